Context: an optimization exercise on an open-source flow, tuned for small area, a short achievable clock period and few clock cycles per item. The choices shown serve that exercise and are no tape-out recipe.
In this exercise RTL edits were held to simulation tests only and were not proved equivalent to the original.
Order is by start time. A run may have started before the one above it ended, and the first run may already hold edits.
The series may have gaps, and a smaller design here may also do less where the tests do not look.
Power is estimated from default activity; no workload was simulated.

<file path="design/flow/config.mk">
export PLATFORM = sky130hd
export DESIGN_NAME = GEMM
export DESIGN_NICKNAME = GEMM
export VERILOG_FILES = /design/flow/design.v
export SDC_FILE = /design/flow/constraint.sdc
export NUM_CORES = 4
export LEC_CHECK = 0
export CAP_MARGIN = 20
export CORE_MARGIN = 2
export CORE_UTILIZATION = 55
export PLACE_DENSITY = 0.65
export SLEW_MARGIN = 20
export SYNTH_HIERARCHICAL = 1
</file>
<file path="design/flow/constraint.sdc">
create_clock -name core_clock -period 11.0 [get_ports {clk}]
set_input_delay 2.2000 -clock core_clock [delete_from_list [all_inputs] [get_ports {clk}]]
set_output_delay 2.2000 -clock core_clock [all_outputs]
set_load 0.01 [all_outputs]
</file>
<file path="design/flow/design.v">
module PE (
    input wire [7:0] a0,
    input wire [7:0] a1,
    input wire [7:0] a2,
    input wire [7:0] a3,
    input wire [7:0] b0,
    input wire [7:0] b1,
    input wire [7:0] b2,
    input wire [7:0] b3,
    output wire [17:0] s,
    output wire [17:0] t
);
    wire pp1, pp2, pp3, pp4, pp5, pp6, pp7, pp8, pp9, pp10, pp11, pp12, pp13, pp14, pp15, pp16, pp17, pp18, pp19, pp20, pp21, pp22, pp23, pp24, pp25, pp26, pp27, pp28, pp29, pp30, pp31, pp32, pp33, pp34, pp35, pp36, pp37, pp38, pp39, pp40, pp41, pp42, pp43, pp44, pp45, pp46, pp47, pp48, pp49, pp50, pp51, pp52, pp53, pp54, pp55, pp56, pp57, pp58, pp59, pp60, pp61, pp62, pp63, pp64, pp65, pp66, pp67, pp68, pp69, pp70, pp71, pp72, pp73, pp74, pp75, pp76, pp77, pp78, pp79, pp80, pp81, pp82, pp83, pp84, pp85, pp86, pp87, pp88, pp89, pp90, pp91, pp92, pp93, pp94, pp95, pp96, pp97, pp98, pp99, pp100, pp101, pp102, pp103, pp104, pp105, pp106, pp107, pp108, pp109, pp110, pp111, pp112, pp113, pp114, pp115, pp116, pp117, pp118, pp119, pp120, pp121, pp122, pp123, pp124, pp125, pp126, pp127, pp128, pp129, pp130, pp131, pp132, pp133, pp134, pp135, pp136, pp137, pp138, pp139, pp140, pp141, pp142, pp143, pp144, pp145, pp146, pp147, pp148, pp149, pp150, pp151, pp152, pp153, pp154, pp155, pp156, pp157, pp158, pp159, pp160, pp161, pp162, pp163, pp164, pp165, pp166, pp167, pp168, pp169, pp170, pp171, pp172, pp173, pp174, pp175, pp176, pp177, pp178, pp179, pp180, pp181, pp182, pp183, pp184, pp185, pp186, pp187, pp188, pp189, pp190, pp191, pp192, pp193, pp194, pp195, pp196, pp197, pp198, pp199, pp200, pp201, pp202, pp203, pp204, pp205, pp206, pp207, pp208, pp209, pp210, pp211, pp212, pp213, pp214, pp215, pp216, pp217, pp218, pp219, pp220, pp221, pp222, pp223, pp224, pp225, pp226, pp227, pp228, pp229, pp230, pp231, pp232, pp233, pp234, pp235, pp236, pp237, pp238, pp239, pp240, pp241, pp242, pp243, pp244, pp245, pp246, pp247, pp248, pp249, pp250, pp251, pp252, pp253, pp254, pp255, pp256, s257, c258, s259, c260, s261, c262, s263, c264, s265, c266, s267, c268, s269, c270, s271, c272, s273, c274, s275, c276, s277, c278, s279, c280, s281, c282, s283, c284, s285, c286, s287, c288, s289, c290, s291, c292, s293, c294, s295, c296, s297, c298, s299, c300, s301, c302, s303, c304, s305, c306, s307, c308, s309, c310, s311, c312, s313, c314, s315, c316, s317, c318, s319, c320, s321, c322, s323, c324, s325, c326, s327, c328, s329, c330, s331, c332, s333, c334, s335, c336, s337, c338, s339, c340, s341, c342, s343, c344, s345, c346, s347, c348, s349, c350, s351, c352, s353, c354, s355, c356, s357, c358, s359, c360, s361, c362, s363, c364, s365, c366, s367, c368, s369, c370, s371, c372, s373, c374, s375, c376, s377, c378, s379, c380, s381, c382, s383, c384, s385, c386, s387, c388, s389, c390, s391, c392, s393, c394, s395, c396, s397, c398, s399, c400, s401, c402, s403, c404, s405, c406, s407, c408, s409, c410, s411, c412, s413, c414, s415, c416, s417, c418, s419, c420, s421, c422, s423, c424, s425, c426, s427, c428, s429, c430, s431, c432, s433, c434, s435, c436, s437, c438, s439, c440, s441, c442, s443, c444, s445, c446, s447, c448, s449, c450, s451, c452, s453, c454, s455, c456, s457, c458, s459, c460, s461, c462, s463, c464, s465, c466, s467, c468, s469, c470, s471, c472, s473, c474, s475, c476, s477, c478, s479, c480, s481, c482, s483, c484, s485, c486, s487, c488, s489, c490, s491, c492, s493, c494, s495, c496, s497, c498, s499, c500, s501, c502, s503, c504, s505, c506, s507, c508, s509, c510, s511, c512, s513, c514, s515, c516, s517, c518, s519, c520, s521, c522, s523, c524, s525, c526, s527, c528, s529, c530, s531, c532, s533, c534, s535, c536, s537, c538, s539, c540, s541, c542, s543, c544, s545, c546, s547, c548, s549, c550, s551, c552, s553, c554, s555, c556, s557, c558, s559, c560, s561, c562, s563, c564, s565, c566, s567, c568, s569, c570, s571, c572, s573, c574, s575, c576, s577, c578, s579, c580, s581, c582, s583, c584, s585, c586, s587, c588, s589, c590, s591, c592, s593, c594, s595, c596, s597, c598, s599, c600, s601, c602, s603, c604, s605, c606, s607, c608, s609, c610, s611, c612, s613, c614, s615, c616, s617, c618, s619, c620, s621, c622, s623, c624, s625, c626, s627, c628, s629, c630, s631, c632, s633, c634, s635, c636, s637, c638, s639, c640, s641, c642, s643, c644, s645, c646, s647, c648, s649, c650, s651, c652, s653, c654, s655, c656, s657, c658, s659, c660, s661, c662, s663, c664, s665, c666, s667, c668, s669, c670, s671, c672, s673, c674, s675, c676, s677, c678, s679, c680, s681, c682, s683, c684, s685, c686, s687, c688, s689, c690, s691, c692, s693, c694, s695, c696, s697, c698, s699, c700, s701, c702, s703, c704, s705, c706, s707, c708, s709, c710, s711, c712, s713, c714, s715, c716, s717, c718, s719, c720, s721, c722, s723, c724, s725, c726;
    assign pp1 = a0[0] & b0[0];
    assign pp2 = a0[0] & b0[1];
    assign pp3 = a0[0] & b0[2];
    assign pp4 = a0[0] & b0[3];
    assign pp5 = a0[0] & b0[4];
    assign pp6 = a0[0] & b0[5];
    assign pp7 = a0[0] & b0[6];
    assign pp8 = ~(a0[0] & b0[7]);
    assign pp9 = a0[1] & b0[0];
    assign pp10 = a0[1] & b0[1];
    assign pp11 = a0[1] & b0[2];
    assign pp12 = a0[1] & b0[3];
    assign pp13 = a0[1] & b0[4];
    assign pp14 = a0[1] & b0[5];
    assign pp15 = a0[1] & b0[6];
    assign pp16 = ~(a0[1] & b0[7]);
    assign pp17 = a0[2] & b0[0];
    assign pp18 = a0[2] & b0[1];
    assign pp19 = a0[2] & b0[2];
    assign pp20 = a0[2] & b0[3];
    assign pp21 = a0[2] & b0[4];
    assign pp22 = a0[2] & b0[5];
    assign pp23 = a0[2] & b0[6];
    assign pp24 = ~(a0[2] & b0[7]);
    assign pp25 = a0[3] & b0[0];
    assign pp26 = a0[3] & b0[1];
    assign pp27 = a0[3] & b0[2];
    assign pp28 = a0[3] & b0[3];
    assign pp29 = a0[3] & b0[4];
    assign pp30 = a0[3] & b0[5];
    assign pp31 = a0[3] & b0[6];
    assign pp32 = ~(a0[3] & b0[7]);
    assign pp33 = a0[4] & b0[0];
    assign pp34 = a0[4] & b0[1];
    assign pp35 = a0[4] & b0[2];
    assign pp36 = a0[4] & b0[3];
    assign pp37 = a0[4] & b0[4];
    assign pp38 = a0[4] & b0[5];
    assign pp39 = a0[4] & b0[6];
    assign pp40 = ~(a0[4] & b0[7]);
    assign pp41 = a0[5] & b0[0];
    assign pp42 = a0[5] & b0[1];
    assign pp43 = a0[5] & b0[2];
    assign pp44 = a0[5] & b0[3];
    assign pp45 = a0[5] & b0[4];
    assign pp46 = a0[5] & b0[5];
    assign pp47 = a0[5] & b0[6];
    assign pp48 = ~(a0[5] & b0[7]);
    assign pp49 = a0[6] & b0[0];
    assign pp50 = a0[6] & b0[1];
    assign pp51 = a0[6] & b0[2];
    assign pp52 = a0[6] & b0[3];
    assign pp53 = a0[6] & b0[4];
    assign pp54 = a0[6] & b0[5];
    assign pp55 = a0[6] & b0[6];
    assign pp56 = ~(a0[6] & b0[7]);
    assign pp57 = ~(a0[7] & b0[0]);
    assign pp58 = ~(a0[7] & b0[1]);
    assign pp59 = ~(a0[7] & b0[2]);
    assign pp60 = ~(a0[7] & b0[3]);
    assign pp61 = ~(a0[7] & b0[4]);
    assign pp62 = ~(a0[7] & b0[5]);
    assign pp63 = ~(a0[7] & b0[6]);
    assign pp64 = a0[7] & b0[7];
    assign pp65 = a1[0] & b1[0];
    assign pp66 = a1[0] & b1[1];
    assign pp67 = a1[0] & b1[2];
    assign pp68 = a1[0] & b1[3];
    assign pp69 = a1[0] & b1[4];
    assign pp70 = a1[0] & b1[5];
    assign pp71 = a1[0] & b1[6];
    assign pp72 = ~(a1[0] & b1[7]);
    assign pp73 = a1[1] & b1[0];
    assign pp74 = a1[1] & b1[1];
    assign pp75 = a1[1] & b1[2];
    assign pp76 = a1[1] & b1[3];
    assign pp77 = a1[1] & b1[4];
    assign pp78 = a1[1] & b1[5];
    assign pp79 = a1[1] & b1[6];
    assign pp80 = ~(a1[1] & b1[7]);
    assign pp81 = a1[2] & b1[0];
    assign pp82 = a1[2] & b1[1];
    assign pp83 = a1[2] & b1[2];
    assign pp84 = a1[2] & b1[3];
    assign pp85 = a1[2] & b1[4];
    assign pp86 = a1[2] & b1[5];
    assign pp87 = a1[2] & b1[6];
    assign pp88 = ~(a1[2] & b1[7]);
    assign pp89 = a1[3] & b1[0];
    assign pp90 = a1[3] & b1[1];
    assign pp91 = a1[3] & b1[2];
    assign pp92 = a1[3] & b1[3];
    assign pp93 = a1[3] & b1[4];
    assign pp94 = a1[3] & b1[5];
    assign pp95 = a1[3] & b1[6];
    assign pp96 = ~(a1[3] & b1[7]);
    assign pp97 = a1[4] & b1[0];
    assign pp98 = a1[4] & b1[1];
    assign pp99 = a1[4] & b1[2];
    assign pp100 = a1[4] & b1[3];
    assign pp101 = a1[4] & b1[4];
    assign pp102 = a1[4] & b1[5];
    assign pp103 = a1[4] & b1[6];
    assign pp104 = ~(a1[4] & b1[7]);
    assign pp105 = a1[5] & b1[0];
    assign pp106 = a1[5] & b1[1];
    assign pp107 = a1[5] & b1[2];
    assign pp108 = a1[5] & b1[3];
    assign pp109 = a1[5] & b1[4];
    assign pp110 = a1[5] & b1[5];
    assign pp111 = a1[5] & b1[6];
    assign pp112 = ~(a1[5] & b1[7]);
    assign pp113 = a1[6] & b1[0];
    assign pp114 = a1[6] & b1[1];
    assign pp115 = a1[6] & b1[2];
    assign pp116 = a1[6] & b1[3];
    assign pp117 = a1[6] & b1[4];
    assign pp118 = a1[6] & b1[5];
    assign pp119 = a1[6] & b1[6];
    assign pp120 = ~(a1[6] & b1[7]);
    assign pp121 = ~(a1[7] & b1[0]);
    assign pp122 = ~(a1[7] & b1[1]);
    assign pp123 = ~(a1[7] & b1[2]);
    assign pp124 = ~(a1[7] & b1[3]);
    assign pp125 = ~(a1[7] & b1[4]);
    assign pp126 = ~(a1[7] & b1[5]);
    assign pp127 = ~(a1[7] & b1[6]);
    assign pp128 = a1[7] & b1[7];
    assign pp129 = a2[0] & b2[0];
    assign pp130 = a2[0] & b2[1];
    assign pp131 = a2[0] & b2[2];
    assign pp132 = a2[0] & b2[3];
    assign pp133 = a2[0] & b2[4];
    assign pp134 = a2[0] & b2[5];
    assign pp135 = a2[0] & b2[6];
    assign pp136 = ~(a2[0] & b2[7]);
    assign pp137 = a2[1] & b2[0];
    assign pp138 = a2[1] & b2[1];
    assign pp139 = a2[1] & b2[2];
    assign pp140 = a2[1] & b2[3];
    assign pp141 = a2[1] & b2[4];
    assign pp142 = a2[1] & b2[5];
    assign pp143 = a2[1] & b2[6];
    assign pp144 = ~(a2[1] & b2[7]);
    assign pp145 = a2[2] & b2[0];
    assign pp146 = a2[2] & b2[1];
    assign pp147 = a2[2] & b2[2];
    assign pp148 = a2[2] & b2[3];
    assign pp149 = a2[2] & b2[4];
    assign pp150 = a2[2] & b2[5];
    assign pp151 = a2[2] & b2[6];
    assign pp152 = ~(a2[2] & b2[7]);
    assign pp153 = a2[3] & b2[0];
    assign pp154 = a2[3] & b2[1];
    assign pp155 = a2[3] & b2[2];
    assign pp156 = a2[3] & b2[3];
    assign pp157 = a2[3] & b2[4];
    assign pp158 = a2[3] & b2[5];
    assign pp159 = a2[3] & b2[6];
    assign pp160 = ~(a2[3] & b2[7]);
    assign pp161 = a2[4] & b2[0];
    assign pp162 = a2[4] & b2[1];
    assign pp163 = a2[4] & b2[2];
    assign pp164 = a2[4] & b2[3];
    assign pp165 = a2[4] & b2[4];
    assign pp166 = a2[4] & b2[5];
    assign pp167 = a2[4] & b2[6];
    assign pp168 = ~(a2[4] & b2[7]);
    assign pp169 = a2[5] & b2[0];
    assign pp170 = a2[5] & b2[1];
    assign pp171 = a2[5] & b2[2];
    assign pp172 = a2[5] & b2[3];
    assign pp173 = a2[5] & b2[4];
    assign pp174 = a2[5] & b2[5];
    assign pp175 = a2[5] & b2[6];
    assign pp176 = ~(a2[5] & b2[7]);
    assign pp177 = a2[6] & b2[0];
    assign pp178 = a2[6] & b2[1];
    assign pp179 = a2[6] & b2[2];
    assign pp180 = a2[6] & b2[3];
    assign pp181 = a2[6] & b2[4];
    assign pp182 = a2[6] & b2[5];
    assign pp183 = a2[6] & b2[6];
    assign pp184 = ~(a2[6] & b2[7]);
    assign pp185 = ~(a2[7] & b2[0]);
    assign pp186 = ~(a2[7] & b2[1]);
    assign pp187 = ~(a2[7] & b2[2]);
    assign pp188 = ~(a2[7] & b2[3]);
    assign pp189 = ~(a2[7] & b2[4]);
    assign pp190 = ~(a2[7] & b2[5]);
    assign pp191 = ~(a2[7] & b2[6]);
    assign pp192 = a2[7] & b2[7];
    assign pp193 = a3[0] & b3[0];
    assign pp194 = a3[0] & b3[1];
    assign pp195 = a3[0] & b3[2];
    assign pp196 = a3[0] & b3[3];
    assign pp197 = a3[0] & b3[4];
    assign pp198 = a3[0] & b3[5];
    assign pp199 = a3[0] & b3[6];
    assign pp200 = ~(a3[0] & b3[7]);
    assign pp201 = a3[1] & b3[0];
    assign pp202 = a3[1] & b3[1];
    assign pp203 = a3[1] & b3[2];
    assign pp204 = a3[1] & b3[3];
    assign pp205 = a3[1] & b3[4];
    assign pp206 = a3[1] & b3[5];
    assign pp207 = a3[1] & b3[6];
    assign pp208 = ~(a3[1] & b3[7]);
    assign pp209 = a3[2] & b3[0];
    assign pp210 = a3[2] & b3[1];
    assign pp211 = a3[2] & b3[2];
    assign pp212 = a3[2] & b3[3];
    assign pp213 = a3[2] & b3[4];
    assign pp214 = a3[2] & b3[5];
    assign pp215 = a3[2] & b3[6];
    assign pp216 = ~(a3[2] & b3[7]);
    assign pp217 = a3[3] & b3[0];
    assign pp218 = a3[3] & b3[1];
    assign pp219 = a3[3] & b3[2];
    assign pp220 = a3[3] & b3[3];
    assign pp221 = a3[3] & b3[4];
    assign pp222 = a3[3] & b3[5];
    assign pp223 = a3[3] & b3[6];
    assign pp224 = ~(a3[3] & b3[7]);
    assign pp225 = a3[4] & b3[0];
    assign pp226 = a3[4] & b3[1];
    assign pp227 = a3[4] & b3[2];
    assign pp228 = a3[4] & b3[3];
    assign pp229 = a3[4] & b3[4];
    assign pp230 = a3[4] & b3[5];
    assign pp231 = a3[4] & b3[6];
    assign pp232 = ~(a3[4] & b3[7]);
    assign pp233 = a3[5] & b3[0];
    assign pp234 = a3[5] & b3[1];
    assign pp235 = a3[5] & b3[2];
    assign pp236 = a3[5] & b3[3];
    assign pp237 = a3[5] & b3[4];
    assign pp238 = a3[5] & b3[5];
    assign pp239 = a3[5] & b3[6];
    assign pp240 = ~(a3[5] & b3[7]);
    assign pp241 = a3[6] & b3[0];
    assign pp242 = a3[6] & b3[1];
    assign pp243 = a3[6] & b3[2];
    assign pp244 = a3[6] & b3[3];
    assign pp245 = a3[6] & b3[4];
    assign pp246 = a3[6] & b3[5];
    assign pp247 = a3[6] & b3[6];
    assign pp248 = ~(a3[6] & b3[7]);
    assign pp249 = ~(a3[7] & b3[0]);
    assign pp250 = ~(a3[7] & b3[1]);
    assign pp251 = ~(a3[7] & b3[2]);
    assign pp252 = ~(a3[7] & b3[3]);
    assign pp253 = ~(a3[7] & b3[4]);
    assign pp254 = ~(a3[7] & b3[5]);
    assign pp255 = ~(a3[7] & b3[6]);
    assign pp256 = a3[7] & b3[7];
    FA fa0 (.a(pp100), .b(pp107), .c(pp114), .s(s257), .co(c258));
    FA fa1 (.a(pp121), .b(pp136), .c(pp143), .s(s259), .co(c260));
    FA fa2 (.a(pp101), .b(pp108), .c(pp115), .s(s261), .co(c262));
    HA ha0 (.a(pp12), .b(pp133), .s(s263), .co(c264));
    FA fa3 (.a(pp105), .b(pp13), .c(pp134), .s(s265), .co(c266));
    FA fa4 (.a(pp141), .b(pp148), .c(pp155), .s(s267), .co(c268));
    FA fa5 (.a(pp162), .b(pp169), .c(pp198), .s(s269), .co(c270));
    FA fa6 (.a(pp106), .b(pp113), .c(pp135), .s(s271), .co(c272));
    FA fa7 (.a(pp14), .b(pp142), .c(pp149), .s(s273), .co(c274));
    FA fa8 (.a(pp156), .b(pp163), .c(pp170), .s(s275), .co(c276));
    FA fa9 (.a(pp177), .b(pp199), .c(pp206), .s(s277), .co(c278));
    FA fa10 (.a(pp21), .b(pp213), .c(pp220), .s(s279), .co(c280));
    FA fa11 (.a(pp227), .b(pp234), .c(pp241), .s(s281), .co(c282));
    FA fa12 (.a(pp15), .b(pp150), .c(pp157), .s(s283), .co(c284));
    FA fa13 (.a(pp164), .b(pp171), .c(pp178), .s(s285), .co(c286));
    FA fa14 (.a(pp185), .b(pp200), .c(pp207), .s(s287), .co(c288));
    FA fa15 (.a(pp214), .b(pp22), .c(pp221), .s(s289), .co(c290));
    FA fa16 (.a(pp228), .b(pp235), .c(pp242), .s(s291), .co(c292));
    FA fa17 (.a(pp249), .b(pp29), .c(pp36), .s(s293), .co(c294));
    FA fa18 (.a(pp43), .b(pp50), .c(pp57), .s(s295), .co(c296));
    HA ha1 (.a(pp72), .b(pp79), .s(s297), .co(c298));
    FA fa19 (.a(pp122), .b(pp144), .c(pp151), .s(s299), .co(c300));
    FA fa20 (.a(pp158), .b(pp16), .c(pp165), .s(s301), .co(c302));
    FA fa21 (.a(pp172), .b(pp179), .c(pp186), .s(s303), .co(c304));
    FA fa22 (.a(pp208), .b(pp215), .c(pp222), .s(s305), .co(c306));
    FA fa23 (.a(pp229), .b(pp23), .c(pp236), .s(s307), .co(c308));
    FA fa24 (.a(pp243), .b(pp250), .c(pp30), .s(s309), .co(c310));
    FA fa25 (.a(pp37), .b(pp44), .c(pp51), .s(s311), .co(c312));
    FA fa26 (.a(pp58), .b(pp80), .c(pp87), .s(s313), .co(c314));
    HA ha2 (.a(pp94), .b(c258), .s(s315), .co(c316));
    FA fa27 (.a(pp102), .b(pp109), .c(pp116), .s(s317), .co(c318));
    FA fa28 (.a(pp123), .b(pp152), .c(pp159), .s(s319), .co(c320));
    FA fa29 (.a(pp166), .b(pp173), .c(pp180), .s(s321), .co(c322));
    FA fa30 (.a(pp187), .b(pp216), .c(pp223), .s(s323), .co(c324));
    FA fa31 (.a(pp230), .b(pp237), .c(pp24), .s(s325), .co(c326));
    FA fa32 (.a(pp244), .b(pp251), .c(pp31), .s(s327), .co(c328));
    FA fa33 (.a(pp38), .b(pp45), .c(pp52), .s(s329), .co(c330));
    HA ha3 (.a(pp59), .b(pp88), .s(s331), .co(c332));
    FA fa34 (.a(1'b1), .b(pp103), .c(pp110), .s(s333), .co(c334));
    FA fa35 (.a(pp117), .b(pp124), .c(pp160), .s(s335), .co(c336));
    FA fa36 (.a(pp167), .b(pp174), .c(pp181), .s(s337), .co(c338));
    FA fa37 (.a(pp188), .b(pp224), .c(pp231), .s(s339), .co(c340));
    FA fa38 (.a(pp238), .b(pp245), .c(pp252), .s(s341), .co(c342));
    FA fa39 (.a(pp104), .b(pp111), .c(pp118), .s(s343), .co(c344));
    FA fa40 (.a(pp11), .b(pp132), .c(pp139), .s(s345), .co(c346));
    HA ha4 (.a(pp146), .b(pp153), .s(s347), .co(c348));
    FA fa41 (.a(pp140), .b(pp147), .c(pp154), .s(s349), .co(c350));
    FA fa42 (.a(pp161), .b(pp19), .c(pp197), .s(s351), .co(c352));
    FA fa43 (.a(pp204), .b(pp211), .c(pp218), .s(s353), .co(c354));
    FA fa44 (.a(pp225), .b(pp26), .c(pp33), .s(s355), .co(c356));
    FA fa45 (.a(pp20), .b(pp205), .c(pp212), .s(s357), .co(c358));
    FA fa46 (.a(pp219), .b(pp226), .c(pp233), .s(s359), .co(c360));
    FA fa47 (.a(pp27), .b(pp34), .c(pp41), .s(s361), .co(c362));
    FA fa48 (.a(pp6), .b(pp70), .c(pp77), .s(s363), .co(c364));
    FA fa49 (.a(pp84), .b(pp91), .c(pp98), .s(s365), .co(c366));
    FA fa50 (.a(pp28), .b(pp35), .c(pp42), .s(s367), .co(c368));
    FA fa51 (.a(pp49), .b(pp7), .c(pp71), .s(s369), .co(c370));
    FA fa52 (.a(pp78), .b(pp85), .c(pp92), .s(s371), .co(c372));
    FA fa53 (.a(pp99), .b(c266), .c(c268), .s(s373), .co(c374));
    FA fa54 (.a(c270), .b(s271), .c(s273), .s(s375), .co(c376));
    HA ha5 (.a(s275), .b(s277), .s(s377), .co(c378));
    FA fa55 (.a(pp8), .b(pp86), .c(pp93), .s(s379), .co(c380));
    FA fa56 (.a(s297), .b(c272), .c(c274), .s(s381), .co(c382));
    FA fa57 (.a(c276), .b(c278), .c(c280), .s(s383), .co(c384));
    FA fa58 (.a(c282), .b(s257), .c(s259), .s(s385), .co(c386));
    FA fa59 (.a(s283), .b(s285), .c(s287), .s(s387), .co(c388));
    FA fa60 (.a(s289), .b(s291), .c(s293), .s(s389), .co(c390));
    FA fa61 (.a(c298), .b(c260), .c(c284), .s(s391), .co(c392));
    FA fa62 (.a(c286), .b(c288), .c(c290), .s(s393), .co(c394));
    FA fa63 (.a(c292), .b(c294), .c(c296), .s(s395), .co(c396));
    FA fa64 (.a(s261), .b(s299), .c(s301), .s(s397), .co(c398));
    FA fa65 (.a(s303), .b(s305), .c(s307), .s(s399), .co(c400));
    FA fa66 (.a(s309), .b(s311), .c(s313), .s(s401), .co(c402));
    FA fa67 (.a(pp95), .b(s331), .c(c262), .s(s403), .co(c404));
    FA fa68 (.a(c300), .b(c302), .c(c304), .s(s405), .co(c406));
    FA fa69 (.a(c306), .b(c308), .c(c310), .s(s407), .co(c408));
    FA fa70 (.a(c312), .b(c314), .c(s317), .s(s409), .co(c410));
    FA fa71 (.a(s319), .b(s321), .c(s323), .s(s411), .co(c412));
    FA fa72 (.a(s325), .b(s327), .c(s329), .s(s413), .co(c414));
    FA fa73 (.a(pp32), .b(pp39), .c(pp46), .s(s415), .co(c416));
    FA fa74 (.a(pp53), .b(pp60), .c(pp96), .s(s417), .co(c418));
    FA fa75 (.a(c332), .b(c318), .c(c320), .s(s419), .co(c420));
    FA fa76 (.a(c322), .b(c324), .c(c326), .s(s421), .co(c422));
    FA fa77 (.a(c328), .b(c330), .c(s333), .s(s423), .co(c424));
    FA fa78 (.a(s335), .b(s337), .c(s339), .s(s425), .co(c426));
    FA fa79 (.a(pp125), .b(pp168), .c(pp175), .s(s427), .co(c428));
    FA fa80 (.a(pp182), .b(pp189), .c(pp232), .s(s429), .co(c430));
    FA fa81 (.a(pp239), .b(pp246), .c(pp253), .s(s431), .co(c432));
    FA fa82 (.a(pp40), .b(pp47), .c(pp54), .s(s433), .co(c434));
    FA fa83 (.a(pp61), .b(c334), .c(c336), .s(s435), .co(c436));
    FA fa84 (.a(c338), .b(c340), .c(c342), .s(s437), .co(c438));
    FA fa85 (.a(pp112), .b(pp119), .c(pp126), .s(s439), .co(c440));
    FA fa86 (.a(pp176), .b(pp183), .c(pp190), .s(s441), .co(c442));
    FA fa87 (.a(pp240), .b(pp247), .c(pp254), .s(s443), .co(c444));
    FA fa88 (.a(pp10), .b(pp131), .c(pp138), .s(s445), .co(c446));
    HA ha6 (.a(pp145), .b(pp17), .s(s447), .co(c448));
    FA fa89 (.a(pp18), .b(pp196), .c(pp203), .s(s449), .co(c450));
    FA fa90 (.a(pp210), .b(pp217), .c(pp25), .s(s451), .co(c452));
    FA fa91 (.a(pp4), .b(pp68), .c(pp75), .s(s453), .co(c454));
    FA fa92 (.a(pp5), .b(pp69), .c(pp76), .s(s455), .co(c456));
    FA fa93 (.a(pp83), .b(pp90), .c(pp97), .s(s457), .co(c458));
    FA fa94 (.a(c348), .b(s263), .c(c346), .s(s459), .co(c460));
    HA ha7 (.a(s349), .b(s351), .s(s461), .co(c462));
    FA fa95 (.a(c264), .b(c350), .c(c352), .s(s463), .co(c464));
    FA fa96 (.a(c354), .b(c356), .c(s265), .s(s465), .co(c466));
    FA fa97 (.a(s267), .b(s269), .c(s357), .s(s467), .co(c468));
    FA fa98 (.a(s359), .b(s361), .c(s363), .s(s469), .co(c470));
    FA fa99 (.a(c358), .b(c360), .c(c362), .s(s471), .co(c472));
    FA fa100 (.a(c364), .b(c366), .c(s279), .s(s473), .co(c474));
    FA fa101 (.a(s281), .b(s367), .c(s369), .s(s475), .co(c476));
    FA fa102 (.a(s371), .b(s377), .c(s373), .s(s477), .co(c478));
    FA fa103 (.a(c368), .b(c370), .c(c372), .s(s479), .co(c480));
    FA fa104 (.a(s295), .b(s379), .c(c378), .s(s481), .co(c482));
    FA fa105 (.a(c374), .b(c376), .c(s381), .s(s483), .co(c484));
    FA fa106 (.a(s383), .b(s385), .c(s387), .s(s485), .co(c486));
    FA fa107 (.a(c380), .b(s315), .c(c382), .s(s487), .co(c488));
    FA fa108 (.a(c384), .b(c386), .c(c388), .s(s489), .co(c490));
    FA fa109 (.a(c390), .b(s391), .c(s393), .s(s491), .co(c492));
    FA fa110 (.a(s395), .b(s397), .c(s399), .s(s493), .co(c494));
    FA fa111 (.a(c316), .b(c392), .c(c394), .s(s495), .co(c496));
    FA fa112 (.a(c396), .b(c398), .c(c400), .s(s497), .co(c498));
    FA fa113 (.a(c402), .b(s403), .c(s405), .s(s499), .co(c500));
    FA fa114 (.a(s407), .b(s409), .c(s411), .s(s501), .co(c502));
    FA fa115 (.a(s341), .b(s415), .c(s417), .s(s503), .co(c504));
    FA fa116 (.a(c404), .b(c406), .c(c408), .s(s505), .co(c506));
    FA fa117 (.a(c410), .b(c412), .c(c414), .s(s507), .co(c508));
    FA fa118 (.a(s419), .b(s421), .c(s423), .s(s509), .co(c510));
    FA fa119 (.a(c416), .b(c418), .c(s343), .s(s511), .co(c512));
    FA fa120 (.a(s427), .b(s429), .c(s431), .s(s513), .co(c514));
    FA fa121 (.a(s433), .b(c420), .c(c422), .s(s515), .co(c516));
    FA fa122 (.a(c424), .b(c426), .c(s435), .s(s517), .co(c518));
    FA fa123 (.a(pp48), .b(pp55), .c(pp62), .s(s519), .co(c520));
    FA fa124 (.a(c344), .b(c428), .c(c430), .s(s521), .co(c522));
    FA fa125 (.a(c432), .b(c434), .c(s439), .s(s523), .co(c524));
    FA fa126 (.a(s441), .b(s443), .c(c436), .s(s525), .co(c526));
    FA fa127 (.a(pp120), .b(pp127), .c(pp184), .s(s527), .co(c528));
    FA fa128 (.a(pp191), .b(pp248), .c(pp255), .s(s529), .co(c530));
    FA fa129 (.a(pp56), .b(pp63), .c(c440), .s(s531), .co(c532));
    FA fa130 (.a(pp130), .b(pp137), .c(pp194), .s(s533), .co(c534));
    FA fa131 (.a(pp195), .b(pp202), .c(pp209), .s(s535), .co(c536));
    FA fa132 (.a(pp3), .b(pp67), .c(pp74), .s(s537), .co(c538));
    FA fa133 (.a(pp82), .b(pp89), .c(c448), .s(s539), .co(c540));
    FA fa134 (.a(s347), .b(c446), .c(s345), .s(s541), .co(c542));
    HA ha8 (.a(s449), .b(s451), .s(s543), .co(c544));
    FA fa135 (.a(c450), .b(c452), .c(c454), .s(s545), .co(c546));
    FA fa136 (.a(s353), .b(s355), .c(s455), .s(s547), .co(c548));
    FA fa137 (.a(s457), .b(s461), .c(s459), .s(s549), .co(c550));
    FA fa138 (.a(c456), .b(c458), .c(s365), .s(s551), .co(c552));
    FA fa139 (.a(c462), .b(c460), .c(s463), .s(s553), .co(c554));
    FA fa140 (.a(s465), .b(s467), .c(s469), .s(s555), .co(c556));
    FA fa141 (.a(c464), .b(c466), .c(c468), .s(s557), .co(c558));
    FA fa142 (.a(c470), .b(s375), .c(s471), .s(s559), .co(c560));
    FA fa143 (.a(s473), .b(s475), .c(s477), .s(s561), .co(c562));
    FA fa144 (.a(c472), .b(c474), .c(c476), .s(s563), .co(c564));
    FA fa145 (.a(s389), .b(s479), .c(s481), .s(s565), .co(c566));
    FA fa146 (.a(c478), .b(s483), .c(s485), .s(s567), .co(c568));
    FA fa147 (.a(c480), .b(s401), .c(c482), .s(s569), .co(c570));
    FA fa148 (.a(c484), .b(c486), .c(s487), .s(s571), .co(c572));
    FA fa149 (.a(s489), .b(s491), .c(s493), .s(s573), .co(c574));
    FA fa150 (.a(s413), .b(c488), .c(c490), .s(s575), .co(c576));
    FA fa151 (.a(c492), .b(c494), .c(s495), .s(s577), .co(c578));
    FA fa152 (.a(s497), .b(s499), .c(s501), .s(s579), .co(c580));
    FA fa153 (.a(s425), .b(s503), .c(c496), .s(s581), .co(c582));
    FA fa154 (.a(c498), .b(c500), .c(c502), .s(s583), .co(c584));
    FA fa155 (.a(s505), .b(s507), .c(s509), .s(s585), .co(c586));
    FA fa156 (.a(c504), .b(s437), .c(s511), .s(s587), .co(c588));
    FA fa157 (.a(s513), .b(c506), .c(c508), .s(s589), .co(c590));
    FA fa158 (.a(c510), .b(s515), .c(s517), .s(s591), .co(c592));
    FA fa159 (.a(s519), .b(c438), .c(c512), .s(s593), .co(c594));
    FA fa160 (.a(c514), .b(s521), .c(s523), .s(s595), .co(c596));
    FA fa161 (.a(c516), .b(c518), .c(s525), .s(s597), .co(c598));
    FA fa162 (.a(c442), .b(c444), .c(c520), .s(s599), .co(c600));
    FA fa163 (.a(s527), .b(s529), .c(c522), .s(s601), .co(c602));
    FA fa164 (.a(c524), .b(s531), .c(c526), .s(s603), .co(c604));
    FA fa165 (.a(pp128), .b(pp192), .c(pp256), .s(s605), .co(c606));
    FA fa166 (.a(pp64), .b(c528), .c(c530), .s(s607), .co(c608));
    FA fa167 (.a(pp2), .b(pp201), .c(pp66), .s(s609), .co(c610));
    FA fa168 (.a(pp81), .b(s447), .c(c534), .s(s611), .co(c612));
    HA ha9 (.a(s445), .b(s535), .s(s613), .co(c614));
    FA fa169 (.a(c536), .b(c538), .c(s453), .s(s615), .co(c616));
    FA fa170 (.a(s539), .b(s543), .c(s541), .s(s617), .co(c618));
    FA fa171 (.a(c540), .b(c544), .c(c542), .s(s619), .co(c620));
    FA fa172 (.a(s545), .b(s547), .c(s549), .s(s621), .co(c622));
    FA fa173 (.a(c546), .b(c548), .c(s551), .s(s623), .co(c624));
    FA fa174 (.a(c550), .b(s553), .c(s555), .s(s625), .co(c626));
    FA fa175 (.a(c552), .b(c554), .c(c556), .s(s627), .co(c628));
    FA fa176 (.a(s557), .b(s559), .c(s561), .s(s629), .co(c630));
    FA fa177 (.a(c558), .b(c560), .c(s563), .s(s631), .co(c632));
    FA fa178 (.a(s565), .b(c562), .c(s567), .s(s633), .co(c634));
    FA fa179 (.a(c564), .b(c566), .c(s569), .s(s635), .co(c636));
    FA fa180 (.a(c568), .b(s571), .c(s573), .s(s637), .co(c638));
    FA fa181 (.a(c570), .b(c572), .c(c574), .s(s639), .co(c640));
    FA fa182 (.a(s575), .b(s577), .c(s579), .s(s641), .co(c642));
    FA fa183 (.a(c576), .b(c578), .c(c580), .s(s643), .co(c644));
    FA fa184 (.a(s581), .b(s583), .c(s585), .s(s645), .co(c646));
    FA fa185 (.a(s587), .b(c582), .c(c584), .s(s647), .co(c648));
    FA fa186 (.a(c586), .b(s589), .c(s591), .s(s649), .co(c650));
    FA fa187 (.a(c588), .b(s593), .c(s595), .s(s651), .co(c652));
    FA fa188 (.a(c590), .b(c592), .c(s597), .s(s653), .co(c654));
    FA fa189 (.a(s599), .b(c594), .c(c596), .s(s655), .co(c656));
    FA fa190 (.a(s601), .b(c598), .c(s603), .s(s657), .co(c658));
    FA fa191 (.a(s605), .b(c532), .c(c600), .s(s659), .co(c660));
    FA fa192 (.a(s607), .b(c602), .c(c604), .s(s661), .co(c662));
    HA ha10 (.a(pp1), .b(pp129), .s(s663), .co(c664));
    FA fa193 (.a(pp73), .b(pp9), .c(s533), .s(s665), .co(c666));
    FA fa194 (.a(c610), .b(s537), .c(s613), .s(s667), .co(c668));
    FA fa195 (.a(c614), .b(c612), .c(s615), .s(s669), .co(c670));
    FA fa196 (.a(c616), .b(c618), .c(s619), .s(s671), .co(c672));
    FA fa197 (.a(c620), .b(s623), .c(c622), .s(s673), .co(c674));
    FA fa198 (.a(c624), .b(c626), .c(s627), .s(s675), .co(c676));
    FA fa199 (.a(c628), .b(s631), .c(c630), .s(s677), .co(c678));
    FA fa200 (.a(c632), .b(s635), .c(c634), .s(s679), .co(c680));
    FA fa201 (.a(c636), .b(c638), .c(s639), .s(s681), .co(c682));
    FA fa202 (.a(c640), .b(c642), .c(s643), .s(s683), .co(c684));
    FA fa203 (.a(c644), .b(c646), .c(s647), .s(s685), .co(c686));
    FA fa204 (.a(s651), .b(c648), .c(c650), .s(s687), .co(c688));
    FA fa205 (.a(c652), .b(s655), .c(c654), .s(s689), .co(c690));
    FA fa206 (.a(s659), .b(c656), .c(c658), .s(s691), .co(c692));
    FA fa207 (.a(c606), .b(c608), .c(c660), .s(s693), .co(c694));
    HA ha11 (.a(pp193), .b(pp65), .s(s695), .co(c696));
    FA fa208 (.a(c664), .b(s609), .c(s665), .s(s697), .co(c698));
    FA fa209 (.a(c666), .b(s611), .c(s667), .s(s699), .co(c700));
    FA fa210 (.a(c668), .b(s617), .c(s669), .s(s701), .co(c702));
    FA fa211 (.a(c670), .b(s621), .c(s671), .s(s703), .co(c704));
    FA fa212 (.a(c672), .b(s625), .c(s673), .s(s705), .co(c706));
    FA fa213 (.a(c674), .b(s629), .c(s675), .s(s707), .co(c708));
    FA fa214 (.a(c676), .b(s633), .c(s677), .s(s709), .co(c710));
    FA fa215 (.a(s637), .b(c678), .c(s679), .s(s711), .co(c712));
    FA fa216 (.a(s641), .b(c680), .c(s681), .s(s713), .co(c714));
    FA fa217 (.a(s645), .b(c682), .c(s683), .s(s715), .co(c716));
    FA fa218 (.a(s649), .b(c684), .c(s685), .s(s717), .co(c718));
    FA fa219 (.a(s653), .b(c686), .c(s687), .s(s719), .co(c720));
    FA fa220 (.a(s657), .b(c688), .c(s689), .s(s721), .co(c722));
    FA fa221 (.a(s661), .b(c690), .c(s691), .s(s723), .co(c724));
    FA fa222 (.a(s693), .b(c662), .c(c692), .s(s725), .co(c726));
    assign s = {1'b1, c694, c724, c722, c720, c718, c716, c714, c712, c710, c708, c706, c704, c702, c700, c698, c696, s663};
    assign t = {1'b0, c726, s725, s723, s721, s719, s717, s715, s713, s711, s709, s707, s705, s703, s701, s699, s697, s695};
endmodule
module FA (
    input wire a, b, c,
    output wire s, co
);
    assign s = a ^ b ^ c;
    assign co = (a & b) | (a & c) | (b & c);
endmodule
module HA (
    input wire a, b,
    output wire s, co
);
    assign s = a ^ b;
    assign co = a & b;
endmodule
module SystolicArray (
    input wire clk,
    input wire [127:0] A_matrix,
    input wire [127:0] B_matrix,
    output reg [127:0] a_q,
    output reg [127:0] b_q
);
    always @(posedge clk) begin
        a_q <= A_matrix;
        b_q <= B_matrix;
    end
endmodule
module GEMMController (
    input wire clk,
    input wire reset_n,
    input wire in_valid,
    output wire in_ready,
    output wire out_valid
);
    reg [1:0] v;
    assign in_ready = 1'b1;
    assign out_valid = v[1];
    always @(posedge clk or negedge reset_n) begin
        if (!reset_n)
            v <= 0;
        else
            v <= {v[0:0], in_valid};
    end
endmodule
module GEMM #(parameter M = 4, K = 4, N = 4)(
    input wire clk,
    input wire reset_n,
    input wire in_valid,
    output wire in_ready,
    input wire [M*K*8-1:0] A_matrix,  
    input wire [K*N*8-1:0] B_matrix,  
    output wire out_valid,
    output wire [M*N*32-1:0] C_matrix  
);
    wire [127:0] a_q;
    wire [127:0] b_q;
    GEMMController ctrl (
        .clk(clk), .reset_n(reset_n), .in_valid(in_valid),
        .in_ready(in_ready), .out_valid(out_valid)
    );
    SystolicArray sa (
        .clk(clk), .A_matrix(A_matrix), .B_matrix(B_matrix), .a_q(a_q),
        .b_q(b_q)
    );
    genvar i, j;
    generate
        for (i = 0; i < M; i = i + 1) begin : row
            for (j = 0; j < N; j = j + 1) begin : col
                wire [17:0] s, t;
                PE pe (
                    .a0(a_q[(i*K+0)*8 +: 8]), .a1(a_q[(i*K+1)*8 +: 8]),
                    .a2(a_q[(i*K+2)*8 +: 8]), .a3(a_q[(i*K+3)*8 +: 8]),
                    .b0(b_q[(0*N+j)*8 +: 8]), .b1(b_q[(1*N+j)*8 +: 8]),
                    .b2(b_q[(2*N+j)*8 +: 8]), .b3(b_q[(3*N+j)*8 +: 8]),
                    .s(s), .t(t)
                );
                reg [17:0] s_q, t_q;
                always @(posedge clk) begin
                    s_q <= s;
                    t_q <= t;
                end
                wire [17:0] c = s_q + t_q;
                assign C_matrix[(i*N+j)*32 +: 32] = {{14{c[17]}}, c};
            end
        end
    endgenerate
endmodule
</file>
<file path="design/flow/run.sh">
#!/bin/bash
# synth_recipe.tcl (not shown) runs the flow's synth.tcl, then flattens the netlist and writes it again
# the make line also repeats each setting of config.mk as NAME=value (left out here)
make -C /OpenROAD-flow-scripts/flow DESIGN_CONFIG=/design/flow/config.mk WORK_HOME=/design/flow/orfs CLKGATE_MAP_FILE= SYNTH_SCRIPT=/design/flow/synth_recipe.tcl finish
</file>
==> results of run 1 <==
## power by group through the flow
stage / clock network, mW / logic, mW / registers (mW)
floorplan: 0 / 31.6 / 5.21
global placement: 0 / 37.7 / 5.15
detailed placement: 0 / 38.0 / 5.18
CTS: 3.80 / 38.2 / 5.13
global route: 3.91 / 41.4 / 5.21
finish: 3.73 / 38.5 / 5.13
## modules after synthesis (local to each module, per instance)
module,times used,cells,area (sq um),flops+latches
GEMMController,1,4,61.3,2
GEMM,1,2454,25400,576
PE,16,297,1750,0
HA,192,1,12.5,0
SystolicArray,1,256,5120,256
FA,3568,1,20.0,0
## metal layers
layer / up-vias / global-route usage, %
li1: 35100 / -
met1: 49900 / 49.8
met2: 8825 / 62.1
met3: 2375 / 15.2
met4: 12 / 27.5
met5: - / 0.920
## state kept, by name (all words and copies together) (netlist names)
| signal | flops |
|---|---|
| ctrl.v | 2 |
| row.col.s_q | 288 |
| row.col.t_q | 288 |
| sa.a_q | 128 |
| sa.b_q | 128 |
## cell families (layout without fill, tap and decap cells)
logic type | Yosys count | count (layout) | synth area share (%)
AO/OA/AOI/OAI | 629 | 629 | 3.09
XOR/XNOR | 250 | 250 | 1.65
adder cells (fa/ha/maj) | 4048 | 4048 | 58.5
buffers and inverters | 972 | 1310 | 5.07
flip-flops | 834 | 834 | 12.6
multiplexers | 5 | 5 | 0.0378
other | 33 | 201 | 0.0935
AND/OR/NAND/NOR | 4455 | 4455 | 18.9
## layout make-up
cell class,count,area share (%)
tap,3185,2.77
sequential,834,11.7
antenna,152,0.264
multi-input combinational,9436,75.8
clock inverter,59,0.568
inverter,114,0.297
clock buffer,136,2.02
timing repair buffer,1001,6.57
## final timing paths
| check | slack [ps] | depth (start not counted) | endpoint |
|---|---|---|---|
| worst max-delay path | 4330 | 11 | C_matrix[144] |
| worst min-delay path | 350 | 0 | ctrl.v[1] |
| worst max register to register | 5720 | 9 | row[0].col[1].t_q[9] |
| worst min register to register | 350 | 0 | ctrl.v[1] |
| max in group asynchronous | 9340 | 1 | ctrl.v[0] |
| min in group asynchronous | 1550 | 1 | ctrl.v[1] |
## placed cells by master, fill, tap and decap left out, types with 49 or more instances in the layout
cell and n:
a21oi_1 192, dfxtp_2 117, nor3_1 51, clkdlybuf4s50_1 771, nand2_1 974, xnor2_1 177, o21ai_0 75, diode_2 152
nor2_1 99, conb_1 49, buf_4 229, and2_1 3204, inv_1 114, ha_1 464, a21o_1 93, fa_1 3584
clkbuf_16 103, dfxtp_1 712, xor2_1 72
## stage by stage
stage,util (%),hold slack [ps]
4_1_cts,59.8,357
3_5_place_dp,58.3,342
2_1_floorplan,-,331
5_1_grt,59.8,369
6_report,60.0,352
3_3_place_gp,58.3,338
==> impl_results.md, run 1 <==
- Outcome: complete, but fails checks
- SO Faults: antenna violations
- Crit path max-delay family: compound AO/OA/AOI/OAI gates
- Share of Yosys cell area claimed by the top area cell type: 54.1%
- Clock Skew: 63.7 ps
- Die outline height: 495 microns
- Mapped Area: 133,000 sq um
- Final Hold Fails: 0
- Vias: 96,200
- Met2 wire len: 223 mm
- CP max stage delay: 670 ps
- Post-synth EDFFs: 0
- Max Cap Viol: 0
- Area of the multi-input gates: 109,000 sq um
- Mapped Cells: 11,200
- Finish-stage setup viols: 0
- Initial antenna violation count: 87
- Post-synth top area cell: fa_1
- Max FO, Critical Path: 4
- Routed WL: 499 mm
- Sw power: 22.6 mW
- CTS buffer count: 103
- Buffers and inverters on the worst path: 2
- Metal-1 WL: 168 mm
- Avg WL per Cell: 33.4 microns
- Slew at the pin closest to its max-slew limit: 1270 ps
- Slowest-stage cell, CP: clkdlybuf4s50_1
- Worst Slack Setup Final: 4330 ps
- Synthesized flop and latch total: 834
- Min-delay src: ctrl.v[0]
- Core box area: 240,000 sq um
- Fin crit period: 6670 ps
- Top Layer Used: met5
- Most common library cells after synthesis: fa_1 (3,584), and2_1 (3,204), nand2_1 (974), dfxtp_1 (832), buf_4 (801)
- Skew-Pair Late Insertion Delay: 810 ps
- Top-count cell post-synth: fa_1
- Top cells by area, synth: fa_1 (54%), and2_1 (15%), dfxtp_1 (13%)
- FF-to-FF Start: sa.a_q[31]
- Leak: 60.4 nW
- Placed cell areas: 140,000 sq um
- Nets: 15,800
- Clk sinks: 834
- Ys async rst share: 0.240%
- Hold crit path type: reg -> reg
- Clock transition at path regs: 60 ps
- Syn Area/Cell: 11.8 sq um
- Comb pwr share: 81.3%
- Total track usage: 41.3%
- Reg power frac: 10.8%
- Cts hold-fix bufs: 0
- Final HPWL DP: 311 mm
- Max-slew headroom: 15.1%
- Detailed Routing Iterations Pass 1: 8
- RSZ-0062 raised after global routing: false
- Pint: 24.7 mW
- First-pass GRT wire length: 722 mm
- Root buffer cell: clkbuf_16
- Initial Util: 55.2%
- Clock share of power: 7.9%
- Placed cell count: 14,600
- Number of setup buffers added after CTS: 0
- Post-CTS resize count: 0
- Sw frac: 47.7%
- FF+latch area: 16,900 sq um
- PD cells: 329 nW/um^2
- Crit path DAT: 4470 ps
- WP data required: 8800 ps
- Die Width: 495 microns
- Share of layout cells above drive strength 1: 4.91%
- Die area: 245,000 sq um
- Cell-by-cell trace of the critical path: ha_1, inv_1, fa_1, nor2b_1, o21ai_1, a21boi_1, o22ai_1, o31ai_1, a21oi_1, xnor2_1, clkdlybuf4s50_1
- Iter 0 DRT Violations: 11,000
- Maximum VDD drop: 480 uV
- ANT nets after route: 1
- Grt ovf: 0
- Crit. Startpoint: row[1].col[0].t_q[0]
- Register area share after synthesis: 12.6%
- Non-Filler Instances: 14,900
- Final Total Pwr: 47.4 mW
- YS warnings: 9
- Crit path kind: reg -> out
- CP Launch Type: flip-flop
- Largest net degree at the start of global routing: 33
- Via density: 6.45
- I/O pin total: 773
- Post-route DRC violation count: 0
- Post-Layout Inst Area: 144,000 sq um
- CP endpoint kind: primary output
- Final Wtd Congestion: 0.943
- Port bufs: 771
- H-Tree Depth: 3
- Tcrit/Tclk final: 60.6%
- Fin Setup TNS: 0 ps
- WL met3: 68.8 mm
- Vias in the first global route: 107,000
- Pre-CTS setup slack: 5300 ps
- Synth cell types: 68
- CTS tree: yes
- Area grow syn2layout: 8.68%
- Synth Flop Type: dfxtp_1
- FILL cells: 19,400
- Num rows: 180
- Final Slew Violations: 0
- FMAX: 150 MHz
- Longest Clk Path Bufs: 3
Testbench counts, summed over its fixed seeds: cycles 784, items 768.
==> inputs of run 2 (changes only) <==
--- a/design/flow/config.mk
+++ b/design/flow/config.mk
@@ -9,5 +9,6 @@
 export CORE_MARGIN = 2
 export CORE_UTILIZATION = 55
 export PLACE_DENSITY = 0.65
+export SETUP_SLACK_MARGIN = 5
 export SLEW_MARGIN = 20
 export SYNTH_HIERARCHICAL = 1
==> impl_results.md, run 2 <==
- Core box area: 240,000 sq um
- Leak: 61.0 nW
- Top-count cell post-synth: fa_1
- CTS tree: yes
- RSZ-0062 raised after global routing: true
- Post-route DRC violation count: 0
- Die Width: 495 microns
- Total track usage: 41.3%
- Non-Filler Instances: 14,900
- CTS buffer count: 103
- Reg2Reg Depth: 9
- Longest Clk Path Bufs: 3
- Fin util: 60.4%
- Fin crit period: 5970 ps
- Post-Synth Adder-Cell Area: 58.5%
- Reg power frac: 10.7%
- Post-synthesis mux area share: 0.0378%
- Finish-stage setup viols: 0
- Ys async rst share: 0.240%
- Clock share of power: 7.8%
- H-Tree Depth: 3
- Cts hold-fix bufs: 0
- Post-Layout Inst Area: 145,000 sq um
- YS warnings: 9
- Most common library cells after synthesis: fa_1 (3,584), and2_1 (3,204), nand2_1 (974), dfxtp_1 (832), buf_4 (801)
- First-pass GRT wire length: 722 mm
- Most frequent cells in the layout: fa_1 (3,584), and2_1 (3,204), nand2_1 (973)
- Area grow syn2layout: 9.40%
- Crit path kind: reg -> out
- Share of Yosys cell area claimed by the top area cell type: 54.1%
- Final HPWL DP: 311 mm
- Post-Synth XOR/XNOR Area: 1.65%
- Initial Util: 55.2%
- Max FO, Critical Path: 4
- Hold crit path type: reg -> reg
- Simple-gate share of the synthesized area: 18.9%
- WP data required: 8800 ps
- Hold slack: 352 ps
- Maximum VDD drop: 473 uV
- Top cells by area, synth: fa_1 (54%), and2_1 (15%), dfxtp_1 (13%)
- Synthesized flop and latch total: 834
- Routed WL: 501 mm
- Post-synth EDFFs: 0
- ANT nets after route: 0
- Die outline height: 495 microns
- Commonest non-fill, non-tap cell in the layout: fa_1
- Outcome: no timing/DRC/antenna violations
- Sw power: 22.9 mW
- Worst hold path cell count: 0
- Clock Skew: 71.7 ps
- Nets: 15,800
- Vias in the first global route: 107,000
- Num rows: 180
- Compound-gate portion of the synthesized area: 3.09%
- CP endpoint kind: primary output
- Crit path DAT: 3770 ps
- Detailed Routing Iterations Pass 1: 8
- Clock transition at path regs: 60 ps
- Vias: 96,100
- Port bufs: 771
- Largest family of logic cells by synthesized area: adder cells
- Final Hold Fails: 0
- Mapped Cells: 11,200
- PD cells: 332 nW/um^2
- Avg WL per Cell: 33.6 microns
- Largest net degree at the start of global routing: 33
- Die area: 245,000 sq um
- Placed cell areas: 140,000 sq um
- Syn Area/Cell: 11.8 sq um
- Placed cell count: 14,600
- Max Cap Viol: 0
- Max-slew headroom: 16.7%
- Skew-Pair Late Insertion Delay: 820 ps
- FMAX: 167 MHz
- Tcrit/Tclk final: 54.3%
- CP Launch Type: flip-flop
- I/O pin total: 773
- Top flop regs: row.col.s_q: 288 flops, row.col.t_q: 288 flops
- Post-synth top area cell: fa_1
- Final Slew Violations: 0
- Fin Setup TNS: 0 ps
- Slew at the pin closest to its max-slew limit: 1250 ps
- Register area share after synthesis: 12.6%
- Via density: 6.45
- Grt ovf: 0
- Iter 0 DRT Violations: 10,600
- Initial antenna violation count: 89
- Synth Flop Type: dfxtp_1
- Clk sinks: 834
- FILL cells: 19,300
- Pint: 25.2 mW
- Sw frac: 47.7%
- Final Wtd Congestion: 0.943
- Synth cell types: 68
- Mapped Area: 133,000 sq um
- Comb pwr share: 81.6%
- Root buffer cell: clkbuf_16
- Share of layout cells above drive strength 1: 5.82%
run 2: cell counts after synthesis:
No cell type changed its count.
run 2: modules after synthesis (local to each module, per instance):
module	area [sq um]	flip-flops and latches	copies in the design	cells
SystolicArray	5120	256	1	256
PE	1750	0	16	297
GEMMController	61.3	2	1	4
GEMM	25400	576	1	2454
FA	20.0	0	3568	1
HA	12.5	0	192	1
run 2: cells by family (layout without fill, tap and decap cells):
logic type	Yosys count	count (layout)
AND/OR/NAND/NOR	4455	4455
other	33	168
adder cells (fa/ha/maj)	4048	4048
buffers and inverters	972	1330
flip-flops	834	834
multiplexers	5	5
XOR/XNOR	250	250
AO/OA/AOI/OAI	629	629
run 2: repair_timing:
action / in CTS / in global routing
setup endpoints to repair: 242 / 272
setup buffers: 4 / 15
endpoints found under the hold margin: 0 / 0
pin swaps: 9 / 29
resized for setup: 51 / 97
gates cloned: 0 / 1
run 2: final cells by class:
cell class                      instances  area [sq um]  area share, %
Antenna cell                          119           298          0.205
Multi-Input combinational cell       9436        110000           75.8
Sequential cell                       834         16900           11.6
Inverter                              114           428          0.295
Timing Repair Buffer                 1021          9790           6.75
Clock buffer                          136          2910           2.01
Clock inverter                         59           818          0.564
Tap cell                             3185          3990           2.75
run 2: per-layer routing:
layer,wire (microns),part of all wire [%],track usage (%),up-vias
li1,-,-,-,35100
met1,169000,34,49.9,50100
met2,223000,45,62.1,8580
met3,68400,14,15.2,2398
met4,39800,7.9,27.5,20
met5,258,0.052,0.352,-
run 2: critical path: stages (launching register included):
cell             delay (ps)
dfxtp_1                 320
ha_1                    270
a21o_1                  100
a21oi_1                  90
nor2b_1                 270
o22ai_2                 170
buf_4                   160
o21ai_1                 260
a41oi_1                 190
xnor2_1                 500
clkdlybuf4s50_1         650
run 2: stage by stage:
step | setup WS (ps) | power, mW
after global routing | 4930 | 51.2
after CTS | 5000 | 47.4
after floorplan | 5770 | 36.9
after detailed placement | 5300 | 43.1
after global placement | 5410 | 42.9
final | 5030 | 48.1
run 2: power groups by stage:
stage | registers [mW] | logic, mW | clock network [mW]
floorplan | 5.21 | 31.6 | 0
global placement | 5.15 | 37.7 | 0
detailed placement | 5.18 | 38.0 | 0
CTS | 5.13 | 38.5 | 3.80
global route | 5.21 | 42.1 | 3.91
finish | 5.13 | 39.3 | 3.73
run 2: final timing paths:
path                                       from                    end  slack, ps
max                        row[3].col[1].s_q[1]          C_matrix[429]       5030
min                                   ctrl.v[0]              ctrl.v[1]        350
max reg2reg                          sa.a_q[31]  row[0].col[3].t_q[10]       5720
min reg2reg                           ctrl.v[0]              ctrl.v[1]        350
max in group asynchronous               reset_n              ctrl.v[0]       9330
min in group asynchronous               reset_n              ctrl.v[1]       1550
==> inputs of run 3 (changes only) <==
==> design/flow/design.v (replaced) <==
module PE (
    input wire [7:0] a0,
    input wire [7:0] a1,
    input wire [7:0] a2,
    input wire [7:0] a3,
    input wire [3:0] neg0, one0, two0,
    input wire [3:0] neg1, one1, two1,
    input wire [3:0] neg2, one2, two2,
    input wire [3:0] neg3, one3, two3,
    input wire [8:0] nsum,
    output wire [17:0] s,
    output wire [17:0] t
);
    wire pp1, pp2, pp3, pp4, pp5, pp6, pp7, pp8, pp9, pp10, pp11, pp12, pp13, pp14, pp15, pp16;
    wire pp17, pp18, pp19, pp20, pp21, pp22, pp23, pp24, pp25, pp26, pp27, pp28, pp29, pp30, pp31, pp32;
    wire pp33, pp34, pp35, pp36, pp37, pp38, pp39, pp40, pp41, pp42, pp43, pp44, pp45, pp46, pp47, pp48;
    wire pp49, pp50, pp51, pp52, pp53, pp54, pp55, pp56, pp57, pp58, pp59, pp60, pp61, pp62, pp63, pp64;
    wire pp65, pp66, pp67, pp68, pp69, pp70, pp71, pp72, pp73, pp74, pp75, pp76, pp77, pp78, pp79, pp80;
    wire pp81, pp82, pp83, pp84, pp85, pp86, pp87, pp88, pp89, pp90, pp91, pp92, pp93, pp94, pp95, pp96;
    wire pp97, pp98, pp99, pp100, pp101, pp102, pp103, pp104, pp105, pp106, pp107, pp108, pp109, pp110, pp111, pp112;
    wire pp113, pp114, pp115, pp116, pp117, pp118, pp119, pp120, pp121, pp122, pp123, pp124, pp125, pp126, pp127, pp128;
    wire pp129, pp130, pp131, pp132, pp133, pp134, pp135, pp136, pp137, pp138, pp139, pp140, pp141, pp142, pp143, pp144;
    wire s145, c146, s147, c148, s149, c150, s151, c152, s153, c154, s155, c156, s157, c158, s159, c160;
    wire s161, c162, s163, c164, s165, c166, s167, c168, s169, c170, s171, c172, s173, c174, s175, c176;
    wire s177, c178, s179, c180, s181, c182, s183, c184, s185, c186, s187, c188, s189, c190, s191, c192;
    wire s193, c194, s195, c196, s197, c198, s199, c200, s201, c202, s203, c204, s205, c206, s207, c208;
    wire s209, c210, s211, c212, s213, c214, s215, c216, s217, c218, s219, c220, s221, c222, s223, c224;
    wire s225, c226, s227, c228, s229, c230, s231, c232, s233, c234, s235, c236, s237, c238, s239, c240;
    wire s241, c242, s243, c244, s245, c246, s247, c248, s249, c250, s251, c252, s253, c254, s255, c256;
    wire s257, c258, s259, c260, s261, c262, s263, c264, s265, c266, s267, c268, s269, c270, s271, c272;
    wire s273, c274, s275, c276, s277, c278, s279, c280, s281, c282, s283, c284, s285, c286, s287, c288;
    wire s289, c290, s291, c292, s293, c294, s295, c296, s297, c298, s299, c300, s301, c302, s303, c304;
    wire s305, c306, s307, c308, s309, c310, s311, c312, s313, c314, s315, c316, s317, c318, s319, c320;
    wire s321, c322, s323, c324, s325, c326, s327, c328, s329, c330, s331, c332, s333, c334, s335, c336;
    wire s337, c338, s339, c340, s341, c342, s343, c344, s345, c346, s347, c348, s349, c350, s351, c352;
    wire s353, c354, s355, c356, s357, c358, s359, c360, s361, c362, s363, c364, s365, c366, s367, c368;
    wire s369, c370, s371, c372, s373, c374, s375, c376, s377, c378, s379, c380, s381, c382, s383, c384;
    wire s385, c386, s387, c388, s389, c390, s391, c392, s393, c394, s395, c396, s397, c398, s399, c400;
    wire s401, c402, s403, c404, s405, c406, s407, c408, s409, c410, s411, c412, s413, c414;
    SEL0 sel1 (.one(one0[0]), .neg(neg0[0]), .x(a0[0]), .p(pp1));
    SEL sel2 (.one(one0[0]), .two(two0[0]), .neg(neg0[0]), .x(a0[1]), .y(a0[0]), .p(pp2));
    SEL sel3 (.one(one0[0]), .two(two0[0]), .neg(neg0[0]), .x(a0[2]), .y(a0[1]), .p(pp3));
    SEL sel4 (.one(one0[0]), .two(two0[0]), .neg(neg0[0]), .x(a0[3]), .y(a0[2]), .p(pp4));
    SEL sel5 (.one(one0[0]), .two(two0[0]), .neg(neg0[0]), .x(a0[4]), .y(a0[3]), .p(pp5));
    SEL sel6 (.one(one0[0]), .two(two0[0]), .neg(neg0[0]), .x(a0[5]), .y(a0[4]), .p(pp6));
    SEL sel7 (.one(one0[0]), .two(two0[0]), .neg(neg0[0]), .x(a0[6]), .y(a0[5]), .p(pp7));
    SEL sel8 (.one(one0[0]), .two(two0[0]), .neg(neg0[0]), .x(a0[7]), .y(a0[6]), .p(pp8));
    SELN sel9 (.one(one0[0]), .two(two0[0]), .neg(neg0[0]), .x(a0[7]), .p(pp9));
    SEL0 sel10 (.one(one0[1]), .neg(neg0[1]), .x(a0[0]), .p(pp10));
    SEL sel11 (.one(one0[1]), .two(two0[1]), .neg(neg0[1]), .x(a0[1]), .y(a0[0]), .p(pp11));
    SEL sel12 (.one(one0[1]), .two(two0[1]), .neg(neg0[1]), .x(a0[2]), .y(a0[1]), .p(pp12));
    SEL sel13 (.one(one0[1]), .two(two0[1]), .neg(neg0[1]), .x(a0[3]), .y(a0[2]), .p(pp13));
    SEL sel14 (.one(one0[1]), .two(two0[1]), .neg(neg0[1]), .x(a0[4]), .y(a0[3]), .p(pp14));
    SEL sel15 (.one(one0[1]), .two(two0[1]), .neg(neg0[1]), .x(a0[5]), .y(a0[4]), .p(pp15));
    SEL sel16 (.one(one0[1]), .two(two0[1]), .neg(neg0[1]), .x(a0[6]), .y(a0[5]), .p(pp16));
    SEL sel17 (.one(one0[1]), .two(two0[1]), .neg(neg0[1]), .x(a0[7]), .y(a0[6]), .p(pp17));
    SELN sel18 (.one(one0[1]), .two(two0[1]), .neg(neg0[1]), .x(a0[7]), .p(pp18));
    SEL0 sel19 (.one(one0[2]), .neg(neg0[2]), .x(a0[0]), .p(pp19));
    SEL sel20 (.one(one0[2]), .two(two0[2]), .neg(neg0[2]), .x(a0[1]), .y(a0[0]), .p(pp20));
    SEL sel21 (.one(one0[2]), .two(two0[2]), .neg(neg0[2]), .x(a0[2]), .y(a0[1]), .p(pp21));
    SEL sel22 (.one(one0[2]), .two(two0[2]), .neg(neg0[2]), .x(a0[3]), .y(a0[2]), .p(pp22));
    SEL sel23 (.one(one0[2]), .two(two0[2]), .neg(neg0[2]), .x(a0[4]), .y(a0[3]), .p(pp23));
    SEL sel24 (.one(one0[2]), .two(two0[2]), .neg(neg0[2]), .x(a0[5]), .y(a0[4]), .p(pp24));
    SEL sel25 (.one(one0[2]), .two(two0[2]), .neg(neg0[2]), .x(a0[6]), .y(a0[5]), .p(pp25));
    SEL sel26 (.one(one0[2]), .two(two0[2]), .neg(neg0[2]), .x(a0[7]), .y(a0[6]), .p(pp26));
    SELN sel27 (.one(one0[2]), .two(two0[2]), .neg(neg0[2]), .x(a0[7]), .p(pp27));
    SEL0 sel28 (.one(one0[3]), .neg(neg0[3]), .x(a0[0]), .p(pp28));
    SEL sel29 (.one(one0[3]), .two(two0[3]), .neg(neg0[3]), .x(a0[1]), .y(a0[0]), .p(pp29));
    SEL sel30 (.one(one0[3]), .two(two0[3]), .neg(neg0[3]), .x(a0[2]), .y(a0[1]), .p(pp30));
    SEL sel31 (.one(one0[3]), .two(two0[3]), .neg(neg0[3]), .x(a0[3]), .y(a0[2]), .p(pp31));
    SEL sel32 (.one(one0[3]), .two(two0[3]), .neg(neg0[3]), .x(a0[4]), .y(a0[3]), .p(pp32));
    SEL sel33 (.one(one0[3]), .two(two0[3]), .neg(neg0[3]), .x(a0[5]), .y(a0[4]), .p(pp33));
    SEL sel34 (.one(one0[3]), .two(two0[3]), .neg(neg0[3]), .x(a0[6]), .y(a0[5]), .p(pp34));
    SEL sel35 (.one(one0[3]), .two(two0[3]), .neg(neg0[3]), .x(a0[7]), .y(a0[6]), .p(pp35));
    SELN sel36 (.one(one0[3]), .two(two0[3]), .neg(neg0[3]), .x(a0[7]), .p(pp36));
    SEL0 sel37 (.one(one1[0]), .neg(neg1[0]), .x(a1[0]), .p(pp37));
    SEL sel38 (.one(one1[0]), .two(two1[0]), .neg(neg1[0]), .x(a1[1]), .y(a1[0]), .p(pp38));
    SEL sel39 (.one(one1[0]), .two(two1[0]), .neg(neg1[0]), .x(a1[2]), .y(a1[1]), .p(pp39));
    SEL sel40 (.one(one1[0]), .two(two1[0]), .neg(neg1[0]), .x(a1[3]), .y(a1[2]), .p(pp40));
    SEL sel41 (.one(one1[0]), .two(two1[0]), .neg(neg1[0]), .x(a1[4]), .y(a1[3]), .p(pp41));
    SEL sel42 (.one(one1[0]), .two(two1[0]), .neg(neg1[0]), .x(a1[5]), .y(a1[4]), .p(pp42));
    SEL sel43 (.one(one1[0]), .two(two1[0]), .neg(neg1[0]), .x(a1[6]), .y(a1[5]), .p(pp43));
    SEL sel44 (.one(one1[0]), .two(two1[0]), .neg(neg1[0]), .x(a1[7]), .y(a1[6]), .p(pp44));
    SELN sel45 (.one(one1[0]), .two(two1[0]), .neg(neg1[0]), .x(a1[7]), .p(pp45));
    SEL0 sel46 (.one(one1[1]), .neg(neg1[1]), .x(a1[0]), .p(pp46));
    SEL sel47 (.one(one1[1]), .two(two1[1]), .neg(neg1[1]), .x(a1[1]), .y(a1[0]), .p(pp47));
    SEL sel48 (.one(one1[1]), .two(two1[1]), .neg(neg1[1]), .x(a1[2]), .y(a1[1]), .p(pp48));
    SEL sel49 (.one(one1[1]), .two(two1[1]), .neg(neg1[1]), .x(a1[3]), .y(a1[2]), .p(pp49));
    SEL sel50 (.one(one1[1]), .two(two1[1]), .neg(neg1[1]), .x(a1[4]), .y(a1[3]), .p(pp50));
    SEL sel51 (.one(one1[1]), .two(two1[1]), .neg(neg1[1]), .x(a1[5]), .y(a1[4]), .p(pp51));
    SEL sel52 (.one(one1[1]), .two(two1[1]), .neg(neg1[1]), .x(a1[6]), .y(a1[5]), .p(pp52));
    SEL sel53 (.one(one1[1]), .two(two1[1]), .neg(neg1[1]), .x(a1[7]), .y(a1[6]), .p(pp53));
    SELN sel54 (.one(one1[1]), .two(two1[1]), .neg(neg1[1]), .x(a1[7]), .p(pp54));
    SEL0 sel55 (.one(one1[2]), .neg(neg1[2]), .x(a1[0]), .p(pp55));
    SEL sel56 (.one(one1[2]), .two(two1[2]), .neg(neg1[2]), .x(a1[1]), .y(a1[0]), .p(pp56));
    SEL sel57 (.one(one1[2]), .two(two1[2]), .neg(neg1[2]), .x(a1[2]), .y(a1[1]), .p(pp57));
    SEL sel58 (.one(one1[2]), .two(two1[2]), .neg(neg1[2]), .x(a1[3]), .y(a1[2]), .p(pp58));
    SEL sel59 (.one(one1[2]), .two(two1[2]), .neg(neg1[2]), .x(a1[4]), .y(a1[3]), .p(pp59));
    SEL sel60 (.one(one1[2]), .two(two1[2]), .neg(neg1[2]), .x(a1[5]), .y(a1[4]), .p(pp60));
    SEL sel61 (.one(one1[2]), .two(two1[2]), .neg(neg1[2]), .x(a1[6]), .y(a1[5]), .p(pp61));
    SEL sel62 (.one(one1[2]), .two(two1[2]), .neg(neg1[2]), .x(a1[7]), .y(a1[6]), .p(pp62));
    SELN sel63 (.one(one1[2]), .two(two1[2]), .neg(neg1[2]), .x(a1[7]), .p(pp63));
    SEL0 sel64 (.one(one1[3]), .neg(neg1[3]), .x(a1[0]), .p(pp64));
    SEL sel65 (.one(one1[3]), .two(two1[3]), .neg(neg1[3]), .x(a1[1]), .y(a1[0]), .p(pp65));
    SEL sel66 (.one(one1[3]), .two(two1[3]), .neg(neg1[3]), .x(a1[2]), .y(a1[1]), .p(pp66));
    SEL sel67 (.one(one1[3]), .two(two1[3]), .neg(neg1[3]), .x(a1[3]), .y(a1[2]), .p(pp67));
    SEL sel68 (.one(one1[3]), .two(two1[3]), .neg(neg1[3]), .x(a1[4]), .y(a1[3]), .p(pp68));
    SEL sel69 (.one(one1[3]), .two(two1[3]), .neg(neg1[3]), .x(a1[5]), .y(a1[4]), .p(pp69));
    SEL sel70 (.one(one1[3]), .two(two1[3]), .neg(neg1[3]), .x(a1[6]), .y(a1[5]), .p(pp70));
    SEL sel71 (.one(one1[3]), .two(two1[3]), .neg(neg1[3]), .x(a1[7]), .y(a1[6]), .p(pp71));
    SELN sel72 (.one(one1[3]), .two(two1[3]), .neg(neg1[3]), .x(a1[7]), .p(pp72));
    SEL0 sel73 (.one(one2[0]), .neg(neg2[0]), .x(a2[0]), .p(pp73));
    SEL sel74 (.one(one2[0]), .two(two2[0]), .neg(neg2[0]), .x(a2[1]), .y(a2[0]), .p(pp74));
    SEL sel75 (.one(one2[0]), .two(two2[0]), .neg(neg2[0]), .x(a2[2]), .y(a2[1]), .p(pp75));
    SEL sel76 (.one(one2[0]), .two(two2[0]), .neg(neg2[0]), .x(a2[3]), .y(a2[2]), .p(pp76));
    SEL sel77 (.one(one2[0]), .two(two2[0]), .neg(neg2[0]), .x(a2[4]), .y(a2[3]), .p(pp77));
    SEL sel78 (.one(one2[0]), .two(two2[0]), .neg(neg2[0]), .x(a2[5]), .y(a2[4]), .p(pp78));
    SEL sel79 (.one(one2[0]), .two(two2[0]), .neg(neg2[0]), .x(a2[6]), .y(a2[5]), .p(pp79));
    SEL sel80 (.one(one2[0]), .two(two2[0]), .neg(neg2[0]), .x(a2[7]), .y(a2[6]), .p(pp80));
    SELN sel81 (.one(one2[0]), .two(two2[0]), .neg(neg2[0]), .x(a2[7]), .p(pp81));
    SEL0 sel82 (.one(one2[1]), .neg(neg2[1]), .x(a2[0]), .p(pp82));
    SEL sel83 (.one(one2[1]), .two(two2[1]), .neg(neg2[1]), .x(a2[1]), .y(a2[0]), .p(pp83));
    SEL sel84 (.one(one2[1]), .two(two2[1]), .neg(neg2[1]), .x(a2[2]), .y(a2[1]), .p(pp84));
    SEL sel85 (.one(one2[1]), .two(two2[1]), .neg(neg2[1]), .x(a2[3]), .y(a2[2]), .p(pp85));
    SEL sel86 (.one(one2[1]), .two(two2[1]), .neg(neg2[1]), .x(a2[4]), .y(a2[3]), .p(pp86));
    SEL sel87 (.one(one2[1]), .two(two2[1]), .neg(neg2[1]), .x(a2[5]), .y(a2[4]), .p(pp87));
    SEL sel88 (.one(one2[1]), .two(two2[1]), .neg(neg2[1]), .x(a2[6]), .y(a2[5]), .p(pp88));
    SEL sel89 (.one(one2[1]), .two(two2[1]), .neg(neg2[1]), .x(a2[7]), .y(a2[6]), .p(pp89));
    SELN sel90 (.one(one2[1]), .two(two2[1]), .neg(neg2[1]), .x(a2[7]), .p(pp90));
    SEL0 sel91 (.one(one2[2]), .neg(neg2[2]), .x(a2[0]), .p(pp91));
    SEL sel92 (.one(one2[2]), .two(two2[2]), .neg(neg2[2]), .x(a2[1]), .y(a2[0]), .p(pp92));
    SEL sel93 (.one(one2[2]), .two(two2[2]), .neg(neg2[2]), .x(a2[2]), .y(a2[1]), .p(pp93));
    SEL sel94 (.one(one2[2]), .two(two2[2]), .neg(neg2[2]), .x(a2[3]), .y(a2[2]), .p(pp94));
    SEL sel95 (.one(one2[2]), .two(two2[2]), .neg(neg2[2]), .x(a2[4]), .y(a2[3]), .p(pp95));
    SEL sel96 (.one(one2[2]), .two(two2[2]), .neg(neg2[2]), .x(a2[5]), .y(a2[4]), .p(pp96));
    SEL sel97 (.one(one2[2]), .two(two2[2]), .neg(neg2[2]), .x(a2[6]), .y(a2[5]), .p(pp97));
    SEL sel98 (.one(one2[2]), .two(two2[2]), .neg(neg2[2]), .x(a2[7]), .y(a2[6]), .p(pp98));
    SELN sel99 (.one(one2[2]), .two(two2[2]), .neg(neg2[2]), .x(a2[7]), .p(pp99));
    SEL0 sel100 (.one(one2[3]), .neg(neg2[3]), .x(a2[0]), .p(pp100));
    SEL sel101 (.one(one2[3]), .two(two2[3]), .neg(neg2[3]), .x(a2[1]), .y(a2[0]), .p(pp101));
    SEL sel102 (.one(one2[3]), .two(two2[3]), .neg(neg2[3]), .x(a2[2]), .y(a2[1]), .p(pp102));
    SEL sel103 (.one(one2[3]), .two(two2[3]), .neg(neg2[3]), .x(a2[3]), .y(a2[2]), .p(pp103));
    SEL sel104 (.one(one2[3]), .two(two2[3]), .neg(neg2[3]), .x(a2[4]), .y(a2[3]), .p(pp104));
    SEL sel105 (.one(one2[3]), .two(two2[3]), .neg(neg2[3]), .x(a2[5]), .y(a2[4]), .p(pp105));
    SEL sel106 (.one(one2[3]), .two(two2[3]), .neg(neg2[3]), .x(a2[6]), .y(a2[5]), .p(pp106));
    SEL sel107 (.one(one2[3]), .two(two2[3]), .neg(neg2[3]), .x(a2[7]), .y(a2[6]), .p(pp107));
    SELN sel108 (.one(one2[3]), .two(two2[3]), .neg(neg2[3]), .x(a2[7]), .p(pp108));
    SEL0 sel109 (.one(one3[0]), .neg(neg3[0]), .x(a3[0]), .p(pp109));
    SEL sel110 (.one(one3[0]), .two(two3[0]), .neg(neg3[0]), .x(a3[1]), .y(a3[0]), .p(pp110));
    SEL sel111 (.one(one3[0]), .two(two3[0]), .neg(neg3[0]), .x(a3[2]), .y(a3[1]), .p(pp111));
    SEL sel112 (.one(one3[0]), .two(two3[0]), .neg(neg3[0]), .x(a3[3]), .y(a3[2]), .p(pp112));
    SEL sel113 (.one(one3[0]), .two(two3[0]), .neg(neg3[0]), .x(a3[4]), .y(a3[3]), .p(pp113));
    SEL sel114 (.one(one3[0]), .two(two3[0]), .neg(neg3[0]), .x(a3[5]), .y(a3[4]), .p(pp114));
    SEL sel115 (.one(one3[0]), .two(two3[0]), .neg(neg3[0]), .x(a3[6]), .y(a3[5]), .p(pp115));
    SEL sel116 (.one(one3[0]), .two(two3[0]), .neg(neg3[0]), .x(a3[7]), .y(a3[6]), .p(pp116));
    SELN sel117 (.one(one3[0]), .two(two3[0]), .neg(neg3[0]), .x(a3[7]), .p(pp117));
    SEL0 sel118 (.one(one3[1]), .neg(neg3[1]), .x(a3[0]), .p(pp118));
    SEL sel119 (.one(one3[1]), .two(two3[1]), .neg(neg3[1]), .x(a3[1]), .y(a3[0]), .p(pp119));
    SEL sel120 (.one(one3[1]), .two(two3[1]), .neg(neg3[1]), .x(a3[2]), .y(a3[1]), .p(pp120));
    SEL sel121 (.one(one3[1]), .two(two3[1]), .neg(neg3[1]), .x(a3[3]), .y(a3[2]), .p(pp121));
    SEL sel122 (.one(one3[1]), .two(two3[1]), .neg(neg3[1]), .x(a3[4]), .y(a3[3]), .p(pp122));
    SEL sel123 (.one(one3[1]), .two(two3[1]), .neg(neg3[1]), .x(a3[5]), .y(a3[4]), .p(pp123));
    SEL sel124 (.one(one3[1]), .two(two3[1]), .neg(neg3[1]), .x(a3[6]), .y(a3[5]), .p(pp124));
    SEL sel125 (.one(one3[1]), .two(two3[1]), .neg(neg3[1]), .x(a3[7]), .y(a3[6]), .p(pp125));
    SELN sel126 (.one(one3[1]), .two(two3[1]), .neg(neg3[1]), .x(a3[7]), .p(pp126));
    SEL0 sel127 (.one(one3[2]), .neg(neg3[2]), .x(a3[0]), .p(pp127));
    SEL sel128 (.one(one3[2]), .two(two3[2]), .neg(neg3[2]), .x(a3[1]), .y(a3[0]), .p(pp128));
    SEL sel129 (.one(one3[2]), .two(two3[2]), .neg(neg3[2]), .x(a3[2]), .y(a3[1]), .p(pp129));
    SEL sel130 (.one(one3[2]), .two(two3[2]), .neg(neg3[2]), .x(a3[3]), .y(a3[2]), .p(pp130));
    SEL sel131 (.one(one3[2]), .two(two3[2]), .neg(neg3[2]), .x(a3[4]), .y(a3[3]), .p(pp131));
    SEL sel132 (.one(one3[2]), .two(two3[2]), .neg(neg3[2]), .x(a3[5]), .y(a3[4]), .p(pp132));
    SEL sel133 (.one(one3[2]), .two(two3[2]), .neg(neg3[2]), .x(a3[6]), .y(a3[5]), .p(pp133));
    SEL sel134 (.one(one3[2]), .two(two3[2]), .neg(neg3[2]), .x(a3[7]), .y(a3[6]), .p(pp134));
    SELN sel135 (.one(one3[2]), .two(two3[2]), .neg(neg3[2]), .x(a3[7]), .p(pp135));
    SEL0 sel136 (.one(one3[3]), .neg(neg3[3]), .x(a3[0]), .p(pp136));
    SEL sel137 (.one(one3[3]), .two(two3[3]), .neg(neg3[3]), .x(a3[1]), .y(a3[0]), .p(pp137));
    SEL sel138 (.one(one3[3]), .two(two3[3]), .neg(neg3[3]), .x(a3[2]), .y(a3[1]), .p(pp138));
    SEL sel139 (.one(one3[3]), .two(two3[3]), .neg(neg3[3]), .x(a3[3]), .y(a3[2]), .p(pp139));
    SEL sel140 (.one(one3[3]), .two(two3[3]), .neg(neg3[3]), .x(a3[4]), .y(a3[3]), .p(pp140));
    SEL sel141 (.one(one3[3]), .two(two3[3]), .neg(neg3[3]), .x(a3[5]), .y(a3[4]), .p(pp141));
    SEL sel142 (.one(one3[3]), .two(two3[3]), .neg(neg3[3]), .x(a3[6]), .y(a3[5]), .p(pp142));
    SEL sel143 (.one(one3[3]), .two(two3[3]), .neg(neg3[3]), .x(a3[7]), .y(a3[6]), .p(pp143));
    SELN sel144 (.one(one3[3]), .two(two3[3]), .neg(neg3[3]), .x(a3[7]), .p(pp144));
    FA fa0 (.a(nsum[6]), .b(pp100), .c(pp115), .s(s145), .co(c146));
    FA fa1 (.a(pp122), .b(pp129), .c(pp136), .s(s147), .co(c148));
    FA fa2 (.a(nsum[7]), .b(pp101), .c(pp116), .s(s149), .co(c150));
    FA fa3 (.a(pp123), .b(pp130), .c(pp137), .s(s151), .co(c152));
    FA fa4 (.a(pp15), .b(pp22), .c(pp29), .s(s153), .co(c154));
    FA fa5 (.a(nsum[8]), .b(pp102), .c(pp117), .s(s155), .co(c156));
    FA fa6 (.a(pp124), .b(pp131), .c(pp138), .s(s157), .co(c158));
    FA fa7 (.a(pp16), .b(pp23), .c(pp30), .s(s159), .co(c160));
    HA ha0 (.a(pp45), .b(pp52), .s(s161), .co(c162));
    FA fa8 (.a(pp103), .b(pp125), .c(pp132), .s(s163), .co(c164));
    HA ha1 (.a(pp139), .b(pp17), .s(s165), .co(c166));
    FA fa9 (.a(1'b1), .b(pp104), .c(pp126), .s(s167), .co(c168));
    FA fa10 (.a(nsum[4]), .b(pp113), .c(pp12), .s(s169), .co(c170));
    FA fa11 (.a(pp120), .b(pp127), .c(pp19), .s(s171), .co(c172));
    FA fa12 (.a(nsum[5]), .b(pp114), .c(pp121), .s(s173), .co(c174));
    FA fa13 (.a(pp128), .b(pp13), .c(pp20), .s(s175), .co(c176));
    FA fa14 (.a(pp42), .b(pp49), .c(pp56), .s(s177), .co(c178));
    FA fa15 (.a(pp14), .b(pp21), .c(pp28), .s(s179), .co(c180));
    FA fa16 (.a(pp43), .b(pp50), .c(pp57), .s(s181), .co(c182));
    FA fa17 (.a(pp64), .b(pp7), .c(pp79), .s(s183), .co(c184));
    HA ha2 (.a(pp86), .b(pp93), .s(s185), .co(c186));
    FA fa18 (.a(pp44), .b(pp51), .c(pp58), .s(s187), .co(c188));
    FA fa19 (.a(pp65), .b(pp8), .c(pp80), .s(s189), .co(c190));
    FA fa20 (.a(pp87), .b(pp94), .c(c146), .s(s191), .co(c192));
    FA fa21 (.a(c148), .b(s149), .c(s151), .s(s193), .co(c194));
    FA fa22 (.a(pp59), .b(pp66), .c(pp81), .s(s195), .co(c196));
    FA fa23 (.a(pp88), .b(pp9), .c(pp95), .s(s197), .co(c198));
    FA fa24 (.a(s161), .b(c150), .c(c152), .s(s199), .co(c200));
    FA fa25 (.a(c154), .b(s155), .c(s157), .s(s201), .co(c202));
    FA fa26 (.a(pp24), .b(pp31), .c(pp53), .s(s203), .co(c204));
    FA fa27 (.a(pp60), .b(pp67), .c(pp89), .s(s205), .co(c206));
    FA fa28 (.a(pp96), .b(c162), .c(s165), .s(s207), .co(c208));
    FA fa29 (.a(c156), .b(c158), .c(c160), .s(s209), .co(c210));
    FA fa30 (.a(pp133), .b(pp140), .c(pp18), .s(s211), .co(c212));
    FA fa31 (.a(pp25), .b(pp32), .c(pp54), .s(s213), .co(c214));
    FA fa32 (.a(pp61), .b(pp68), .c(pp90), .s(s215), .co(c216));
    FA fa33 (.a(pp97), .b(c166), .c(c164), .s(s217), .co(c218));
    FA fa34 (.a(1'b1), .b(pp105), .c(pp134), .s(s219), .co(c220));
    FA fa35 (.a(pp141), .b(pp26), .c(pp33), .s(s221), .co(c222));
    HA ha3 (.a(pp62), .b(pp69), .s(s223), .co(c224));
    FA fa36 (.a(pp106), .b(pp135), .c(pp142), .s(s225), .co(c226));
    FA fa37 (.a(nsum[2]), .b(pp10), .c(pp111), .s(s227), .co(c228));
    HA ha4 (.a(pp118), .b(pp3), .s(s229), .co(c230));
    FA fa38 (.a(nsum[3]), .b(pp11), .c(pp112), .s(s231), .co(c232));
    FA fa39 (.a(pp119), .b(pp4), .c(pp40), .s(s233), .co(c234));
    HA ha5 (.a(pp47), .b(pp76), .s(s235), .co(c236));
    FA fa40 (.a(pp41), .b(pp48), .c(pp5), .s(s237), .co(c238));
    FA fa41 (.a(pp55), .b(pp77), .c(pp84), .s(s239), .co(c240));
    FA fa42 (.a(pp91), .b(s169), .c(s171), .s(s241), .co(c242));
    FA fa43 (.a(pp6), .b(pp78), .c(pp85), .s(s243), .co(c244));
    FA fa44 (.a(pp92), .b(c170), .c(c172), .s(s245), .co(c246));
    FA fa45 (.a(s173), .b(s175), .c(s177), .s(s247), .co(c248));
    FA fa46 (.a(s185), .b(c174), .c(c176), .s(s249), .co(c250));
    FA fa47 (.a(c178), .b(s145), .c(s147), .s(s251), .co(c252));
    FA fa48 (.a(s179), .b(s181), .c(s183), .s(s253), .co(c254));
    FA fa49 (.a(c186), .b(c180), .c(c182), .s(s255), .co(c256));
    FA fa50 (.a(c184), .b(s153), .c(s187), .s(s257), .co(c258));
    FA fa51 (.a(s189), .b(s191), .c(s193), .s(s259), .co(c260));
    FA fa52 (.a(c188), .b(c190), .c(s159), .s(s261), .co(c262));
    FA fa53 (.a(s195), .b(s197), .c(c192), .s(s263), .co(c264));
    FA fa54 (.a(c194), .b(s199), .c(s201), .s(s265), .co(c266));
    FA fa55 (.a(c196), .b(c198), .c(s163), .s(s267), .co(c268));
    FA fa56 (.a(s203), .b(s205), .c(s207), .s(s269), .co(c270));
    FA fa57 (.a(c200), .b(c202), .c(s209), .s(s271), .co(c272));
    FA fa58 (.a(c204), .b(c206), .c(s167), .s(s273), .co(c274));
    FA fa59 (.a(s211), .b(s213), .c(s215), .s(s275), .co(c276));
    FA fa60 (.a(c208), .b(c210), .c(s217), .s(s277), .co(c278));
    FA fa61 (.a(pp98), .b(s223), .c(c168), .s(s279), .co(c280));
    FA fa62 (.a(c212), .b(c214), .c(c216), .s(s281), .co(c282));
    FA fa63 (.a(s219), .b(s221), .c(c218), .s(s283), .co(c284));
    FA fa64 (.a(pp27), .b(pp34), .c(pp63), .s(s285), .co(c286));
    FA fa65 (.a(pp70), .b(pp99), .c(c224), .s(s287), .co(c288));
    FA fa66 (.a(c220), .b(c222), .c(s225), .s(s289), .co(c290));
    FA fa67 (.a(1'b1), .b(pp107), .c(pp143), .s(s291), .co(c292));
    HA ha6 (.a(pp35), .b(pp71), .s(s293), .co(c294));
    HA ha7 (.a(nsum[0]), .b(pp1), .s(s295), .co(c296));
    FA fa68 (.a(nsum[1]), .b(pp110), .c(pp2), .s(s297), .co(c298));
    FA fa69 (.a(pp39), .b(pp46), .c(pp75), .s(s299), .co(c300));
    HA ha8 (.a(pp82), .b(s229), .s(s301), .co(c302));
    FA fa70 (.a(pp83), .b(c230), .c(s235), .s(s303), .co(c304));
    FA fa71 (.a(c228), .b(s231), .c(s233), .s(s305), .co(c306));
    FA fa72 (.a(c236), .b(c232), .c(c234), .s(s307), .co(c308));
    FA fa73 (.a(s237), .b(s239), .c(s241), .s(s309), .co(c310));
    FA fa74 (.a(c238), .b(c240), .c(s243), .s(s311), .co(c312));
    FA fa75 (.a(c242), .b(s245), .c(s247), .s(s313), .co(c314));
    FA fa76 (.a(c244), .b(c246), .c(c248), .s(s315), .co(c316));
    FA fa77 (.a(s249), .b(s251), .c(s253), .s(s317), .co(c318));
    FA fa78 (.a(c250), .b(c252), .c(c254), .s(s319), .co(c320));
    FA fa79 (.a(s255), .b(s257), .c(s259), .s(s321), .co(c322));
    FA fa80 (.a(c256), .b(c258), .c(s261), .s(s323), .co(c324));
    FA fa81 (.a(c260), .b(s263), .c(s265), .s(s325), .co(c326));
    FA fa82 (.a(c262), .b(s267), .c(s269), .s(s327), .co(c328));
    FA fa83 (.a(c264), .b(c266), .c(s271), .s(s329), .co(c330));
    FA fa84 (.a(c268), .b(s273), .c(s275), .s(s331), .co(c332));
    FA fa85 (.a(c270), .b(c272), .c(s277), .s(s333), .co(c334));
    FA fa86 (.a(c274), .b(c276), .c(s279), .s(s335), .co(c336));
    FA fa87 (.a(s281), .b(c278), .c(s283), .s(s337), .co(c338));
    FA fa88 (.a(s285), .b(s287), .c(c280), .s(s339), .co(c340));
    FA fa89 (.a(c282), .b(s289), .c(c284), .s(s341), .co(c342));
    FA fa90 (.a(s293), .b(c226), .c(c286), .s(s343), .co(c344));
    FA fa91 (.a(s291), .b(c288), .c(c290), .s(s345), .co(c346));
    FA fa92 (.a(pp108), .b(pp144), .c(pp36), .s(s347), .co(c348));
    FA fa93 (.a(pp72), .b(c294), .c(c292), .s(s349), .co(c350));
    HA ha9 (.a(pp109), .b(pp37), .s(s351), .co(c352));
    FA fa94 (.a(pp38), .b(pp74), .c(c296), .s(s353), .co(c354));
    FA fa95 (.a(c298), .b(s227), .c(s299), .s(s355), .co(c356));
    FA fa96 (.a(c300), .b(c302), .c(s303), .s(s357), .co(c358));
    FA fa97 (.a(c304), .b(c306), .c(s307), .s(s359), .co(c360));
    FA fa98 (.a(c308), .b(s311), .c(c310), .s(s361), .co(c362));
    FA fa99 (.a(c312), .b(c314), .c(s315), .s(s363), .co(c364));
    FA fa100 (.a(c316), .b(c318), .c(s319), .s(s365), .co(c366));
    FA fa101 (.a(c320), .b(s323), .c(c322), .s(s367), .co(c368));
    FA fa102 (.a(c324), .b(s327), .c(c326), .s(s369), .co(c370));
    FA fa103 (.a(s331), .b(c328), .c(c330), .s(s371), .co(c372));
    FA fa104 (.a(c332), .b(s335), .c(c334), .s(s373), .co(c374));
    FA fa105 (.a(c336), .b(s339), .c(c338), .s(s375), .co(c376));
    FA fa106 (.a(s343), .b(c340), .c(s345), .s(s377), .co(c378));
    FA fa107 (.a(s347), .b(c344), .c(s349), .s(s379), .co(c380));
    HA ha10 (.a(1'b1), .b(c348), .s(s381), .co(c382));
    HA ha11 (.a(pp73), .b(s295), .s(s383), .co(c384));
    FA fa108 (.a(c352), .b(s297), .c(s353), .s(s385), .co(c386));
    FA fa109 (.a(s301), .b(c354), .c(s355), .s(s387), .co(c388));
    FA fa110 (.a(c356), .b(s305), .c(s357), .s(s389), .co(c390));
    FA fa111 (.a(c358), .b(s309), .c(s359), .s(s391), .co(c392));
    FA fa112 (.a(c360), .b(s313), .c(s361), .s(s393), .co(c394));
    FA fa113 (.a(s317), .b(c362), .c(s363), .s(s395), .co(c396));
    FA fa114 (.a(c364), .b(s321), .c(s365), .s(s397), .co(c398));
    FA fa115 (.a(c366), .b(s325), .c(s367), .s(s399), .co(c400));
    FA fa116 (.a(s329), .b(c368), .c(s369), .s(s401), .co(c402));
    FA fa117 (.a(s333), .b(c370), .c(s371), .s(s403), .co(c404));
    FA fa118 (.a(s337), .b(c372), .c(s373), .s(s405), .co(c406));
    FA fa119 (.a(s341), .b(c374), .c(s375), .s(s407), .co(c408));
    FA fa120 (.a(c342), .b(s377), .c(c376), .s(s409), .co(c410));
    FA fa121 (.a(c346), .b(s379), .c(c378), .s(s411), .co(c412));
    FA fa122 (.a(s381), .b(c350), .c(c380), .s(s413), .co(c414));
    assign s = {1'b1, c382, s413, s411, c408, c406, c404, c402, c400, c398, c396, c394, c392, c390, c388, c386, c384, s351};
    assign t = {1'b0, c414, c412, c410, s409, s407, s405, s403, s401, s399, s397, s395, s393, s391, s389, s387, s385, s383};
endmodule
module FA (
    input wire a, b, c,
    output wire s, co
);
    assign s = a ^ b ^ c;
    assign co = (a & b) | (a & c) | (b & c);
endmodule
module SEL (
    input wire one, two, neg, x, y,
    output wire p
);
    assign p = ((one & x) | (two & y)) ^ neg;
endmodule
module SEL0 (
    input wire one, neg, x,
    output wire p
);
    assign p = (one & x) ^ neg;
endmodule
module SELN (
    input wire one, two, neg, x,
    output wire p
);
    assign p = ~(((one | two) & x) ^ neg);
endmodule
module HA (
    input wire a, b,
    output wire s, co
);
    assign s = a ^ b;
    assign co = a & b;
endmodule
module SystolicArray (
    input wire clk,
    input wire [127:0] A_matrix,
    input wire [127:0] B_matrix,
    output reg [127:0] a_q,
    output reg [63:0] neg_q,
    output reg [63:0] one_q,
    output reg [63:0] two_q,
    output reg [35:0] nsum_q
);
    wire [63:0] neg_w, one_w, two_w;
    wire [35:0] nsum_w;
    genvar e, m, j;
    generate
        for (e = 0; e < 16; e = e + 1) begin : enc
            wire [8:0] bb = {B_matrix[e*8 +: 8], 1'b0};
            for (m = 0; m < 4; m = m + 1) begin : dig
                wire [2:0] d = bb[2*m +: 3];
                assign neg_w[e*4+m] = d[2];
                assign one_w[e*4+m] = d[1] ^ d[0];
                assign two_w[e*4+m] = (d[2] & ~d[1] & ~d[0]) | (~d[2] & d[1] & d[0]);
            end
        end
        for (j = 0; j < 4; j = j + 1) begin : ns
            wire [6:0] o0 = {B_matrix[(0*4+j)*8+7], 1'b0, B_matrix[(0*4+j)*8+5], 1'b0, B_matrix[(0*4+j)*8+3], 1'b0, B_matrix[(0*4+j)*8+1]};
            wire [6:0] o1 = {B_matrix[(1*4+j)*8+7], 1'b0, B_matrix[(1*4+j)*8+5], 1'b0, B_matrix[(1*4+j)*8+3], 1'b0, B_matrix[(1*4+j)*8+1]};
            wire [6:0] o2 = {B_matrix[(2*4+j)*8+7], 1'b0, B_matrix[(2*4+j)*8+5], 1'b0, B_matrix[(2*4+j)*8+3], 1'b0, B_matrix[(2*4+j)*8+1]};
            wire [6:0] o3 = {B_matrix[(3*4+j)*8+7], 1'b0, B_matrix[(3*4+j)*8+5], 1'b0, B_matrix[(3*4+j)*8+3], 1'b0, B_matrix[(3*4+j)*8+1]};
            assign nsum_w[j*9 +: 9] = {2'b00, o0} + {2'b00, o1} + {2'b00, o2} + {2'b00, o3};
        end
    endgenerate
    always @(posedge clk) begin
        a_q <= A_matrix;
        neg_q <= neg_w;
        one_q <= one_w;
        two_q <= two_w;
        nsum_q <= nsum_w;
    end
endmodule
module GEMMController (
    input wire clk,
    input wire reset_n,
    input wire in_valid,
    output wire in_ready,
    output wire out_valid
);
    reg [1:0] v;
    assign in_ready = 1'b1;
    assign out_valid = v[1];
    always @(posedge clk or negedge reset_n) begin
        if (!reset_n)
            v <= 2'b00;
        else
            v <= {v[0], in_valid};
    end
endmodule
module GEMM #(parameter M = 4, K = 4, N = 4)(
    input wire clk,
    input wire reset_n,
    input wire in_valid,
    output wire in_ready,
    input wire [M*K*8-1:0] A_matrix,  
    input wire [K*N*8-1:0] B_matrix,  
    output wire out_valid,
    output wire [M*N*32-1:0] C_matrix  
);
    wire [127:0] a_q;
    wire [63:0] neg_q, one_q, two_q;
    wire [35:0] nsum_q;
    GEMMController ctrl (
        .clk(clk), .reset_n(reset_n), .in_valid(in_valid),
        .in_ready(in_ready), .out_valid(out_valid)
    );
    SystolicArray sa (
        .clk(clk), .A_matrix(A_matrix), .B_matrix(B_matrix), .a_q(a_q),
        .neg_q(neg_q), .one_q(one_q), .two_q(two_q), .nsum_q(nsum_q)
    );
    genvar i, j;
    generate
        for (i = 0; i < M; i = i + 1) begin : row
            for (j = 0; j < N; j = j + 1) begin : col
                wire [17:0] s, t;
                PE pe (
                    .a0(a_q[(i*K+0)*8 +: 8]), .a1(a_q[(i*K+1)*8 +: 8]),
                    .a2(a_q[(i*K+2)*8 +: 8]), .a3(a_q[(i*K+3)*8 +: 8]),
                    .neg0(neg_q[(0*N+j)*4 +: 4]), .one0(one_q[(0*N+j)*4 +: 4]), .two0(two_q[(0*N+j)*4 +: 4]),
                    .neg1(neg_q[(1*N+j)*4 +: 4]), .one1(one_q[(1*N+j)*4 +: 4]), .two1(two_q[(1*N+j)*4 +: 4]),
                    .neg2(neg_q[(2*N+j)*4 +: 4]), .one2(one_q[(2*N+j)*4 +: 4]), .two2(two_q[(2*N+j)*4 +: 4]),
                    .neg3(neg_q[(3*N+j)*4 +: 4]), .one3(one_q[(3*N+j)*4 +: 4]), .two3(two_q[(3*N+j)*4 +: 4]),
                    .nsum(nsum_q[j*9 +: 9]),
                    .s(s), .t(t)
                );
                wire [8:0] lo = {1'b0, s[7:0]} + {1'b0, t[7:0]};
                reg [7:0] lo_q;
                reg cy_q;
                reg [9:0] s_q, t_q;
                always @(posedge clk) begin
                    lo_q <= lo[7:0];
                    cy_q <= lo[8];
                    s_q <= s[17:8];
                    t_q <= t[17:8];
                end
                wire [10:0] hi = {s_q, 1'b1} + {t_q, cy_q};
                wire [17:0] c = {hi[10:1], lo_q};
                assign C_matrix[(i*N+j)*32 +: 32] = {{14{c[17]}}, c};
            end
        end
    endgenerate
endmodule
==> design/flow/flow/run.sh (new file) <==
#!/bin/bash
set -euo pipefail
R=orfs/results/sky130hd/GEMM/base
bash standard.sh synth > flow_synth.log 2>&1
ODB=$R/1_synth.odb openroad -no_init -exit flow/downsize.tcl > flow_downsize.log 2>&1
touch $R/1_synth.sdc
bash standard.sh REMOVE_ABC_BUFFERS=1 SETUP_SLACK_MARGIN=6 MAX_REPAIR_ANTENNAS_ITER_DRT=15 finish > flow_layout.log 2>&1
==> design/flow/flow/downsize.tcl (new file) <==
# Set every combinational cell of the synthesized netlist to its smallest drive
# strength (ABC sizes for a far larger load than the cells see). Registers keep
# their cells. The resizer later sizes up what timing needs.
read_liberty $::env(FLOW_HOME)/platforms/sky130hd/lib/sky130_fd_sc_hd__tt_025C_1v80.lib
read_db $::env(ODB)
set n 0
foreach inst [[ord::get_db_block] getInsts] {
  set m [[$inst getMaster] getName]
  if {[regexp {^(sky130_fd_sc_hd__[a-z0-9]+)_([0-9]+)$} $m -> base drive]} {
    if {[string match "*__df*" $base] || [string match "*__dl*" $base] || [string match "*__sdf*" $base]} { continue }
    if {$drive > 1 && [llength [get_lib_cells -quiet ${base}_1]] > 0} {
      replace_cell [$inst getName] ${base}_1
      incr n
    }
  }
}
puts "downsized $n cells"
write_db $::env(ODB)
==> design/flow/standard.sh (new file) <==
#!/bin/bash
# synth_recipe.tcl (not shown) runs the flow's synth.tcl, then flattens the netlist and writes it again
# the make line also repeats each setting of config.mk as NAME=value (left out here)
make -C /OpenROAD-flow-scripts/flow DESIGN_CONFIG=/design/flow/config.mk WORK_HOME=/design/flow/orfs CLKGATE_MAP_FILE= SYNTH_SCRIPT=/design/flow/synth_recipe.tcl "${@:-finish}"
--- a/design/flow/config.mk
+++ b/design/flow/config.mk
@@ -9,6 +9,5 @@
 export CORE_MARGIN = 2
 export CORE_UTILIZATION = 55
 export PLACE_DENSITY = 0.65
-export SETUP_SLACK_MARGIN = 5
 export SLEW_MARGIN = 20
 export SYNTH_HIERARCHICAL = 1
removed: design/flow/run.sh
==> impl_results.md, run 3 <==
- Outcome: no timing/DRC/antenna violations
- Share of layout cells above drive strength 1: 11.6%
- Fin Setup TNS: 0 ps
- Vias: 96,300
- Commonest non-fill, non-tap cell in the layout: xnor2_1
- Die Width: 454 microns
- Slew at the pin closest to its max-slew limit: 1370 ps
- Crit path kind: reg -> out
- Nets: 13,600
- Core box area: 201,000 sq um
- First-pass GRT wire length: 685 mm
- Port bufs: 771
- Clock transition at path regs: 60 ps
- Longest Clk Path Bufs: 3
- Fin util: 63.9%
- Detailed Routing Iterations Pass 1: 12
- Final Slew Violations: 0
- Syn Area/Cell: 10.8 sq um
- Tcrit/Tclk final: 47.5%
- H-Tree Depth: 3
- YS warnings: 9
- Mapped Area: 111,000 sq um
- Die area: 206,000 sq um
- Mapped Cells: 10,300
- I/O pin total: 773
- WP data required: 8800 ps
- Hold crit path type: reg -> reg
- Die outline height: 454 microns
- Top flop regs: row.col.s_q: 160 flops, row.col.t_q: 160 flops
- Num rows: 165
- Final Hold Fails: 0
- Fin crit period: 5230 ps
- Routed WL: 480 mm
- Root buffer cell: clkbuf_16
- Final Wtd Congestion: 0.942
- Avg WL per Cell: 35.2 microns
- Post-route DRC violation count: 0
- Clock Skew: 72.7 ps
- Area grow syn2layout: 15.8%
- Largest net degree at the start of global routing: 37
- CP endpoint kind: primary output
- Iter 0 DRT Violations: 15,800
- Total track usage: 45.7%
- Grt ovf: 0
- ANT nets after route: 0
- Via density: 7.06
- Max Cap Viol: 0
- CP Launch Type: flip-flop
- Vias in the first global route: 101,000
- Clk sinks: 822
- FMAX: 191 MHz
- Finish-stage setup viols: 0
- Initial antenna violation count: 18
- Max FO, Critical Path: 5
- CTS tree: yes
- Final HPWL DP: 285 mm
- RSZ-0062 raised after global routing: true
- Max-slew headroom: 8.76%
- Skew-Pair Late Insertion Delay: 820 ps
- Crit path DAT: 3030 ps
- Most frequent cells in the layout: xnor2_1 (2,181), fa_1 (2,000), a22oi_1 (1,792)
- Initial Util: 55.2%
- CTS buffer count: 97
- FILL cells: 16,100
[run 3: timing repair]
action	CTS	global route
gates cloned	11	5
hold buffers	0	0
pin swaps	96	90
buffers inserted	69	48
gates resized for setup	1246	399
setup endpoints to repair	334	303
[run 3: worst max-delay path, stage by stage, from the launching register on]
cell and delay, ps:
dfxtp_1 320, ha_1 390, a21oi_1 210, nand2_1 140, o31a_1 340, o41ai_4 70
xnor2_2 240, buf_6 180, buf_6 110, buf_6 110, buf_6 100
[run 3: layout make-up]
cell class / count / area, sq um / area share, %
Clock inverter: 55 / 683 / 0.531
Antenna cell: 9 / 22.5 / 0.0175
Clock buffer: 127 / 2690 / 2.09
Sequential cell: 822 / 16700 / 13.0
Multi-Input combinational cell: 8590 / 93700 / 72.7
Timing Repair Buffer: 1224 / 11200 / 8.66
Tap cell: 2672 / 3340 / 2.60
Inverter: 132 / 495 / 0.385
[run 3: worst paths after layout]
check	startpoint	endpoint	slack [ps]	depth (start not counted)
worst min register to register	ctrl.v[0]	ctrl.v[1]	350	0
min in group asynchronous	reset_n	ctrl.v[1]	1580	1
worst min-delay path	ctrl.v[0]	ctrl.v[1]	350	0
worst max-delay path	row[3].col[2].s_q[7]	C_matrix[476]	5770	10
worst max register to register	sa.a_q[21]	row[0].col[2].cy_q	6010	12
max in group asynchronous	reset_n	ctrl.v[0]	9300	1
[run 3: routing by layer]
metal  wire (microns)  global-route usage (%)  up-vias  share of wire [%]
li1                 -                       -    36400                  -
met1           163000                    56.6    47600                 34
met2           191000                    62.4     9917                 40
met3            81900                    20.6     2277                 17
met4            43900                    33.5       23                9.1
met5              340                   0.326        -              0.071
[run 3: stage by stage]
step / instance area [sq um] / worst slack, ps / hold WS [ps] / instances
floorplan: 108000 / 5110 / 331 / 9538
global placement: 122000 / 5540 / 338 / 13300
detailed placement: 122000 / 5500 / 337 / 13300
CTS: 127000 / 5670 / 351 / 13600
global route: 129000 / 5690 / 356 / 13600
finish: 129000 / 5770 / 349 / 13600
Testbench counts for the RTL of run 3, summed over its fixed seeds: cycles 784, items 768.
Power of run 3 is not shown: the default activity estimate is doubtful for this run.
==> inputs of run 4 (changes only) <==
==> design/flow/flow/run.sh (replaced) <==
#!/bin/bash
set -euo pipefail
R=orfs/results/sky130hd/GEMM/base
bash standard.sh synth > flow_synth.log 2>&1
ODB=$R/1_synth.odb openroad -no_init -exit flow/downsize.tcl > flow_downsize.log 2>&1
touch $R/1_synth.sdc
bash standard.sh REMOVE_ABC_BUFFERS=1 SETUP_SLACK_MARGIN=6 MAX_REPAIR_ANTENNAS_ITER_DRT=15 \
  "BUFFER_PORTS_ARGS=-buffer_cell sky130_fd_sc_hd__buf_1" finish > flow_layout.log 2>&1
==> impl_results.md, run 4 <==
- Port bufs: 771
- First-pass GRT wire length: 656 mm
- Mapped Cells: 10,300
- Fin crit period: 5170 ps
- CTS tree: yes
- Die Width: 454 microns
- Post-route DRC violation count: 0
- Outcome: no timing/DRC/antenna violations
- CP Launch Type: flip-flop
- Most frequent cells in the layout: xnor2_1 (2,201), fa_1 (2,000), a22oi_1 (1,792)
- Core box area: 201,000 sq um
- CTS buffer count: 99
- Syn Area/Cell: 10.8 sq um
- Area grow syn2layout: 11.3%
- Root buffer cell: clkbuf_16
- Share of layout cells above drive strength 1: 9.29%
- Final Hold Fails: 0
- Vias: 95,100
- Fin Setup TNS: 0 ps
- Routed WL: 464 mm
- H-Tree Depth: 3
- Initial antenna violation count: 17
- Vias in the first global route: 98,400
- Clock transition at path regs: 60 ps
- Die area: 206,000 sq um
- Crit path DAT: 2970 ps
- Hold crit path type: reg -> reg
- I/O pin total: 773
- Via density: 7.01
- Longest Clk Path Bufs: 3
- Tcrit/Tclk final: 47.0%
- Skew-Pair Late Insertion Delay: 820 ps
- Mapped Area: 111,000 sq um
- Largest net degree at the start of global routing: 37
- WP data required: 8800 ps
- Final Slew Violations: 0
- RSZ-0062 raised after global routing: true
- Top flop regs: row.col.s_q: 160 flops, row.col.t_q: 160 flops
- Die outline height: 454 microns
- YS warnings: 9
- Crit path kind: reg -> out
- Slew at the pin closest to its max-slew limit: 1220 ps
- Final Wtd Congestion: 0.948
- Initial Util: 55.2%
- Max Cap Viol: 0
- ANT nets after route: 0
- Nets: 13,600
- Iter 0 DRT Violations: 15,500
- Detailed Routing Iterations Pass 1: 9
- FMAX: 194 MHz
- CP endpoint kind: primary output
- Max-slew headroom: 18.9%
- Grt ovf: 0
- Clock Skew: 37.2 ps
- Total track usage: 43.8%
- Max FO, Critical Path: 8
- Clk sinks: 822
- Avg WL per Cell: 34.2 microns
- Finish-stage setup viols: 0
- Commonest non-fill, non-tap cell in the layout: xnor2_1
- Num rows: 165
- Final HPWL DP: 280 mm
==> run 4: critical path: stages (launching register included) <==
cell	delay (ps)
dfxtp_2	330
fa_2	390
a21o_1	200
a2111oi_4	370
o211ai_1	170
a21oi_2	290
xnor2_2	210
buf_2	210
==> run 4: path summary, 6_finish.rpt <==
kind	startpoint	to	slack (ps)	cells after the start
setup / recovery	row[3].col[0].cy_q	C_matrix[404]	5830	7
min in group asynchronous	reset_n	ctrl.v[1]	1190	1
max in group asynchronous	reset_n	ctrl.v[0]	9670	1
setup reg to reg	sa.one_q[61]	row[2].col[3].cy_q	6030	13
hold / removal	ctrl.v[0]	ctrl.v[1]	360	0
hold reg to reg	ctrl.v[0]	ctrl.v[1]	360	0
==> run 4: per-stage QoR <==
| stage | utilization [%] | instance area [sq um] | setup slack [ps] | std cells | hold WS (ps) |
|---|---|---|---|---|---|
| 2_1_floorplan | - | 108000 | 5110 | 9538 | 331 |
| 3_3_place_gp | 58.2 | 117000 | 5940 | 13300 | 336 |
| 3_5_place_dp | 58.2 | 117000 | 6020 | 13300 | 353 |
| 4_1_cts | 60.6 | 122000 | 5740 | 13500 | 366 |
| 5_1_grt | 61.4 | 124000 | 5730 | 13500 | 382 |
| 6_report | 61.5 | 124000 | 5830 | 13600 | 361 |
==> run 4: layout make-up <==
| type | count | area [sq um] |
|---|---|---|
| Antenna cell | 15 | 37.5 |
| Clock buffer | 128 | 2760 |
| Clock inverter | 52 | 728 |
| Fill cell | 16600 | 77700 |
| Inverter | 132 | 495 |
| Multi-Input combinational cell | 8594 | 93100 |
| Sequential cell | 822 | 16700 |
| Tap cell | 2672 | 3340 |
| Timing Repair Buffer | 1145 | 6680 |
==> run 4: per-layer routing <==
metal / routed length, microns / global-route usage (%)
met5: 180 / 0.210
met4: 42200 / 31.1
met3: 76500 / 19.3
met2: 186000 / 60.7
met1: 160000 / 54.3
==> run 4: repair_timing <==
item                       4_1_cts  5_1_grt
hold buffers                     0        0
pin swaps                       55       73
setup endpoints to repair      262      274
cloned                          10        3
buffers inserted                21       27
resized for setup              210      417
Power of run 4 is not shown: the default activity estimate is doubtful for this run.
==> inputs of run 5 (changes only) <==
--- a/design/flow/design.v
+++ b/design/flow/design.v
@@ -8,8 +8,7 @@
     input wire [3:0] neg2, one2, two2,
     input wire [3:0] neg3, one3, two3,
     input wire [8:0] nsum,
-    output wire [17:0] s,
-    output wire [17:0] t
+    output wire [49:0] q
 );
     wire pp1, pp2, pp3, pp4, pp5, pp6, pp7, pp8, pp9, pp10, pp11, pp12, pp13, pp14, pp15, pp16;
     wire pp17, pp18, pp19, pp20, pp21, pp22, pp23, pp24, pp25, pp26, pp27, pp28, pp29, pp30, pp31, pp32;
@@ -34,9 +33,7 @@
     wire s321, c322, s323, c324, s325, c326, s327, c328, s329, c330, s331, c332, s333, c334, s335, c336;
     wire s337, c338, s339, c340, s341, c342, s343, c344, s345, c346, s347, c348, s349, c350, s351, c352;
     wire s353, c354, s355, c356, s357, c358, s359, c360, s361, c362, s363, c364, s365, c366, s367, c368;
-    wire s369, c370, s371, c372, s373, c374, s375, c376, s377, c378, s379, c380, s381, c382, s383, c384;
-    wire s385, c386, s387, c388, s389, c390, s391, c392, s393, c394, s395, c396, s397, c398, s399, c400;
-    wire s401, c402, s403, c404, s405, c406, s407, c408, s409, c410, s411, c412, s413, c414;
+    wire s369, c370, s371, c372, s373, c374, s375, c376, s377, c378, s379, c380, s381, c382;
     SEL0 sel1 (.one(one0[0]), .neg(neg0[0]), .x(a0[0]), .p(pp1));
     SEL sel2 (.one(one0[0]), .two(two0[0]), .neg(neg0[0]), .x(a0[1]), .y(a0[0]), .p(pp2));
     SEL sel3 (.one(one0[0]), .two(two0[0]), .neg(neg0[0]), .x(a0[2]), .y(a0[1]), .p(pp3));
@@ -300,24 +297,7 @@
     FA fa106 (.a(s343), .b(c340), .c(s345), .s(s377), .co(c378));
     FA fa107 (.a(s347), .b(c344), .c(s349), .s(s379), .co(c380));
     HA ha10 (.a(1'b1), .b(c348), .s(s381), .co(c382));
-    HA ha11 (.a(pp73), .b(s295), .s(s383), .co(c384));
-    FA fa108 (.a(c352), .b(s297), .c(s353), .s(s385), .co(c386));
-    FA fa109 (.a(s301), .b(c354), .c(s355), .s(s387), .co(c388));
-    FA fa110 (.a(c356), .b(s305), .c(s357), .s(s389), .co(c390));
-    FA fa111 (.a(c358), .b(s309), .c(s359), .s(s391), .co(c392));
-    FA fa112 (.a(c360), .b(s313), .c(s361), .s(s393), .co(c394));
-    FA fa113 (.a(s317), .b(c362), .c(s363), .s(s395), .co(c396));
-    FA fa114 (.a(c364), .b(s321), .c(s365), .s(s397), .co(c398));
-    FA fa115 (.a(c366), .b(s325), .c(s367), .s(s399), .co(c400));
-    FA fa116 (.a(s329), .b(c368), .c(s369), .s(s401), .co(c402));
-    FA fa117 (.a(s333), .b(c370), .c(s371), .s(s403), .co(c404));
-    FA fa118 (.a(s337), .b(c372), .c(s373), .s(s405), .co(c406));
-    FA fa119 (.a(s341), .b(c374), .c(s375), .s(s407), .co(c408));
-    FA fa120 (.a(c342), .b(s377), .c(c376), .s(s409), .co(c410));
-    FA fa121 (.a(c346), .b(s379), .c(c378), .s(s411), .co(c412));
-    FA fa122 (.a(s381), .b(c350), .c(c380), .s(s413), .co(c414));
-    assign s = {1'b1, c382, s413, s411, c408, c406, c404, c402, c400, c398, c396, c394, c392, c390, c388, c386, c384, s351};
-    assign t = {1'b0, c414, c412, c410, s409, s407, s405, s403, s401, s399, s397, s395, s393, s391, s389, s387, s385, s383};
+    assign q = {1'b1, c382, c380, c350, s381, c378, s379, c346, c376, s377, c342, s375, c374, s341, s373, c372, s337, s371, c370, s333, s369, c368, s329, s367, s325, c366, s365, s321, c364, s363, c362, s317, s361, s313, c360, s359, s309, c358, s357, s305, c356, s355, c354, s301, s353, s297, c352, s351, s295, pp73};
 endmodule
 module FA (
     input wire a, b, c,
@@ -351,6 +331,58 @@
     assign s = a ^ b;
     assign co = a & b;
 endmodule
+module FIN (
+    input wire [49:0] q,
+    output wire [17:0] c
+);
+    wire s383, c384, s385, c386, s387, c388, s389, c390, s391, c392, s393, c394, s395, c396, s397, c398;
+    wire s399, c400, s401, c402, s403, c404, s405, c406, s407, c408, s409, c410, s411, c412, s413, c414;
+    HA ha0 (.a(q[0]), .b(q[1]), .s(s383), .co(c384));
+    FA fa0 (.a(q[3]), .b(q[4]), .c(q[5]), .s(s385), .co(c386));
+    FA fa1 (.a(q[6]), .b(q[7]), .c(q[8]), .s(s387), .co(c388));
+    FA fa2 (.a(q[10]), .b(q[11]), .c(q[9]), .s(s389), .co(c390));
+    FA fa3 (.a(q[12]), .b(q[13]), .c(q[14]), .s(s391), .co(c392));
+    FA fa4 (.a(q[15]), .b(q[16]), .c(q[17]), .s(s393), .co(c394));
+    FA fa5 (.a(q[18]), .b(q[19]), .c(q[20]), .s(s395), .co(c396));
+    FA fa6 (.a(q[21]), .b(q[22]), .c(q[23]), .s(s397), .co(c398));
+    FA fa7 (.a(q[24]), .b(q[25]), .c(q[26]), .s(s399), .co(c400));
+    FA fa8 (.a(q[27]), .b(q[28]), .c(q[29]), .s(s401), .co(c402));
+    FA fa9 (.a(q[30]), .b(q[31]), .c(q[32]), .s(s403), .co(c404));
+    FA fa10 (.a(q[33]), .b(q[34]), .c(q[35]), .s(s405), .co(c406));
+    FA fa11 (.a(q[36]), .b(q[37]), .c(q[38]), .s(s407), .co(c408));
+    FA fa12 (.a(q[39]), .b(q[40]), .c(q[41]), .s(s409), .co(c410));
+    FA fa13 (.a(q[42]), .b(q[43]), .c(q[44]), .s(s411), .co(c412));
+    FA fa14 (.a(q[45]), .b(q[46]), .c(q[47]), .s(s413), .co(c414));
+    wire [17:0] x = {q[49], q[48], c412, c410, c408, c406, c404, c402, c400, c398, c396, c394, c392, c390, c388, c386, c384, q[2]};
+    wire [17:0] y = {1'b0, c414, s413, s411, s409, s407, s405, s403, s401, s399, s397, s395, s393, s391, s389, s387, s385, s383};
+    CPA cpa (.p(x ^ y), .g(x & y), .ci(1'b0), .s(c));
+endmodule
+module CPA (
+    input wire [17:0] p,
+    input wire [17:0] g,
+    input wire ci,
+    output wire [17:0] s
+);
+    wire [18:0] gg [0:5];
+    wire [18:0] pp [0:5];
+    assign gg[0] = {g, ci};
+    assign pp[0] = {p, 1'b0};
+    genvar l, i;
+    generate
+        for (l = 0; l < 5; l = l + 1) begin : lvl
+            for (i = 0; i <= 18; i = i + 1) begin : pos
+                if (i >= (1 << l)) begin : comb
+                    assign gg[l+1][i] = gg[l][i] | (pp[l][i] & gg[l][i - (1 << l)]);
+                    assign pp[l+1][i] = pp[l][i] & pp[l][i - (1 << l)];
+                end else begin : pass
+                    assign gg[l+1][i] = gg[l][i];
+                    assign pp[l+1][i] = pp[l][i];
+                end
+            end
+        end
+    endgenerate
+    assign s = p ^ gg[5][17:0];
+endmodule
 module SystolicArray (
     input wire clk,
     input wire [127:0] A_matrix,
@@ -397,14 +429,14 @@
     output wire in_ready,
     output wire out_valid
 );
-    reg [1:0] v;
+    reg [2:0] v;
     assign in_ready = 1'b1;
-    assign out_valid = v[1];
+    assign out_valid = v[2];
     always @(posedge clk or negedge reset_n) begin
         if (!reset_n)
-            v <= 2'b00;
+            v <= 3'b000;
         else
-            v <= {v[0], in_valid};
+            v <= {v[1:0], in_valid};
     end
 endmodule
 module GEMM #(parameter M = 4, K = 4, N = 4)(
@@ -432,7 +464,7 @@
     generate
         for (i = 0; i < M; i = i + 1) begin : row
             for (j = 0; j < N; j = j + 1) begin : col
-                wire [17:0] s, t;
+                wire [49:0] q;
                 PE pe (
                     .a0(a_q[(i*K+0)*8 +: 8]), .a1(a_q[(i*K+1)*8 +: 8]),
                     .a2(a_q[(i*K+2)*8 +: 8]), .a3(a_q[(i*K+3)*8 +: 8]),
@@ -441,21 +473,17 @@
                     .neg2(neg_q[(2*N+j)*4 +: 4]), .one2(one_q[(2*N+j)*4 +: 4]), .two2(two_q[(2*N+j)*4 +: 4]),
                     .neg3(neg_q[(3*N+j)*4 +: 4]), .one3(one_q[(3*N+j)*4 +: 4]), .two3(two_q[(3*N+j)*4 +: 4]),
                     .nsum(nsum_q[j*9 +: 9]),
-                    .s(s), .t(t)
+                    .q(q)
                 );
-                wire [8:0] lo = {1'b0, s[7:0]} + {1'b0, t[7:0]};
-                reg [7:0] lo_q;
-                reg cy_q;
-                reg [9:0] s_q, t_q;
+                reg [49:0] q_q;
+                reg [17:0] c_q;
+                wire [17:0] c;
+                FIN fin (.q(q_q), .c(c));
                 always @(posedge clk) begin
-                    lo_q <= lo[7:0];
-                    cy_q <= lo[8];
-                    s_q <= s[17:8];
-                    t_q <= t[17:8];
+                    q_q <= q;
+                    c_q <= c;
                 end
-                wire [10:0] hi = {s_q, 1'b1} + {t_q, cy_q};
-                wire [17:0] c = {hi[10:1], lo_q};
-                assign C_matrix[(i*N+j)*32 +: 32] = {{14{c[17]}}, c};
+                assign C_matrix[(i*N+j)*32 +: 32] = {{14{c_q[17]}}, c_q};
             end
         end
     endgenerate
==> design/flow/flow/run.sh (replaced) <==
#!/bin/bash
set -euo pipefail
R=orfs/results/sky130hd/GEMM/base
bash standard.sh synth > flow_synth.log 2>&1
ODB=$R/1_synth.odb openroad -no_init -exit flow/downsize.tcl > flow_downsize.log 2>&1
touch $R/1_synth.sdc
bash standard.sh REMOVE_ABC_BUFFERS=1 SETUP_SLACK_MARGIN=7 MAX_REPAIR_ANTENNAS_ITER_DRT=15 \
  "BUFFER_PORTS_ARGS=-buffer_cell sky130_fd_sc_hd__buf_1" finish > flow_layout.log 2>&1
--- a/design/flow/config.mk
+++ b/design/flow/config.mk
@@ -7,7 +7,7 @@
 export LEC_CHECK = 0
 export CAP_MARGIN = 20
 export CORE_MARGIN = 2
-export CORE_UTILIZATION = 55
-export PLACE_DENSITY = 0.65
+export CORE_UTILIZATION = 50
+export PLACE_DENSITY = 0.6
 export SLEW_MARGIN = 20
 export SYNTH_HIERARCHICAL = 1
==> impl_results.md, run 5 <==
- H-Tree Depth: 4
- Placed cell count: 15,100
- CP Launch Type: flip-flop
- Port bufs: 771
- Clock transition at path regs: 60 ps
- Max-slew headroom: 11.8%
- Cts hold-fix bufs: 0
- Tcrit/Tclk final: 36.8%
- Cell-by-cell trace of the critical path: buf_6, a22oi_1, xnor2_1, fa_1, fa_1, fa_1, fa_1, fa_1
- CP max stage delay: 650 ps
- Largest net degree at the start of global routing: 37
- Grt ovf: 0
- Core box area: 253,000 sq um
- Avg WL per Cell: 35.1 microns
- Iter 0 DRT Violations: 15,700
- Number of setup buffers added after CTS: 0
- FMAX: 247 MHz
- I/O pin total: 773
- Final Wtd Congestion: 0.948
- Crit path DAT: 4800 ps
- Die Width: 508 microns
- Nets: 14,600
- Mapped Area: 127,000 sq um
- Most Used Layer, Global Route: met2
- Num rows: 185
- RSZ-0062 raised after global routing: true
- Longest Clk Path Bufs: 3
- Most frequent cells in the layout: xnor2_1 (2,186), fa_1 (1,984), a22oi_1 (1,792)
- Final Slew Violations: 0
- Grt met2 use: 59.2%
- Crit-path most repeated cell: fa_1
- Root buffer cell: clkbuf_16
- Skew-Pair Late Insertion Delay: 890 ps
- ANT nets after route: 0
- Post-Layout Inst Area: 139,000 sq um
- Crit path max-delay family: adder cells
- Fin Setup TNS: 0 ps
- Detailed Routing Iterations Pass 1: 9
- Outcome: no timing/DRC/antenna violations
- Initial Util: 50.1%
- Placed cell areas: 133,000 sq um
- Vias in the first global route: 109,000
- Final Hold Fails: 0
- CTS tree: yes
- Met1 usage: 49.9%
- CP endpoint kind: flip-flop
- Area grow syn2layout: 9.73%
- Via density: 6.81
- Routed WL: 542 mm
- Top flop regs: row.col.q_q: 800 flops, row.col.c_q: 288 flops, sa.a_q: 128 flops
- Met3 Use GR: 15.9%
- Total track usage: 41.3%
- YS warnings: 10
- Slowest-stage cell, CP: dfxtp_2
- Fin crit period: 4050 ps
- WP data required: 11,750 ps
- Max FO, Critical Path: 19
- Mapped Cells: 11,600
- Finish-stage setup viols: 0
- Post-route DRC violation count: 0
- Buffers and inverters on the worst path: 1
- CTS buffer count: 171
- Max reg flops: 800
- Hold crit path type: reg -> reg
- Max Cap Viol: 0
- Syn Area/Cell: 11.0 sq um
- Initial antenna violation count: 35
- First-pass GRT wire length: 768 mm
- Clock Skew: 41.9 ps
- Die area: 258,000 sq um
- Die outline height: 508 microns
- Share of layout cells above drive strength 1: 6.10%
- Clk sinks: 1,447
- Crit path kind: reg -> reg
- Fin util: 55.0%
- Slew at the pin closest to its max-slew limit: 1310 ps
- Final HPWL DP: 328 mm
- Top reg by flops: row.col.q_q
- Commonest non-fill, non-tap cell in the layout: xnor2_1
- Non-Filler Instances: 15,400
- Vias: 105,000
run 5: cell types whose count changed in the layout (fill, tap and decap cells not counted), sizes merged, moves of 39 or more:
| cell | delta |
|---|---|
| a31oi | +80 |
| buf | -44 |
| o21ai | +104 |
| nand3 | -39 |
| clkbuf | +72 |
| clkinv | +49 |
| a211oi | +40 |
| dfxtp | +624 |
| a21o | +143 |
| nand4 | +47 |
| a21oi | +69 |
| xnor2 | -47 |
run 5: cell type report:
| cell class | instances | area [sq um] |
|---|---|---|
| well taps | 3366 | 4210 |
| diodes | 36 | 90.1 |
| flip-flops and latches | 1447 | 29200 |
| clock buffers | 224 | 4810 |
| repair buffers | 1077 | 5300 |
| fillers | 21900 | 114000 |
| multi-input cells | 9028 | 94000 |
| inverters | 153 | 574 |
| clock inverters | 96 | 1230 |
run 5: metrics by stage:
stage | hold WS, ps | setup WS [ps]
final | 357 | 6950
after global routing | 374 | 6980
after CTS | 365 | 7010
after detailed placement | 342 | 6590
after global placement | 342 | 6580
after floorplan | 331 | 6970
run 5: final timing paths:
| path | startpoint | end | slack (ps) | cells past startpoint |
|---|---|---|---|---|
| worst max-delay path | sa.a_q[89] | row[2].col[0].q_q[29] | 6950 | 8 |
| worst min-delay path | ctrl.v[1] | ctrl.v[2] | 360 | 0 |
| min in group asynchronous | reset_n | ctrl.v[0] | 1100 | 1 |
| worst min register to register | ctrl.v[1] | ctrl.v[2] | 360 | 0 |
| worst max register to register | sa.a_q[89] | row[2].col[0].q_q[29] | 6950 | 8 |
| max in group asynchronous | reset_n | ctrl.v[1] | 9750 | 1 |
run 5: repair_timing:
item | CTS | global route
resized for setup | 11 | 35
pin swaps | 0 | 0
hold endpoints to repair | 0 | 0
endpoints found under the setup margin | 26 | 85
gates cloned | 0 | 0
run 5: metal layers:
layer | part of all wire [%] | wire length (microns)
met2 | 42 | 225000
met3 | 14 | 78200
met1 | 35 | 188000
met5 | 0.027 | 144
met4 | 9.3 | 50300
Testbench counts for the RTL of run 5, summed over its fixed seeds: cycles 792, items 768.
Power of run 5 is not shown: the default activity estimate is doubtful for this run.
==> inputs of run 6 (changes only) <==
--- a/design/flow/config.mk
+++ b/design/flow/config.mk
@@ -7,7 +7,7 @@
 export LEC_CHECK = 0
 export CAP_MARGIN = 20
 export CORE_MARGIN = 2
-export CORE_UTILIZATION = 50
-export PLACE_DENSITY = 0.6
+export CORE_UTILIZATION = 60
+export PLACE_DENSITY = 0.7
 export SLEW_MARGIN = 20
 export SYNTH_HIERARCHICAL = 1
==> impl_results.md, run 6 <==
- CTS buffer count: 167
- Initial Util: 60.5%
- Most frequent cells in the layout: xnor2_1 (2,186), fa_1 (1,984), a22oi_1 (1,792)
- Syn Area/Cell: 11.0 sq um
- Top flop regs: row.col.q_q: 800 flops, row.col.c_q: 288 flops, sa.a_q: 128 flops
- Cell-by-cell trace of the critical path: a22oi_1, xnor2_1, fa_1, fa_1, fa_1, fa_1, fa_1
- Final Hold Fails: 0
- Fin crit period: 4130 ps
- Die Width: 464 microns
- Root buffer cell: clkbuf_16
- Post-route DRC violation count: 0
- Routed WL: 524 mm
- Clock Skew: 42.2 ps
- Max reg flops: 800
- Commonest non-fill, non-tap cell in the layout: xnor2_1
- Mapped Area: 127,000 sq um
- Hold crit path type: reg -> reg
- CP endpoint kind: flip-flop
- Final Wtd Congestion: 0.968
- Total track usage: 47.4%
- Top reg by flops: row.col.q_q
- CTS tree: yes
- Avg WL per Cell: 35.2 microns
- Final HPWL DP: 307 mm
- ANT nets after route: 0
- Grt ovf: 0
- Vias: 108,000
- Iter 0 DRT Violations: 19,400
- Crit path DAT: 4910 ps
- Fin Setup TNS: 0 ps
- Finish-stage setup viols: 0
- CP max stage delay: 1110 ps
- Crit-path most repeated cell: fa_1
- Area grow syn2layout: 8.91%
- FMAX: 242 MHz
- H-Tree Depth: 4
- Max-slew headroom: 8.53%
- Max FO, Critical Path: 32
- Final Slew Violations: 0
- I/O pin total: 773
- Mapped Cells: 11,600
- RSZ-0062 raised after global routing: false
- Tcrit/Tclk final: 37.5%
- Skew-Pair Late Insertion Delay: 920 ps
- Crit path kind: reg -> reg
- Nets: 14,600
- Num rows: 168
- Via density: 7.26
- Longest Clk Path Bufs: 3
- Share of layout cells above drive strength 1: 5.72%
- Largest net degree at the start of global routing: 37
- Max Cap Viol: 0
- Clock transition at path regs: 60 ps
- Detailed Routing Iterations Pass 1: 12
- Die area: 215,000 sq um
- Core box area: 210,000 sq um
- First-pass GRT wire length: 746 mm
- Slowest-stage cell, CP: dfxtp_2
- YS warnings: 10
- WP data required: 11,780 ps
- Clk sinks: 1,447
- Vias in the first global route: 111,000
- Slew at the pin closest to its max-slew limit: 1370 ps
- Initial antenna violation count: 37
- Die outline height: 464 microns
- Outcome: no timing/DRC/antenna violations
- CP Launch Type: flip-flop
- Port bufs: 771
==> run 6: area by class of cell <==
cell class                      count  area [sq um]
Clock buffer                      213          4610
Multi-Input combinational cell   9028         94000
Tap cell                         2805          3510
Antenna cell                       41           103
Sequential cell                  1447         29200
Inverter                          153           574
Clock inverter                     93          1230
Fill cell                       16200         71600
Timing Repair Buffer             1075          5230
==> run 6: stage by stage <==
step	worst slack, ps	cell area, sq um	util [%]	instances	hold slack [ps]
global placement	6540	132000	63.0	14500	344
floorplan	6970	124000	-	10600	331
CTS	7020	138000	65.8	14800	361
detailed placement	6480	132000	63.0	14500	337
global route	7000	138000	65.9	14800	364
finish	6870	138000	65.9	14900	354
==> run 6: path summary, 6_finish.rpt <==
path / start / endpoint / slack (ps) / cells after the start
worst max-delay path: sa.two_q[58] / row[0].col[2].q_q[26] / 6870 / 7
worst min-delay path: ctrl.v[0] / ctrl.v[1] / 350 / 0
worst max register to register: sa.two_q[58] / row[0].col[2].q_q[26] / 6870 / 7
worst min register to register: ctrl.v[0] / ctrl.v[1] / 350 / 0
max in group asynchronous: reset_n / ctrl.v[2] / 9740 / 1
min in group asynchronous: reset_n / ctrl.v[0] / 1110 / 1
==> run 6: worst max-delay path: cells and delay by family, from the launching register on <==
kind,cells,cell delay [ps]
fa+ha+maj,5,2300
flops,1,1110
xor+xnor,1,310
compound gates,1,240
==> run 6: what timing repair did <==
action,4_1_cts,5_1_grt
setup buffers,0,0
gates resized for setup,2,18
setup endpoints to repair,7,45
hold buffers,0,0
==> run 6: per-layer routing <==
metal	part of all wire, %	GRT usage [%]
met1	33	55.5
met2	39	63.7
met3	18	25.0
met4	11	39.2
met5	0.054	0.735
Power of run 6 is not shown: the default activity estimate is doubtful for this run.
==> inputs of run 7 (changes only) <==
==> design/flow/flow/run.sh (replaced) <==
#!/bin/bash
set -euo pipefail
R=orfs/results/sky130hd/GEMM/base
bash standard.sh synth > flow_synth.log 2>&1
ODB=$R/1_synth.odb openroad -no_init -exit flow/downsize.tcl > flow_downsize.log 2>&1
touch $R/1_synth.sdc
bash standard.sh REMOVE_ABC_BUFFERS=1 SETUP_SLACK_MARGIN=7.1 MAX_REPAIR_ANTENNAS_ITER_DRT=15 \
  "BUFFER_PORTS_ARGS=-buffer_cell sky130_fd_sc_hd__buf_1" finish > flow_layout.log 2>&1
--- a/design/flow/config.mk
+++ b/design/flow/config.mk
@@ -7,7 +7,7 @@
 export LEC_CHECK = 0
 export CAP_MARGIN = 20
 export CORE_MARGIN = 2
-export CORE_UTILIZATION = 60
-export PLACE_DENSITY = 0.7
+export CORE_UTILIZATION = 50
+export PLACE_DENSITY = 0.6
 export SLEW_MARGIN = 20
 export SYNTH_HIERARCHICAL = 1
==> impl_results.md, run 7 <==
- Total track usage: 41.3%
- Port bufs: 771
- Share of layout cells above drive strength 1: 6.27%
- Die area: 258,000 sq um
- Fin crit period: 3930 ps
- Fin Setup TNS: 0 ps
- Mapped Cells: 11,600
- Skew-Pair Late Insertion Delay: 890 ps
- Die Width: 508 microns
- Nets: 14,600
- Vias: 105,000
- Finish-stage setup viols: 0
- Final Hold Fails: 0
- CP endpoint kind: flip-flop
- Syn Area/Cell: 11.0 sq um
- Detailed Routing Iterations Pass 1: 9
- YS warnings: 10
- I/O pin total: 773
- Outcome: no timing/DRC/antenna violations
- Max reg flops: 800
- CP max stage delay: 630 ps
- Routed WL: 542 mm
- Initial Util: 50.1%
- Most frequent cells in the layout: xnor2_1 (2,186), fa_1 (1,984), a22oi_1 (1,792)
- Grt ovf: 0
- Crit path DAT: 4680 ps
- Num rows: 185
- ANT nets after route: 0
- Vias in the first global route: 109,000
- Clk sinks: 1,447
- Root buffer cell: clkbuf_16
- Top flop regs: row.col.q_q: 800 flops, row.col.c_q: 288 flops, sa.a_q: 128 flops
- CP Launch Type: flip-flop
- FMAX: 254 MHz
- Via density: 6.79
- Slew at the pin closest to its max-slew limit: 1310 ps
- Mapped Area: 127,000 sq um
- Final Slew Violations: 0
- Crit path max-delay family: adder cells
- CTS tree: yes
- Clock Skew: 45.4 ps
- Iter 0 DRT Violations: 15,400
- Crit path kind: reg -> reg
- Tcrit/Tclk final: 35.8%
- Crit-path most repeated cell: fa_1
- Avg WL per Cell: 35.2 microns
- Top reg by flops: row.col.q_q
- Cell-by-cell trace of the critical path: buf_4, a22oi_1, xnor2_1, fa_1, fa_1, fa_1, fa_1, fa_1
- Clock transition at path regs: 60 ps
- Hold crit path type: reg -> reg
- Max-slew headroom: 12.7%
- Die outline height: 508 microns
- First-pass GRT wire length: 769 mm
- RSZ-0062 raised after global routing: true
- Max FO, Critical Path: 17
- H-Tree Depth: 4
- Buffers and inverters on the worst path: 1
- Initial antenna violation count: 34
- WP data required: 11,740 ps
- Final Wtd Congestion: 0.948
- Commonest non-fill, non-tap cell in the layout: xnor2_1
- Max Cap Viol: 0
- Area grow syn2layout: 9.94%
- Largest net degree at the start of global routing: 37
- Slowest-stage cell, CP: dfxtp_4
- Cts hold-fix bufs: 0
- Longest Clk Path Bufs: 3
- Post-route DRC violation count: 0
- Core box area: 253,000 sq um
- CTS buffer count: 171
- Final HPWL DP: 328 mm
## run 7: changes by cell type in the layout (fill, tap and decap cells not counted), sizes merged
| cell | change |
|---|---|
| diode | -14 |
| inv | +4 |
| buf | +4 |
| clkinvlp | -2 |
| clkbuf | +13 |
| bufinv | +1 |
## run 7: layout make-up
| cell class | instances | area (sq um) |
|---|---|---|
| well taps | 3366 | 4210 |
| flip-flops and latches | 1447 | 29300 |
| multi-input cells | 9028 | 94000 |
| fillers | 21900 | 114000 |
| clock buffers | 224 | 4810 |
| repair buffers | 1081 | 5550 |
| diodes | 27 | 67.6 |
| inverters | 153 | 574 |
| clock inverters | 96 | 1230 |
## run 7: metal layers
layer	vias to the layer above	GRT usage [%]	wire, microns
met2	9532	59.2	225000
met3	2672	15.7	77900
met5	-	0.241	247
met1	52100	50.0	188000
met4	23	31.5	50900
li1	40400	-	-
## run 7: worst paths after layout
path                       slack [ps]                     to  cells past startpoint       start
min in group asynchronous        1100              ctrl.v[0]                      1     reset_n
max in group asynchronous        9750              ctrl.v[1]                      1     reset_n
max                              7070  row[2].col[3].q_q[26]                      8  sa.a_q[88]
min reg2reg                       360              ctrl.v[2]                      0   ctrl.v[1]
min                               360              ctrl.v[2]                      0   ctrl.v[1]
max reg2reg                      7070  row[2].col[3].q_q[26]                      8  sa.a_q[88]
## run 7: stage by stage
| stage | hold WS [ps] | instances | setup WS (ps) | cell area, sq um | utilization [%] |
|---|---|---|---|---|---|
| after global routing | 374 | 15400 | 7070 | 140000 | 55.1 |
| after detailed placement | 342 | 15100 | 6590 | 133000 | 52.5 |
| final | 357 | 15400 | 7070 | 140000 | 55.1 |
| after floorplan | 331 | 10600 | 6970 | 124000 | - |
| after CTS | 365 | 15400 | 7100 | 139000 | 55.0 |
| after global placement | 342 | 15100 | 6580 | 133000 | 52.5 |
## run 7: timing repair
action,CTS,global route
endpoints found under the setup margin,97,271
gates resized for setup,33,90
setup buffers,0,4
pin swaps,0,0
Power of run 7 is not shown: the default activity estimate is doubtful for this run.

==> afterwards: timing with drivers on the ports <==
In the flow no input, the clock included, has a driving cell. The finished layouts below were timed again as built, in two steps.
Step 1 assumes that a clkbuf_16 drives the clock port and a buf_2 every other input.
Step 2 adds t to the input delays and takes it off the output delays; t is the mean of the earliest and latest rising clock arrival at the registers after step 1. Input paths then give back, and output paths get back, about the clock's delay inside the block.
Three values: no drivers, after step 1, after step 2; two values: the first two.
run | t, ns | setup slack, ns | worst data-port slew with drivers (ns)
run 1 | 0.881 | 4.334 / 4.232 / 5.113 | 0.08
run 2 | 0.883 | 5.028 / 4.926 / 5.720 | 0.08
run 3 | 0.880 | 5.772 / 5.676 / 6.008 | 0.09
run 4 | 0.908 | 5.834 / 5.730 / 6.026 | 0.18
run 5 | 0.964 | 6.947 / 6.947 / 6.542 | 0.14
run 6 | 0.978 | 6.871 / 6.871 / 6.422 | 0.06
run 7 | 0.966 | 7.066 / 7.066 / 6.530 | 0.15
For run 7, which loses most, drivers alone change the setup slack by 0.000 ns; drivers and shift together by -0.536 ns.
